Source: an optimization exercise on an open RTL-to-GDS flow (aim: small area). Production flows keep margins and buffers that such runs may drop.
In this exercise RTL edits were held to simulation tests only and were not proved equivalent to the original.
Runs are listed by start time; runs that overlapped did not see each other's results, and the first one shown may already differ from the original design.
The series may have gaps, and a smaller design here may also do less where the tests do not look.
Power is estimated from default activity; no workload was simulated.

==> design/flow/design.v <==
module register_file_2r_1w
#(
    parameter ADDR_WIDTH    = 5,  
    parameter DATA_WIDTH    = 32
)
(
    input  logic         clk,
    input  logic         rst_n,
    input  logic [ADDR_WIDTH-1:0]  raddr_a_i,
    output logic [DATA_WIDTH-1:0]  rdata_a_o,
    input  logic [ADDR_WIDTH-1:0]  raddr_b_i,
    output logic [DATA_WIDTH-1:0]  rdata_b_o,
    input logic [ADDR_WIDTH-1:0]   waddr_c_i,
    input logic [DATA_WIDTH-1:0]   wdata_c_i,
    input logic                    we_c_i
);
  localparam    NUM_WORDS = 2**ADDR_WIDTH;
  logic [NUM_WORDS-1:0][DATA_WIDTH-1:0] rf_reg;
  logic [NUM_WORDS-1:0]                 we_c_dec;
  always_comb begin : we_c_decoder
    for (int i=0; i<NUM_WORDS; i++) begin
      if (waddr_c_i == i)
        we_c_dec[i] = we_c_i;
      else
        we_c_dec[i] = 1'b0;
    end
  end
  genvar i;
  generate 
   for (i=0; i<NUM_WORDS; i++) begin : rf_gen
      always_ff @(posedge clk or negedge rst_n) begin : register_write_behavioral
         if (rst_n==1'b0) begin
            rf_reg[i] <= 'b0;
         end else begin
            if(we_c_dec[i])
              rf_reg[i] <= wdata_c_i;
            else
              rf_reg[i] <= rf_reg[i];
         end
      end
    end 
  endgenerate
  always_comb begin : register_read_a_behavioral
    rdata_a_o = rf_reg[raddr_a_i];
  end
  always_comb begin : register_read_b_behavioral
    rdata_b_o = rf_reg[raddr_b_i];
  end
endmodule
module alu
#(
    parameter DATA_WIDTH    = 32
)
(
    input logic                   clk,
    input logic                   rst_n,
    input logic [1:0]             op_i,
    input logic [DATA_WIDTH-1:0]  data_a_i,
    input logic [DATA_WIDTH-1:0]  data_b_i,
    output logic [DATA_WIDTH-1:0] data_c_o,
    output logic                  c_o
);
  logic                           carry;
  always_comb begin
     carry = 1'b0;
     case(op_i)
        2'b00: {carry,data_c_o} = $signed(data_a_i) + $signed(data_b_i);
        2'b01: {carry,data_c_o} = $signed(data_a_i) - $signed(data_b_i);
        2'b10: data_c_o         = data_a_i ^ data_b_i;
        2'b11: data_c_o         = data_a_i & data_b_i;
     endcase  
  end
  assign c_o = carry;
endmodule
module top
#(
    parameter ADDR_WIDTH    = 5,  
    parameter DATA_WIDTH    = 32
)
(
    input logic                   clk,
    input logic                   rst_n,
    input logic [1:0]             op_i,
    input logic [ADDR_WIDTH-1:0]  raddr_a_i,
    output logic [DATA_WIDTH-1:0] rdata_a_o,
    input logic [ADDR_WIDTH-1:0]  raddr_b_i,
    output logic [DATA_WIDTH-1:0] rdata_b_o,
    input logic [ADDR_WIDTH-1:0]  waddr_c_i,
    input logic [DATA_WIDTH-1:0]  wdata_c_i,
    input logic                   we_c_i,
    output logic [DATA_WIDTH-1:0] data_c_o,
    output logic                  c_o 
);
   logic [DATA_WIDTH-1:0]         data_a;
   logic [DATA_WIDTH-1:0]         data_b;
   register_file_2r_1w i_rf(
             .clk       ( clk       ),
             .rst_n     ( rst_n     ),
             .raddr_a_i ( raddr_a_i ),
             .rdata_a_o ( data_a    ),
             .raddr_b_i ( raddr_b_i ),
             .rdata_b_o ( data_b    ),
             .waddr_c_i ( waddr_c_i ),
             .wdata_c_i ( wdata_c_i ),
             .we_c_i    ( we_c_i    )
             );
   assign rdata_a_o = data_a;
   assign rdata_b_o = data_b;
   alu i_alu(
      .clk       ( clk      ),
      .rst_n     ( rst_n    ),
      .op_i      ( op_i     ),
      .data_a_i  ( data_a   ),
      .data_b_i  ( data_b   ),
      .data_c_o  ( data_c_o ),
      .c_o       ( c_o      )
  );
endmodule
==> design/flow/run.sh <==
#!/bin/bash
# synth_recipe.tcl (not shown) runs the flow's synth.tcl, then flattens the netlist and writes it again
# the make line also repeats each setting of config.mk as NAME=value (left out here)
make -C /OpenROAD-flow-scripts/flow DESIGN_CONFIG=/design/flow/config.mk WORK_HOME=/design/flow/orfs CLKGATE_MAP_FILE= SYNTH_SCRIPT=/design/flow/synth_recipe.tcl finish
==> design/flow/config.mk <==
export PLATFORM = sky130hd
export DESIGN_NAME = top
export DESIGN_NICKNAME = top
export VERILOG_FILES = /design/flow/design.v
export SDC_FILE = /design/flow/constraint.sdc
export NUM_CORES = 4
export LEC_CHECK = 0
export CAP_MARGIN = 20
export CORE_MARGIN = 2
export CORE_UTILIZATION = 40
export SLEW_MARGIN = 20
==> design/flow/constraint.sdc <==
create_clock -name core_clock -period 9.0 [get_ports {clk}]
set_input_delay 1.8000 -clock core_clock [delete_from_list [all_inputs] [get_ports {clk}]]
set_output_delay 1.8000 -clock core_clock [all_outputs]
set_load 0.01 [all_outputs]
==> results_dict.tcl, run 1 <==
set metrics [dict create \
    die_y_um 386 \
    hpwlAfterDp_um 112000 \
    io_buffers 148 \
    grt-busiest-layer "met2" \
    required_ns 7.20 \
    rsz0062_at_grt "no" \
    finalCritPeriodShare_pct 97.1 \
    holdWs_ns 0.504 \
    fp.dieW_um 386 \
    finalPower_w 0.0159 \
    cpLargestDelayFamily "compound AO/OA/AOI/OAI gates" \
    drv_slew 0 \
    cp_slowest_cell "clkdlybuf4s50_1" \
    grt_pass1_vias 38300 \
    synth-compound-area-share_pct 3.63 \
    routedWlPerCell_um 31.0 \
    clk_pin_slew_ns 0.06 \
    ys.flop_type "dfrtp_1" \
    cts.htree.levels 3 \
    post_cts_resized 0 \
    drv_cap 0 \
    fp-row-count 140 \
    syn_area_um2 58500 \
    synth_xor_area_share_pct 0.0749 \
    setup-violations-final 0 \
    worst_pin_slew_ns 1.14 \
    cp_cell_sequence "buf_8 -> buf_12 -> buf_4 -> mux4_2 -> mux4_2 -> mux2_2 -> ha_1 -> o211ai_1 -> a21oi_1 -> o211ai_1 -> a2111oi_2 -> o211ai_1 -> o21ai_2 -> a21oi_1 -> xor2_1 -> o221ai_1 -> clkdlybuf4s50_1" \
    ys_ff_latch 1024 \
    fin_ws_ns 0.263 \
    cpMostUsedCell "o211ai_1" \
    arrival_ns 6.94 \
    grtUsageTotal_pct 25.2 \
    worstSetupStartpointType "input port" \
    crit_type "in2out" \
    start_util_pct 40.2 \
    hold_class "reg2reg" \
    synth_edf_count 0 \
    ant_nets 0 \
    vias 37600 \
    place_ws_ns 0.268 \
    syn_nets 3991 \
    antenna_found_initial 13 \
    yosys.area_share.simple_pct 2.20 \
    setup_tns_ns 0 \
    fin_skew_ns 0 \
    initialDrtViolationCount 3570 \
    synth_top_family_by_area "multiplexers" \
    drive_gt1_share_pct 53.4 \
    synthMuxAreaShare_pct 45.7 \
    ir_drop_mv 0.149 \
    yosysWarnings 2 \
    status "no timing/DRC/antenna violations" \
    coreArea_um2 145000 \
    cts_root_buf "clkbuf_16" \
    synth_area_per_cell_um2 15.1 \
    gp_congestion 0.957 \
    dr.pass1.iters 5 \
    timing.fmax_ghz 0.114 \
    cts.sinks 1024 \
    maxSlewHeadroom_pct 23.9 \
    holdBufCountCts 0 \
    synthDistinctLibCells 79 \
    end_kind "output port" \
    vias_per_cell 6.28 \
    final_cell_area_um2 66800 \
    grt_util_met2_pct 37.8 \
    ios 149 \
    crit_fanout 11 \
    synth-seq-area-share_pct 43.8 \
    path_buf_inv 4 \
    fin_crit_ns 8.74 \
    async_reset_ff_share_pct 100 \
    clk_path_buf_depth 3 \
    hold_violations 0 \
    drc_errors 0 \
    globalRouteMet3Util_pct 5.20 \
    wirelength_um 185000 \
    nets 4085 \
    power_density_nw_per_um2 238 \
    cts_tree "done" \
    syn_inst 3873 \
    cts_buffers 112 \
    postPlaceCellArea_um2 63200 \
    p_leak_nw 28.4 \
    n_fill_cell 12800 \
    slowest_delay_ns 0.60 \
    cts_setup_buffers 0 \
    clock_latency_ns 0.72 \
    synth-adder-area-share_pct 1.44 \
    area_growth_syn_to_layout_pct 14.2 \
    grt-ovfl-total 0 \
    grt_max_degree 182 \
    grt_pass1_wl_um 274000 \
    die-area_um2 149000 \
    largest_register_ffs 1024 \
    use_met1_pct 37.3 \
]
-- layer usage --
layer  vias up  wire length (um)
met5         -                27
met4         4              5270
met3       298             14000
met2      1440             82800
met1     20500             83400
li1      15300                 -
-- synth_stat cells (8+ instances only) --
cell type	instances	share of area (%)
a211oi_1	18	0.23
a21o_1	18	0.23
a21oi_1	86	0.74
a31oi_1	11	0.12
buf_1	64	0.41
buf_2	57	0.49
clkbuf_1	269	1.7
dfrtp_1	1024	44
ha_1	64	1.4
inv_1	65	0.42
mux2_1	19	0.37
mux2_2	1039	20
mux2i_1	38	0.65
mux4_2	640	25
nand2_1	61	0.39
nand2b_1	17	0.18
nand3_1	16	0.14
nor2_1	91	0.58
nor2b_1	13	0.14
nor3_1	40	0.34
nor4_1	8	0.086
o211ai_1	15	0.19
o21ai_0	46	0.39
o21bai_1	10	0.13
o31ai_1	11	0.14
-- worst paths after layout --
kind | from | to | slack, ns | depth (start not counted)
setup / recovery | raddr_a_i[0] | data_c_o[27] | 0.26 | 17
max in group asynchronous | rst_n | i_rf.rf_reg[787] | 5.88 | 3
setup reg to reg | i_rf.rf_reg[16] | i_rf.rf_reg[16] | 8.19 | 1
hold / removal | i_rf.rf_reg[375] | i_rf.rf_reg[375] | 0.50 | 1
min in group asynchronous | rst_n | i_rf.rf_reg[614] | 1.06 | 1
hold reg to reg | i_rf.rf_reg[375] | i_rf.rf_reg[375] | 0.50 | 1
-- layout by cell type, fill, tap and decap left out, types with 21 or more instances in the layout --
master	instances
mux2_2	1039
dfrtp_1	1024
mux4_2	640
buf_4	187
clkdlybuf4s50_1	119
clkbuf_16	112
a21oi_1	86
nor2_1	80
inv_1	65
ha_1	63
nand2_1	51
o21ai_0	46
buf_12	43
mux2i_1	37
nor3_1	37
clkbuf_1	36
clkbuf_8	23
clkinv_2	21
-- power by group --
group / switching (W) / internal (W) / leakage (nW) / total (W)
combinational: 0.00239 / 0.00281 / 13.6 / 0.00521
sequential: 0.000625 / 0.00551 / 13.1 / 0.00613
clock: 0.00195 / 0.00260 / 1.77 / 0.00455
total: 0.00497 / 0.0109 / 28.4 / 0.0159
-- area by class of cell --
cell class              instances  area, um2  share of cell area (%)
inverters                      68        255                   0.382
diodes                          6       15.0                  0.0225
clock buffers                 171       3250                    4.87
repair buffers                376       3670                    5.50
well taps                    1917       2400                    3.59
multi-input cells            2385      31200                    46.8
flip-flops and latches       1024      25600                    38.4
clock inverters                34        335                   0.502
-- stage by stage --
step	util [%]	instances
floorplan	-	3873
global placement	43.5	5768
detailed placement	43.5	5768
CTS	46.0	5973
global route	45.9	5979
finish	45.9	5981
-- kinds of logic after synthesis --
kind of cell    count (synthesis)
fa+ha+maj                      66
mux                          1736
buf+inv                       464
simple gates                  275
compound gates                303
flops                        1024
xor+xnor                        5
==> run 2, diff against run 1 <==
==> design/flow/design.v (replaced) <==
module rf_aoi222 (
    input  logic s0, d0, s1, d1, s2, d2,
    output logic y_n
);
  assign y_n = ~((s0 & d0) | (s1 & d1) | (s2 & d2));
endmodule
module rf_aoi22 (
    input  logic s0, d0, s1, d1,
    output logic y_n
);
  assign y_n = ~((s0 & d0) | (s1 & d1));
endmodule
module rf_nand4 (
    input  logic a, b, c, d,
    output logic y
);
  assign y = ~(a & b & c & d);
endmodule
module rf_nand3 (
    input  logic a, b, c,
    output logic y
);
  assign y = ~(a & b & c);
endmodule
module rf_or3 (
    input  logic a, b, c,
    output logic y
);
  assign y = a | b | c;
endmodule
module rf_rmux32 (
    input  logic [31:0] sel,
    input  logic [31:0] d,
    output logic        y
);
  logic [10:0] t_n;
  logic [2:0]  p;
  genvar g;
  generate
    for (g = 0; g < 10; g++) begin : aoi
      rf_aoi222 u (.s0(sel[3*g]), .d0(d[3*g]), .s1(sel[3*g+1]), .d1(d[3*g+1]),
                   .s2(sel[3*g+2]), .d2(d[3*g+2]), .y_n(t_n[g]));
    end
  endgenerate
  rf_aoi22 u_last (.s0(sel[30]), .d0(d[30]), .s1(sel[31]), .d1(d[31]), .y_n(t_n[10]));
  rf_nand4 u_p0 (.a(t_n[0]), .b(t_n[1]), .c(t_n[2]),  .d(t_n[3]), .y(p[0]));
  rf_nand4 u_p1 (.a(t_n[4]), .b(t_n[5]), .c(t_n[6]),  .d(t_n[7]), .y(p[1]));
  rf_nand3 u_p2 (.a(t_n[8]), .b(t_n[9]), .c(t_n[10]), .y(p[2]));
  rf_or3   u_y  (.a(p[0]), .b(p[1]), .c(p[2]), .y(y));
endmodule
module rf_wcell (
    input  logic we, we_n, d, q,
    output logic y
);
  assign y = (we & d) | (we_n & q);
endmodule
module alu_xor2 (input logic a, b, output logic y);
  assign y = a ^ b;
endmodule
module alu_xnor2 (input logic a, b, output logic y);
  assign y = ~(a ^ b);
endmodule
module alu_nand3 (input logic a, b, c, output logic y);
  assign y = ~(a & b & c);
endmodule
module alu_nand2 (input logic a, b, output logic y);
  assign y = ~(a & b);
endmodule
module alu_nor2 (input logic a, b, output logic y);
  assign y = ~(a | b);
endmodule
module alu_inv (input logic a, output logic y);
  assign y = ~a;
endmodule
module alu_aoi21 (input logic a1, a2, b1, output logic y);
  assign y = ~((a1 & a2) | b1);
endmodule
module alu_oai21 (input logic a1, a2, b1, output logic y);
  assign y = ~((a1 | a2) & b1);
endmodule
module alu_g0 (input logic a, tn, arith, cin, output logic y);
  assign y = ~((a & tn & arith) | (~tn & cin));
endmodule
module alu_cout (input logic arith, tn, c, output logic y);
  assign y = arith & ~(tn ^ c);
endmodule
module alu
#(
    parameter DATA_WIDTH    = 32
)
(
    input  logic                  clk,
    input  logic                  rst_n,
    input  logic [1:0]            op_i,
    input  logic [DATA_WIDTH-1:0] data_a_i,
    input  logic [DATA_WIDTH-1:0] data_b_i,
    output logic [DATA_WIDTH-1:0] data_c_o,
    output logic                  c_o
);
  logic sub, arith, op_and;
  assign sub    = ~op_i[1] & op_i[0];
  assign arith  = ~op_i[1];
  assign op_and = op_i[1] & op_i[0];
  logic tn0;
  logic gn0;
  logic tn1;
  logic gn1;
  logic tn2;
  logic gn2;
  logic tn3;
  logic gn3;
  logic tn4;
  logic gn4;
  logic tn5;
  logic gn5;
  logic tn6;
  logic gn6;
  logic tn7;
  logic gn7;
  logic tn8;
  logic gn8;
  logic tn9;
  logic gn9;
  logic tn10;
  logic gn10;
  logic tn11;
  logic gn11;
  logic tn12;
  logic gn12;
  logic tn13;
  logic gn13;
  logic tn14;
  logic gn14;
  logic tn15;
  logic gn15;
  logic tn16;
  logic gn16;
  logic tn17;
  logic gn17;
  logic tn18;
  logic gn18;
  logic tn19;
  logic gn19;
  logic tn20;
  logic gn20;
  logic tn21;
  logic gn21;
  logic tn22;
  logic gn22;
  logic tn23;
  logic gn23;
  logic tn24;
  logic gn24;
  logic tn25;
  logic gn25;
  logic tn26;
  logic gn26;
  logic tn27;
  logic gn27;
  logic tn28;
  logic gn28;
  logic tn29;
  logic gn29;
  logic tn30;
  logic gn30;
  logic tn31;
  logic gn31;
  logic g10_0;
  alu_oai21 u1 (.a1(tn1), .a2(gn0), .b1(gn1), .y(g10_0));
  logic p10_0;
  alu_nor2 u2 (.a(tn1), .b(tn0), .y(p10_0));
  logic g32_0;
  alu_oai21 u3 (.a1(tn3), .a2(gn2), .b1(gn3), .y(g32_0));
  logic p32_0;
  alu_nor2 u4 (.a(tn3), .b(tn2), .y(p32_0));
  logic gn2_i;
  alu_inv u5 (.a(gn2), .y(gn2_i));
  logic tn2_i;
  alu_inv u6 (.a(tn2), .y(tn2_i));
  logic g210_0;
  alu_aoi21 u7 (.a1(tn2_i), .a2(g10_0), .b1(gn2_i), .y(g210_0));
  logic p210_0;
  alu_nand2 u8 (.a(tn2_i), .b(p10_0), .y(p210_0));
  logic gb0;
  alu_aoi21 u9 (.a1(p32_0), .a2(g10_0), .b1(g32_0), .y(gb0));
  logic pb0;
  alu_nand2 u10 (.a(p32_0), .b(p10_0), .y(pb0));
  logic g10_1;
  alu_oai21 u11 (.a1(tn5), .a2(gn4), .b1(gn5), .y(g10_1));
  logic p10_1;
  alu_nor2 u12 (.a(tn5), .b(tn4), .y(p10_1));
  logic g32_1;
  alu_oai21 u13 (.a1(tn7), .a2(gn6), .b1(gn7), .y(g32_1));
  logic p32_1;
  alu_nor2 u14 (.a(tn7), .b(tn6), .y(p32_1));
  logic gn6_i;
  alu_inv u15 (.a(gn6), .y(gn6_i));
  logic tn6_i;
  alu_inv u16 (.a(tn6), .y(tn6_i));
  logic g210_1;
  alu_aoi21 u17 (.a1(tn6_i), .a2(g10_1), .b1(gn6_i), .y(g210_1));
  logic p210_1;
  alu_nand2 u18 (.a(tn6_i), .b(p10_1), .y(p210_1));
  logic gb1;
  alu_aoi21 u19 (.a1(p32_1), .a2(g10_1), .b1(g32_1), .y(gb1));
  logic pb1;
  alu_nand2 u20 (.a(p32_1), .b(p10_1), .y(pb1));
  logic g10_2;
  alu_oai21 u21 (.a1(tn9), .a2(gn8), .b1(gn9), .y(g10_2));
  logic p10_2;
  alu_nor2 u22 (.a(tn9), .b(tn8), .y(p10_2));
  logic g32_2;
  alu_oai21 u23 (.a1(tn11), .a2(gn10), .b1(gn11), .y(g32_2));
  logic p32_2;
  alu_nor2 u24 (.a(tn11), .b(tn10), .y(p32_2));
  logic gn10_i;
  alu_inv u25 (.a(gn10), .y(gn10_i));
  logic tn10_i;
  alu_inv u26 (.a(tn10), .y(tn10_i));
  logic g210_2;
  alu_aoi21 u27 (.a1(tn10_i), .a2(g10_2), .b1(gn10_i), .y(g210_2));
  logic p210_2;
  alu_nand2 u28 (.a(tn10_i), .b(p10_2), .y(p210_2));
  logic gb2;
  alu_aoi21 u29 (.a1(p32_2), .a2(g10_2), .b1(g32_2), .y(gb2));
  logic pb2;
  alu_nand2 u30 (.a(p32_2), .b(p10_2), .y(pb2));
  logic g10_3;
  alu_oai21 u31 (.a1(tn13), .a2(gn12), .b1(gn13), .y(g10_3));
  logic p10_3;
  alu_nor2 u32 (.a(tn13), .b(tn12), .y(p10_3));
  logic g32_3;
  alu_oai21 u33 (.a1(tn15), .a2(gn14), .b1(gn15), .y(g32_3));
  logic p32_3;
  alu_nor2 u34 (.a(tn15), .b(tn14), .y(p32_3));
  logic gn14_i;
  alu_inv u35 (.a(gn14), .y(gn14_i));
  logic tn14_i;
  alu_inv u36 (.a(tn14), .y(tn14_i));
  logic g210_3;
  alu_aoi21 u37 (.a1(tn14_i), .a2(g10_3), .b1(gn14_i), .y(g210_3));
  logic p210_3;
  alu_nand2 u38 (.a(tn14_i), .b(p10_3), .y(p210_3));
  logic gb3;
  alu_aoi21 u39 (.a1(p32_3), .a2(g10_3), .b1(g32_3), .y(gb3));
  logic pb3;
  alu_nand2 u40 (.a(p32_3), .b(p10_3), .y(pb3));
  logic g10_4;
  alu_oai21 u41 (.a1(tn17), .a2(gn16), .b1(gn17), .y(g10_4));
  logic p10_4;
  alu_nor2 u42 (.a(tn17), .b(tn16), .y(p10_4));
  logic g32_4;
  alu_oai21 u43 (.a1(tn19), .a2(gn18), .b1(gn19), .y(g32_4));
  logic p32_4;
  alu_nor2 u44 (.a(tn19), .b(tn18), .y(p32_4));
  logic gn18_i;
  alu_inv u45 (.a(gn18), .y(gn18_i));
  logic tn18_i;
  alu_inv u46 (.a(tn18), .y(tn18_i));
  logic g210_4;
  alu_aoi21 u47 (.a1(tn18_i), .a2(g10_4), .b1(gn18_i), .y(g210_4));
  logic p210_4;
  alu_nand2 u48 (.a(tn18_i), .b(p10_4), .y(p210_4));
  logic gb4;
  alu_aoi21 u49 (.a1(p32_4), .a2(g10_4), .b1(g32_4), .y(gb4));
  logic pb4;
  alu_nand2 u50 (.a(p32_4), .b(p10_4), .y(pb4));
  logic g10_5;
  alu_oai21 u51 (.a1(tn21), .a2(gn20), .b1(gn21), .y(g10_5));
  logic p10_5;
  alu_nor2 u52 (.a(tn21), .b(tn20), .y(p10_5));
  logic g32_5;
  alu_oai21 u53 (.a1(tn23), .a2(gn22), .b1(gn23), .y(g32_5));
  logic p32_5;
  alu_nor2 u54 (.a(tn23), .b(tn22), .y(p32_5));
  logic gn22_i;
  alu_inv u55 (.a(gn22), .y(gn22_i));
  logic tn22_i;
  alu_inv u56 (.a(tn22), .y(tn22_i));
  logic g210_5;
  alu_aoi21 u57 (.a1(tn22_i), .a2(g10_5), .b1(gn22_i), .y(g210_5));
  logic p210_5;
  alu_nand2 u58 (.a(tn22_i), .b(p10_5), .y(p210_5));
  logic gb5;
  alu_aoi21 u59 (.a1(p32_5), .a2(g10_5), .b1(g32_5), .y(gb5));
  logic pb5;
  alu_nand2 u60 (.a(p32_5), .b(p10_5), .y(pb5));
  logic g10_6;
  alu_oai21 u61 (.a1(tn25), .a2(gn24), .b1(gn25), .y(g10_6));
  logic p10_6;
  alu_nor2 u62 (.a(tn25), .b(tn24), .y(p10_6));
  logic g32_6;
  alu_oai21 u63 (.a1(tn27), .a2(gn26), .b1(gn27), .y(g32_6));
  logic p32_6;
  alu_nor2 u64 (.a(tn27), .b(tn26), .y(p32_6));
  logic gn26_i;
  alu_inv u65 (.a(gn26), .y(gn26_i));
  logic tn26_i;
  alu_inv u66 (.a(tn26), .y(tn26_i));
  logic g210_6;
  alu_aoi21 u67 (.a1(tn26_i), .a2(g10_6), .b1(gn26_i), .y(g210_6));
  logic p210_6;
  alu_nand2 u68 (.a(tn26_i), .b(p10_6), .y(p210_6));
  logic gb6;
  alu_aoi21 u69 (.a1(p32_6), .a2(g10_6), .b1(g32_6), .y(gb6));
  logic pb6;
  alu_nand2 u70 (.a(p32_6), .b(p10_6), .y(pb6));
  logic g10_7;
  alu_oai21 u71 (.a1(tn29), .a2(gn28), .b1(gn29), .y(g10_7));
  logic p10_7;
  alu_nor2 u72 (.a(tn29), .b(tn28), .y(p10_7));
  logic g32_7;
  alu_oai21 u73 (.a1(tn31), .a2(gn30), .b1(gn31), .y(g32_7));
  logic p32_7;
  alu_nor2 u74 (.a(tn31), .b(tn30), .y(p32_7));
  logic gn30_i;
  alu_inv u75 (.a(gn30), .y(gn30_i));
  logic tn30_i;
  alu_inv u76 (.a(tn30), .y(tn30_i));
  logic g210_7;
  alu_aoi21 u77 (.a1(tn30_i), .a2(g10_7), .b1(gn30_i), .y(g210_7));
  logic p210_7;
  alu_nand2 u78 (.a(tn30_i), .b(p10_7), .y(p210_7));
  logic gb7;
  alu_aoi21 u79 (.a1(p32_7), .a2(g10_7), .b1(g32_7), .y(gb7));
  logic pb7;
  alu_nand2 u80 (.a(p32_7), .b(p10_7), .y(pb7));
  logic pg_1_0;
  alu_oai21 u81 (.a1(pb1), .a2(gb0), .b1(gb1), .y(pg_1_0));
  logic pg_3_2;
  alu_oai21 u82 (.a1(pb3), .a2(gb2), .b1(gb3), .y(pg_3_2));
  logic pp_3_2;
  alu_nor2 u83 (.a(pb3), .b(pb2), .y(pp_3_2));
  logic pg_5_4;
  alu_oai21 u84 (.a1(pb5), .a2(gb4), .b1(gb5), .y(pg_5_4));
  logic pp_5_4;
  alu_nor2 u85 (.a(pb5), .b(pb4), .y(pp_5_4));
  logic pg_7_6;
  alu_oai21 u86 (.a1(pb7), .a2(gb6), .b1(gb7), .y(pg_7_6));
  logic pp_7_6;
  alu_nor2 u87 (.a(pb7), .b(pb6), .y(pp_7_6));
  logic gb2_i;
  alu_inv u88 (.a(gb2), .y(gb2_i));
  logic pb2_i;
  alu_inv u89 (.a(pb2), .y(pb2_i));
  logic pg_2_0;
  alu_aoi21 u90 (.a1(pb2_i), .a2(pg_1_0), .b1(gb2_i), .y(pg_2_0));
  logic pg_3_0;
  alu_aoi21 u91 (.a1(pp_3_2), .a2(pg_1_0), .b1(pg_3_2), .y(pg_3_0));
  logic gb6_i;
  alu_inv u92 (.a(gb6), .y(gb6_i));
  logic pb6_i;
  alu_inv u93 (.a(pb6), .y(pb6_i));
  logic pg_6_4;
  alu_aoi21 u94 (.a1(pb6_i), .a2(pg_5_4), .b1(gb6_i), .y(pg_6_4));
  logic pp_6_4;
  alu_nand2 u95 (.a(pb6_i), .b(pp_5_4), .y(pp_6_4));
  logic pg_7_4;
  alu_aoi21 u96 (.a1(pp_7_6), .a2(pg_5_4), .b1(pg_7_6), .y(pg_7_4));
  logic pp_7_4;
  alu_nand2 u97 (.a(pp_7_6), .b(pp_5_4), .y(pp_7_4));
  logic pg_4_0;
  alu_oai21 u98 (.a1(pb4), .a2(pg_3_0), .b1(gb4), .y(pg_4_0));
  logic pg_5_4_i;
  alu_inv u99 (.a(pg_5_4), .y(pg_5_4_i));
  logic pp_5_4_i;
  alu_inv u100 (.a(pp_5_4), .y(pp_5_4_i));
  logic pg_5_0;
  alu_oai21 u101 (.a1(pp_5_4_i), .a2(pg_3_0), .b1(pg_5_4_i), .y(pg_5_0));
  logic pg_6_0;
  alu_oai21 u102 (.a1(pp_6_4), .a2(pg_3_0), .b1(pg_6_4), .y(pg_6_0));
  logic pg_7_0;
  alu_oai21 u103 (.a1(pp_7_4), .a2(pg_3_0), .b1(pg_7_4), .y(pg_7_0));
  logic c5;
  alu_oai21 u104 (.a1(tn4), .a2(gb0), .b1(gn4), .y(c5));
  logic g10_1_i;
  alu_inv u105 (.a(g10_1), .y(g10_1_i));
  logic p10_1_i;
  alu_inv u106 (.a(p10_1), .y(p10_1_i));
  logic c6;
  alu_oai21 u107 (.a1(p10_1_i), .a2(gb0), .b1(g10_1_i), .y(c6));
  logic c7;
  alu_oai21 u108 (.a1(p210_1), .a2(gb0), .b1(g210_1), .y(c7));
  logic gn8_i;
  alu_inv u109 (.a(gn8), .y(gn8_i));
  logic tn8_i;
  alu_inv u110 (.a(tn8), .y(tn8_i));
  logic c9;
  alu_aoi21 u111 (.a1(tn8_i), .a2(pg_1_0), .b1(gn8_i), .y(c9));
  logic c10;
  alu_aoi21 u112 (.a1(p10_2), .a2(pg_1_0), .b1(g10_2), .y(c10));
  logic g210_2_i;
  alu_inv u113 (.a(g210_2), .y(g210_2_i));
  logic p210_2_i;
  alu_inv u114 (.a(p210_2), .y(p210_2_i));
  logic c11;
  alu_aoi21 u115 (.a1(p210_2_i), .a2(pg_1_0), .b1(g210_2_i), .y(c11));
  logic c13;
  alu_oai21 u116 (.a1(tn12), .a2(pg_2_0), .b1(gn12), .y(c13));
  logic g10_3_i;
  alu_inv u117 (.a(g10_3), .y(g10_3_i));
  logic p10_3_i;
  alu_inv u118 (.a(p10_3), .y(p10_3_i));
  logic c14;
  alu_oai21 u119 (.a1(p10_3_i), .a2(pg_2_0), .b1(g10_3_i), .y(c14));
  logic c15;
  alu_oai21 u120 (.a1(p210_3), .a2(pg_2_0), .b1(g210_3), .y(c15));
  logic c17;
  alu_oai21 u121 (.a1(tn16), .a2(pg_3_0), .b1(gn16), .y(c17));
  logic g10_4_i;
  alu_inv u122 (.a(g10_4), .y(g10_4_i));
  logic p10_4_i;
  alu_inv u123 (.a(p10_4), .y(p10_4_i));
  logic c18;
  alu_oai21 u124 (.a1(p10_4_i), .a2(pg_3_0), .b1(g10_4_i), .y(c18));
  logic c19;
  alu_oai21 u125 (.a1(p210_4), .a2(pg_3_0), .b1(g210_4), .y(c19));
  logic gn20_i;
  alu_inv u126 (.a(gn20), .y(gn20_i));
  logic tn20_i;
  alu_inv u127 (.a(tn20), .y(tn20_i));
  logic c21;
  alu_aoi21 u128 (.a1(tn20_i), .a2(pg_4_0), .b1(gn20_i), .y(c21));
  logic c22;
  alu_aoi21 u129 (.a1(p10_5), .a2(pg_4_0), .b1(g10_5), .y(c22));
  logic g210_5_i;
  alu_inv u130 (.a(g210_5), .y(g210_5_i));
  logic p210_5_i;
  alu_inv u131 (.a(p210_5), .y(p210_5_i));
  logic c23;
  alu_aoi21 u132 (.a1(p210_5_i), .a2(pg_4_0), .b1(g210_5_i), .y(c23));
  logic gn24_i;
  alu_inv u133 (.a(gn24), .y(gn24_i));
  logic tn24_i;
  alu_inv u134 (.a(tn24), .y(tn24_i));
  logic c25;
  alu_aoi21 u135 (.a1(tn24_i), .a2(pg_5_0), .b1(gn24_i), .y(c25));
  logic c26;
  alu_aoi21 u136 (.a1(p10_6), .a2(pg_5_0), .b1(g10_6), .y(c26));
  logic g210_6_i;
  alu_inv u137 (.a(g210_6), .y(g210_6_i));
  logic p210_6_i;
  alu_inv u138 (.a(p210_6), .y(p210_6_i));
  logic c27;
  alu_aoi21 u139 (.a1(p210_6_i), .a2(pg_5_0), .b1(g210_6_i), .y(c27));
  logic gn28_i;
  alu_inv u140 (.a(gn28), .y(gn28_i));
  logic tn28_i;
  alu_inv u141 (.a(tn28), .y(tn28_i));
  logic c29;
  alu_aoi21 u142 (.a1(tn28_i), .a2(pg_6_0), .b1(gn28_i), .y(c29));
  logic c30;
  alu_aoi21 u143 (.a1(p10_7), .a2(pg_6_0), .b1(g10_7), .y(c30));
  logic g210_7_i;
  alu_inv u144 (.a(g210_7), .y(g210_7_i));
  logic p210_7_i;
  alu_inv u145 (.a(p210_7), .y(p210_7_i));
  logic c31;
  alu_aoi21 u146 (.a1(p210_7_i), .a2(pg_6_0), .b1(g210_7_i), .y(c31));
  logic x0, hn0, sn0;
  alu_xor2  ux0 (.a(data_a_i[0]), .b(data_b_i[0]), .y(x0));
  alu_xnor2 ut0 (.a(x0), .b(sub), .y(tn0));
  alu_g0    ug0 (.a(data_a_i[0]), .tn(tn0), .arith(arith), .cin(sub), .y(gn0));
  alu_nand3 uh0 (.a(data_a_i[0]), .b(tn0), .c(op_and), .y(hn0));
  logic x1, hn1, sn1;
  alu_xor2  ux1 (.a(data_a_i[1]), .b(data_b_i[1]), .y(x1));
  alu_xnor2 ut1 (.a(x1), .b(sub), .y(tn1));
  alu_nand3 ug1 (.a(data_a_i[1]), .b(tn1), .c(arith), .y(gn1));
  alu_nand3 uh1 (.a(data_a_i[1]), .b(tn1), .c(op_and), .y(hn1));
  logic x2, hn2, sn2;
  alu_xor2  ux2 (.a(data_a_i[2]), .b(data_b_i[2]), .y(x2));
  alu_xnor2 ut2 (.a(x2), .b(sub), .y(tn2));
  alu_nand3 ug2 (.a(data_a_i[2]), .b(tn2), .c(arith), .y(gn2));
  alu_nand3 uh2 (.a(data_a_i[2]), .b(tn2), .c(op_and), .y(hn2));
  logic x3, hn3, sn3;
  alu_xor2  ux3 (.a(data_a_i[3]), .b(data_b_i[3]), .y(x3));
  alu_xnor2 ut3 (.a(x3), .b(sub), .y(tn3));
  alu_nand3 ug3 (.a(data_a_i[3]), .b(tn3), .c(arith), .y(gn3));
  alu_nand3 uh3 (.a(data_a_i[3]), .b(tn3), .c(op_and), .y(hn3));
  logic x4, hn4, sn4;
  alu_xor2  ux4 (.a(data_a_i[4]), .b(data_b_i[4]), .y(x4));
  alu_xnor2 ut4 (.a(x4), .b(sub), .y(tn4));
  alu_nand3 ug4 (.a(data_a_i[4]), .b(tn4), .c(arith), .y(gn4));
  alu_nand3 uh4 (.a(data_a_i[4]), .b(tn4), .c(op_and), .y(hn4));
  logic x5, hn5, sn5;
  alu_xor2  ux5 (.a(data_a_i[5]), .b(data_b_i[5]), .y(x5));
  alu_xnor2 ut5 (.a(x5), .b(sub), .y(tn5));
  alu_nand3 ug5 (.a(data_a_i[5]), .b(tn5), .c(arith), .y(gn5));
  alu_nand3 uh5 (.a(data_a_i[5]), .b(tn5), .c(op_and), .y(hn5));
  logic x6, hn6, sn6;
  alu_xor2  ux6 (.a(data_a_i[6]), .b(data_b_i[6]), .y(x6));
  alu_xnor2 ut6 (.a(x6), .b(sub), .y(tn6));
  alu_nand3 ug6 (.a(data_a_i[6]), .b(tn6), .c(arith), .y(gn6));
  alu_nand3 uh6 (.a(data_a_i[6]), .b(tn6), .c(op_and), .y(hn6));
  logic x7, hn7, sn7;
  alu_xor2  ux7 (.a(data_a_i[7]), .b(data_b_i[7]), .y(x7));
  alu_xnor2 ut7 (.a(x7), .b(sub), .y(tn7));
  alu_nand3 ug7 (.a(data_a_i[7]), .b(tn7), .c(arith), .y(gn7));
  alu_nand3 uh7 (.a(data_a_i[7]), .b(tn7), .c(op_and), .y(hn7));
  logic x8, hn8, sn8;
  alu_xor2  ux8 (.a(data_a_i[8]), .b(data_b_i[8]), .y(x8));
  alu_xnor2 ut8 (.a(x8), .b(sub), .y(tn8));
  alu_nand3 ug8 (.a(data_a_i[8]), .b(tn8), .c(arith), .y(gn8));
  alu_nand3 uh8 (.a(data_a_i[8]), .b(tn8), .c(op_and), .y(hn8));
  logic x9, hn9, sn9;
  alu_xor2  ux9 (.a(data_a_i[9]), .b(data_b_i[9]), .y(x9));
  alu_xnor2 ut9 (.a(x9), .b(sub), .y(tn9));
  alu_nand3 ug9 (.a(data_a_i[9]), .b(tn9), .c(arith), .y(gn9));
  alu_nand3 uh9 (.a(data_a_i[9]), .b(tn9), .c(op_and), .y(hn9));
  logic x10, hn10, sn10;
  alu_xor2  ux10 (.a(data_a_i[10]), .b(data_b_i[10]), .y(x10));
  alu_xnor2 ut10 (.a(x10), .b(sub), .y(tn10));
  alu_nand3 ug10 (.a(data_a_i[10]), .b(tn10), .c(arith), .y(gn10));
  alu_nand3 uh10 (.a(data_a_i[10]), .b(tn10), .c(op_and), .y(hn10));
  logic x11, hn11, sn11;
  alu_xor2  ux11 (.a(data_a_i[11]), .b(data_b_i[11]), .y(x11));
  alu_xnor2 ut11 (.a(x11), .b(sub), .y(tn11));
  alu_nand3 ug11 (.a(data_a_i[11]), .b(tn11), .c(arith), .y(gn11));
  alu_nand3 uh11 (.a(data_a_i[11]), .b(tn11), .c(op_and), .y(hn11));
  logic x12, hn12, sn12;
  alu_xor2  ux12 (.a(data_a_i[12]), .b(data_b_i[12]), .y(x12));
  alu_xnor2 ut12 (.a(x12), .b(sub), .y(tn12));
  alu_nand3 ug12 (.a(data_a_i[12]), .b(tn12), .c(arith), .y(gn12));
  alu_nand3 uh12 (.a(data_a_i[12]), .b(tn12), .c(op_and), .y(hn12));
  logic x13, hn13, sn13;
  alu_xor2  ux13 (.a(data_a_i[13]), .b(data_b_i[13]), .y(x13));
  alu_xnor2 ut13 (.a(x13), .b(sub), .y(tn13));
  alu_nand3 ug13 (.a(data_a_i[13]), .b(tn13), .c(arith), .y(gn13));
  alu_nand3 uh13 (.a(data_a_i[13]), .b(tn13), .c(op_and), .y(hn13));
  logic x14, hn14, sn14;
  alu_xor2  ux14 (.a(data_a_i[14]), .b(data_b_i[14]), .y(x14));
  alu_xnor2 ut14 (.a(x14), .b(sub), .y(tn14));
  alu_nand3 ug14 (.a(data_a_i[14]), .b(tn14), .c(arith), .y(gn14));
  alu_nand3 uh14 (.a(data_a_i[14]), .b(tn14), .c(op_and), .y(hn14));
  logic x15, hn15, sn15;
  alu_xor2  ux15 (.a(data_a_i[15]), .b(data_b_i[15]), .y(x15));
  alu_xnor2 ut15 (.a(x15), .b(sub), .y(tn15));
  alu_nand3 ug15 (.a(data_a_i[15]), .b(tn15), .c(arith), .y(gn15));
  alu_nand3 uh15 (.a(data_a_i[15]), .b(tn15), .c(op_and), .y(hn15));
  logic x16, hn16, sn16;
  alu_xor2  ux16 (.a(data_a_i[16]), .b(data_b_i[16]), .y(x16));
  alu_xnor2 ut16 (.a(x16), .b(sub), .y(tn16));
  alu_nand3 ug16 (.a(data_a_i[16]), .b(tn16), .c(arith), .y(gn16));
  alu_nand3 uh16 (.a(data_a_i[16]), .b(tn16), .c(op_and), .y(hn16));
  logic x17, hn17, sn17;
  alu_xor2  ux17 (.a(data_a_i[17]), .b(data_b_i[17]), .y(x17));
  alu_xnor2 ut17 (.a(x17), .b(sub), .y(tn17));
  alu_nand3 ug17 (.a(data_a_i[17]), .b(tn17), .c(arith), .y(gn17));
  alu_nand3 uh17 (.a(data_a_i[17]), .b(tn17), .c(op_and), .y(hn17));
  logic x18, hn18, sn18;
  alu_xor2  ux18 (.a(data_a_i[18]), .b(data_b_i[18]), .y(x18));
  alu_xnor2 ut18 (.a(x18), .b(sub), .y(tn18));
  alu_nand3 ug18 (.a(data_a_i[18]), .b(tn18), .c(arith), .y(gn18));
  alu_nand3 uh18 (.a(data_a_i[18]), .b(tn18), .c(op_and), .y(hn18));
  logic x19, hn19, sn19;
  alu_xor2  ux19 (.a(data_a_i[19]), .b(data_b_i[19]), .y(x19));
  alu_xnor2 ut19 (.a(x19), .b(sub), .y(tn19));
  alu_nand3 ug19 (.a(data_a_i[19]), .b(tn19), .c(arith), .y(gn19));
  alu_nand3 uh19 (.a(data_a_i[19]), .b(tn19), .c(op_and), .y(hn19));
  logic x20, hn20, sn20;
  alu_xor2  ux20 (.a(data_a_i[20]), .b(data_b_i[20]), .y(x20));
  alu_xnor2 ut20 (.a(x20), .b(sub), .y(tn20));
  alu_nand3 ug20 (.a(data_a_i[20]), .b(tn20), .c(arith), .y(gn20));
  alu_nand3 uh20 (.a(data_a_i[20]), .b(tn20), .c(op_and), .y(hn20));
  logic x21, hn21, sn21;
  alu_xor2  ux21 (.a(data_a_i[21]), .b(data_b_i[21]), .y(x21));
  alu_xnor2 ut21 (.a(x21), .b(sub), .y(tn21));
  alu_nand3 ug21 (.a(data_a_i[21]), .b(tn21), .c(arith), .y(gn21));
  alu_nand3 uh21 (.a(data_a_i[21]), .b(tn21), .c(op_and), .y(hn21));
  logic x22, hn22, sn22;
  alu_xor2  ux22 (.a(data_a_i[22]), .b(data_b_i[22]), .y(x22));
  alu_xnor2 ut22 (.a(x22), .b(sub), .y(tn22));
  alu_nand3 ug22 (.a(data_a_i[22]), .b(tn22), .c(arith), .y(gn22));
  alu_nand3 uh22 (.a(data_a_i[22]), .b(tn22), .c(op_and), .y(hn22));
  logic x23, hn23, sn23;
  alu_xor2  ux23 (.a(data_a_i[23]), .b(data_b_i[23]), .y(x23));
  alu_xnor2 ut23 (.a(x23), .b(sub), .y(tn23));
  alu_nand3 ug23 (.a(data_a_i[23]), .b(tn23), .c(arith), .y(gn23));
  alu_nand3 uh23 (.a(data_a_i[23]), .b(tn23), .c(op_and), .y(hn23));
  logic x24, hn24, sn24;
  alu_xor2  ux24 (.a(data_a_i[24]), .b(data_b_i[24]), .y(x24));
  alu_xnor2 ut24 (.a(x24), .b(sub), .y(tn24));
  alu_nand3 ug24 (.a(data_a_i[24]), .b(tn24), .c(arith), .y(gn24));
  alu_nand3 uh24 (.a(data_a_i[24]), .b(tn24), .c(op_and), .y(hn24));
  logic x25, hn25, sn25;
  alu_xor2  ux25 (.a(data_a_i[25]), .b(data_b_i[25]), .y(x25));
  alu_xnor2 ut25 (.a(x25), .b(sub), .y(tn25));
  alu_nand3 ug25 (.a(data_a_i[25]), .b(tn25), .c(arith), .y(gn25));
  alu_nand3 uh25 (.a(data_a_i[25]), .b(tn25), .c(op_and), .y(hn25));
  logic x26, hn26, sn26;
  alu_xor2  ux26 (.a(data_a_i[26]), .b(data_b_i[26]), .y(x26));
  alu_xnor2 ut26 (.a(x26), .b(sub), .y(tn26));
  alu_nand3 ug26 (.a(data_a_i[26]), .b(tn26), .c(arith), .y(gn26));
  alu_nand3 uh26 (.a(data_a_i[26]), .b(tn26), .c(op_and), .y(hn26));
  logic x27, hn27, sn27;
  alu_xor2  ux27 (.a(data_a_i[27]), .b(data_b_i[27]), .y(x27));
  alu_xnor2 ut27 (.a(x27), .b(sub), .y(tn27));
  alu_nand3 ug27 (.a(data_a_i[27]), .b(tn27), .c(arith), .y(gn27));
  alu_nand3 uh27 (.a(data_a_i[27]), .b(tn27), .c(op_and), .y(hn27));
  logic x28, hn28, sn28;
  alu_xor2  ux28 (.a(data_a_i[28]), .b(data_b_i[28]), .y(x28));
  alu_xnor2 ut28 (.a(x28), .b(sub), .y(tn28));
  alu_nand3 ug28 (.a(data_a_i[28]), .b(tn28), .c(arith), .y(gn28));
  alu_nand3 uh28 (.a(data_a_i[28]), .b(tn28), .c(op_and), .y(hn28));
  logic x29, hn29, sn29;
  alu_xor2  ux29 (.a(data_a_i[29]), .b(data_b_i[29]), .y(x29));
  alu_xnor2 ut29 (.a(x29), .b(sub), .y(tn29));
  alu_nand3 ug29 (.a(data_a_i[29]), .b(tn29), .c(arith), .y(gn29));
  alu_nand3 uh29 (.a(data_a_i[29]), .b(tn29), .c(op_and), .y(hn29));
  logic x30, hn30, sn30;
  alu_xor2  ux30 (.a(data_a_i[30]), .b(data_b_i[30]), .y(x30));
  alu_xnor2 ut30 (.a(x30), .b(sub), .y(tn30));
  alu_nand3 ug30 (.a(data_a_i[30]), .b(tn30), .c(arith), .y(gn30));
  alu_nand3 uh30 (.a(data_a_i[30]), .b(tn30), .c(op_and), .y(hn30));
  logic x31, hn31, sn31;
  alu_xor2  ux31 (.a(data_a_i[31]), .b(data_b_i[31]), .y(x31));
  alu_xnor2 ut31 (.a(x31), .b(sub), .y(tn31));
  alu_nand3 ug31 (.a(data_a_i[31]), .b(tn31), .c(arith), .y(gn31));
  alu_nand3 uh31 (.a(data_a_i[31]), .b(tn31), .c(op_and), .y(hn31));
  alu_xor2  us0 (.a(tn0), .b(sub), .y(sn0));
  alu_oai21 uo0 (.a1(op_and), .a2(sn0), .b1(hn0), .y(data_c_o[0]));
  alu_xnor2 us1 (.a(tn1), .b(gn0), .y(sn1));
  alu_oai21 uo1 (.a1(op_and), .a2(sn1), .b1(hn1), .y(data_c_o[1]));
  alu_xor2  us2 (.a(tn2), .b(g10_0), .y(sn2));
  alu_oai21 uo2 (.a1(op_and), .a2(sn2), .b1(hn2), .y(data_c_o[2]));
  alu_xnor2 us3 (.a(tn3), .b(g210_0), .y(sn3));
  alu_oai21 uo3 (.a1(op_and), .a2(sn3), .b1(hn3), .y(data_c_o[3]));
  alu_xnor2 us4 (.a(tn4), .b(gb0), .y(sn4));
  alu_oai21 uo4 (.a1(op_and), .a2(sn4), .b1(hn4), .y(data_c_o[4]));
  alu_xor2  us5 (.a(tn5), .b(c5), .y(sn5));
  alu_oai21 uo5 (.a1(op_and), .a2(sn5), .b1(hn5), .y(data_c_o[5]));
  alu_xor2  us6 (.a(tn6), .b(c6), .y(sn6));
  alu_oai21 uo6 (.a1(op_and), .a2(sn6), .b1(hn6), .y(data_c_o[6]));
  alu_xor2  us7 (.a(tn7), .b(c7), .y(sn7));
  alu_oai21 uo7 (.a1(op_and), .a2(sn7), .b1(hn7), .y(data_c_o[7]));
  alu_xor2  us8 (.a(tn8), .b(pg_1_0), .y(sn8));
  alu_oai21 uo8 (.a1(op_and), .a2(sn8), .b1(hn8), .y(data_c_o[8]));
  alu_xnor2 us9 (.a(tn9), .b(c9), .y(sn9));
  alu_oai21 uo9 (.a1(op_and), .a2(sn9), .b1(hn9), .y(data_c_o[9]));
  alu_xnor2 us10 (.a(tn10), .b(c10), .y(sn10));
  alu_oai21 uo10 (.a1(op_and), .a2(sn10), .b1(hn10), .y(data_c_o[10]));
  alu_xnor2 us11 (.a(tn11), .b(c11), .y(sn11));
  alu_oai21 uo11 (.a1(op_and), .a2(sn11), .b1(hn11), .y(data_c_o[11]));
  alu_xnor2 us12 (.a(tn12), .b(pg_2_0), .y(sn12));
  alu_oai21 uo12 (.a1(op_and), .a2(sn12), .b1(hn12), .y(data_c_o[12]));
  alu_xor2  us13 (.a(tn13), .b(c13), .y(sn13));
  alu_oai21 uo13 (.a1(op_and), .a2(sn13), .b1(hn13), .y(data_c_o[13]));
  alu_xor2  us14 (.a(tn14), .b(c14), .y(sn14));
  alu_oai21 uo14 (.a1(op_and), .a2(sn14), .b1(hn14), .y(data_c_o[14]));
  alu_xor2  us15 (.a(tn15), .b(c15), .y(sn15));
  alu_oai21 uo15 (.a1(op_and), .a2(sn15), .b1(hn15), .y(data_c_o[15]));
  alu_xnor2 us16 (.a(tn16), .b(pg_3_0), .y(sn16));
  alu_oai21 uo16 (.a1(op_and), .a2(sn16), .b1(hn16), .y(data_c_o[16]));
  alu_xor2  us17 (.a(tn17), .b(c17), .y(sn17));
  alu_oai21 uo17 (.a1(op_and), .a2(sn17), .b1(hn17), .y(data_c_o[17]));
  alu_xor2  us18 (.a(tn18), .b(c18), .y(sn18));
  alu_oai21 uo18 (.a1(op_and), .a2(sn18), .b1(hn18), .y(data_c_o[18]));
  alu_xor2  us19 (.a(tn19), .b(c19), .y(sn19));
  alu_oai21 uo19 (.a1(op_and), .a2(sn19), .b1(hn19), .y(data_c_o[19]));
  alu_xor2  us20 (.a(tn20), .b(pg_4_0), .y(sn20));
  alu_oai21 uo20 (.a1(op_and), .a2(sn20), .b1(hn20), .y(data_c_o[20]));
  alu_xnor2 us21 (.a(tn21), .b(c21), .y(sn21));
  alu_oai21 uo21 (.a1(op_and), .a2(sn21), .b1(hn21), .y(data_c_o[21]));
  alu_xnor2 us22 (.a(tn22), .b(c22), .y(sn22));
  alu_oai21 uo22 (.a1(op_and), .a2(sn22), .b1(hn22), .y(data_c_o[22]));
  alu_xnor2 us23 (.a(tn23), .b(c23), .y(sn23));
  alu_oai21 uo23 (.a1(op_and), .a2(sn23), .b1(hn23), .y(data_c_o[23]));
  alu_xor2  us24 (.a(tn24), .b(pg_5_0), .y(sn24));
  alu_oai21 uo24 (.a1(op_and), .a2(sn24), .b1(hn24), .y(data_c_o[24]));
  alu_xnor2 us25 (.a(tn25), .b(c25), .y(sn25));
  alu_oai21 uo25 (.a1(op_and), .a2(sn25), .b1(hn25), .y(data_c_o[25]));
  alu_xnor2 us26 (.a(tn26), .b(c26), .y(sn26));
  alu_oai21 uo26 (.a1(op_and), .a2(sn26), .b1(hn26), .y(data_c_o[26]));
  alu_xnor2 us27 (.a(tn27), .b(c27), .y(sn27));
  alu_oai21 uo27 (.a1(op_and), .a2(sn27), .b1(hn27), .y(data_c_o[27]));
  alu_xor2  us28 (.a(tn28), .b(pg_6_0), .y(sn28));
  alu_oai21 uo28 (.a1(op_and), .a2(sn28), .b1(hn28), .y(data_c_o[28]));
  alu_xnor2 us29 (.a(tn29), .b(c29), .y(sn29));
  alu_oai21 uo29 (.a1(op_and), .a2(sn29), .b1(hn29), .y(data_c_o[29]));
  alu_xnor2 us30 (.a(tn30), .b(c30), .y(sn30));
  alu_oai21 uo30 (.a1(op_and), .a2(sn30), .b1(hn30), .y(data_c_o[30]));
  alu_xnor2 us31 (.a(tn31), .b(c31), .y(sn31));
  alu_oai21 uo31 (.a1(op_and), .a2(sn31), .b1(hn31), .y(data_c_o[31]));
  alu_cout  ucout (.arith(arith), .tn(tn31), .c(pg_7_0), .y(c_o));
endmodule
module top
#(
    parameter ADDR_WIDTH    = 5,
    parameter DATA_WIDTH    = 32
)
(
    input  logic                  clk,
    input  logic                  rst_n,
    input  logic [1:0]            op_i,
    input  logic [ADDR_WIDTH-1:0] raddr_a_i,
    output logic [DATA_WIDTH-1:0] rdata_a_o,
    input  logic [ADDR_WIDTH-1:0] raddr_b_i,
    output logic [DATA_WIDTH-1:0] rdata_b_o,
    input  logic [ADDR_WIDTH-1:0] waddr_c_i,
    input  logic [DATA_WIDTH-1:0] wdata_c_i,
    input  logic                  we_c_i,
    output logic [DATA_WIDTH-1:0] data_c_o,
    output logic                  c_o
);
  localparam NUM_WORDS = 2**ADDR_WIDTH;
  logic [NUM_WORDS-1:0][DATA_WIDTH-1:0] mem, mem_d;
  logic [NUM_WORDS-1:0]                 valid;
  logic [NUM_WORDS-1:0]                 we_dec, we_dec_n;
  logic [NUM_WORDS-1:0]                 sel_a, sel_b;
  always_comb begin
    for (int i = 0; i < NUM_WORDS; i++) begin
      we_dec[i]   = we_c_i && (waddr_c_i == i);
      we_dec_n[i] = ~we_dec[i];
      sel_a[i]    = valid[i] && (raddr_a_i == i);
      sel_b[i]    = valid[i] && (raddr_b_i == i);
    end
  end
  always_ff @(posedge clk or negedge rst_n) begin
    if (!rst_n) valid <= '0;
    else        valid <= valid | we_dec;
  end
  always_ff @(posedge clk) begin
    mem <= mem_d;
  end
  genvar g, b;
  generate
    for (g = 0; g < NUM_WORDS; g++) begin : wr_gen
      for (b = 0; b < DATA_WIDTH; b++) begin : bit_gen
        rf_wcell u_w (.we(we_dec[g]), .we_n(we_dec_n[g]), .d(wdata_c_i[b]),
                      .q(mem[g][b]), .y(mem_d[g][b]));
      end
    end
    for (b = 0; b < DATA_WIDTH; b++) begin : rd_gen
      logic [NUM_WORDS-1:0] col;
      for (g = 0; g < NUM_WORDS; g++) begin : col_gen
        assign col[g] = mem[g][b];
      end
      rf_rmux32 u_ra (.sel(sel_a), .d(col), .y(rdata_a_o[b]));
      rf_rmux32 u_rb (.sel(sel_b), .d(col), .y(rdata_b_o[b]));
    end
  endgenerate
  alu i_alu (
      .clk      ( clk       ),
      .rst_n    ( rst_n     ),
      .op_i     ( op_i      ),
      .data_a_i ( rdata_a_o ),
      .data_b_i ( rdata_b_o ),
      .data_c_o ( data_c_o  ),
      .c_o      ( c_o       )
  );
endmodule
==> design/flow/flow/run.sh (new file) <==
#!/bin/bash
# The standard layout (standard.sh, with its synthesis unchanged), with:
#  - plain buf_1 cells as the input/output port buffers,
#  - a clock tree of clkbuf_8 cells in sink clusters of up to 20, without dummy loads.
# make's full output goes to flow_make.log in this folder.
set -euo pipefail
bash standard.sh \
  "BUFFER_PORTS_ARGS=-buffer_cell sky130_fd_sc_hd__buf_1" \
  "CTS_ARGS=-sink_clustering_enable -repair_clock_nets -buf_list sky130_fd_sc_hd__clkbuf_8 -sink_clustering_size 20 -sink_clustering_max_diameter 55 -dont_use_dummy_load" \
  finish > flow_make.log 2>&1
==> design/flow/standard.sh (new file) <==
#!/bin/bash
# synth_recipe.tcl (not shown) runs the flow's synth.tcl, then flattens the netlist and writes it again
# the make line also repeats each setting of config.mk as NAME=value (left out here)
make -C /OpenROAD-flow-scripts/flow DESIGN_CONFIG=/design/flow/config.mk WORK_HOME=/design/flow/orfs CLKGATE_MAP_FILE= SYNTH_SCRIPT=/design/flow/synth_recipe.tcl "${@:-finish}"
--- a/design/flow/config.mk
+++ b/design/flow/config.mk
@@ -9,3 +9,6 @@
 export CORE_MARGIN = 2
 export CORE_UTILIZATION = 40
+export GPL_TIMING_DRIVEN = 0
+export SETUP_SLACK_MARGIN = 0.15
 export SLEW_MARGIN = 20
+export SYNTH_HIERARCHICAL = 1
removed: design/flow/run.sh
==> run 2 against run 1 <==
Highest routed layer unchanged. Clock skew unchanged. Via count increased by 13%. Area after synthesis decreased by 27%. Fmax decreased by 1.7%. Power decreased by 30%.
==> results_dict.tcl, run 2 <==
set metrics [dict create \
    rsz0062_at_grt "yes" \
    syn_nets 3662 \
    grt-ovfl-total 0 \
    synthMuxAreaShare_pct 0 \
    ant_nets 0 \
    fin_skew_ns 0 \
    grt-busiest-layer "met2" \
    vias 42300 \
    cts.sinks 1056 \
    synth_xor_area_share_pct 2.00 \
    ys.flop_type "dfxtp_1" \
    area_growth_syn_to_layout_pct 19.0 \
    slowest_delay_ns 0.81 \
    cp_slowest_cell "nor2b_1" \
    synth-seq-area-share_pct 50.1 \
    cts_tree "done" \
    ys_top_cells_by_count "a22o_1 (1,024), dfxtp_1 (1,024), a222oi_1 (640)" \
    cp_cell_sequence "buf_1 -> nor2b_1 -> and3_2 -> buf_12 -> a222oi_1 -> nand4_1 -> or3_1 -> xor2_1 -> xnor2_1 -> nor2_1 -> nand2_1 -> o21ai_4 -> a21oi_4 -> buf_12 -> o21ai_2 -> a21oi_2 -> xnor2_1 -> o21ai_1 -> buf_1" \
    timing.fmax_ghz 0.113 \
    worstSetupStartpointType "input port" \
    fp-row-count 119 \
    clock_latency_ns 0.83 \
    syn_area_um2 42500 \
    synth_area_leaders "dfxtp_1 (48%), a22o_1 (21%), a222oi_1 (15%)" \
    finalNonFillerCells 5418 \
    setup_tns_ns 0 \
    ios 149 \
    power_density_nw_per_um2 220 \
    vias_per_cell 7.81 \
    antenna_found_initial 37 \
    yosysWarnings 7 \
    synth_edf_count 0 \
    n_fill_cell 9377 \
    fin_crit_ns 8.88 \
    start_util_pct 40.4 \
    cts.htree.levels 3 \
    grtUsageTotal_pct 36.6 \
    async_reset_ff_share_pct 3.03 \
    holdWs_ns 0.467 \
    synthDistinctLibCells 39 \
    grt_pass1_vias 39800 \
    routedWlPerCell_um 38.4 \
    drv_slew 0 \
    grt_util_met2_pct 51.0 \
    cts_root_buf "clkbuf_8" \
    hold_violations 0 \
    nets 4073 \
    maxSlewHeadroom_pct 28.3 \
    clk_path_buf_depth 3 \
    required_ns 7.20 \
    synth_area_per_cell_um2 11.8 \
    synth_top_family_by_area "compound AO/OA/AOI/OAI gates" \
    crit_fanout 20 \
    use_met1_pct 46.1 \
    hpwlAfterDp_um 135000 \
    ys_ff_latch 1056 \
    syn_inst 3610 \
    synth_top_area_cell "dfxtp_1" \
    clk_pin_slew_ns 0.07 \
    arrival_ns 7.08 \
    crit_type "in2out" \
    worst_pin_slew_ns 1.08 \
    coreArea_um2 105000 \
    io_buffers 148 \
    initialDrtViolationCount 8860 \
    status "no timing/DRC/antenna violations" \
    fin_ws_ns 0.116 \
    fp.dieW_um 330 \
    drive_gt1_share_pct 14.4 \
    place_ws_ns -0.960 \
    synth-adder-area-share_pct 0 \
    setup-violations-final 0 \
    synth-compound-area-share_pct 40.1 \
    dr.pass1.iters 14 \
    seqCellArea_um2 21300 \
    hold_class "reg2reg" \
    most-common-layout-cells "a22o_1 (1,024), dfxtp_1 (1,024), a222oi_1 (640)" \
    finalCritPeriodShare_pct 98.7 \
    grt_max_degree 65 \
    die_y_um 330 \
    ir_drop_mv 0.138 \
    end_kind "output port" \
    p_leak_nw 20.1 \
    drc_errors 0 \
    globalRouteMet3Util_pct 14.9 \
    yosys.area_share.simple_pct 7.13 \
    multi_input_area_um2 21600 \
    drv_cap 0 \
    grt_pass1_wl_um 290000 \
    wirelength_um 208000 \
    gp_congestion 0.937 \
    die-area_um2 109000 \
    largest_register_ffs 1024 \
    placed_cells 5304 \
    cts_buffers 100 \
    synth_top_area_share_pct 48.3 \
]
-- run 2: cell count changes in the layout (fill, tap and decap cells not counted), sizes merged, moves of 60 or more --
| cell | delta |
|---|---|
| a222oi | +640 |
| a22o | +1023 |
| a22oi | +63 |
| and3 | +66 |
| buf | +60 |
| clkdlybuf4s50 | -119 |
| dfrtp | -992 |
| dfxtp | +1024 |
| ha | -64 |
| mux2 | -1058 |
| mux4 | -640 |
| nand3 | +111 |
| nand4 | +123 |
-- run 2: path summary, 6_finish.rpt --
check	slack [ns]	end	startpoint	cells past startpoint
max	0.12	data_c_o[21]	raddr_b_i[0]	19
min	0.47	valid[20]	valid[20]	1
max reg2reg	8.17	valid[30]	valid[30]	1
min reg2reg	0.47	valid[20]	valid[20]	1
max in group asynchronous	7.62	valid[12]	rst_n	2
min in group asynchronous	0.94	valid[19]	rst_n	1
-- run 2: Yosys stat by module, one instance, submodules excluded, a selection --
module | cells | cell area (um2) | flip-flops and latches
alu_inv | 1 | 3.75 | 0
alu_nand3 | 1 | 5.00 | 0
rf_or3 | 1 | 6.26 | 0
alu_oai21 | 1 | 5.00 | 0
rf_nand3 | 1 | 5.00 | 0
rf_aoi22 | 1 | 12.5 | 0
alu | 3 | 16.3 | 0
-- run 2: cell families after synthesis --
family,Yosys count
AOI/OAI and AO/OA,1858
xor gates and xnor gates,97
buffers and inverters,66
DFF,1056
and+or+nand+nor,533
-- run 2: critical path, delay by kind of cell --
family          cells  cell delay [ns]
xor+xnor            3             0.89
compound gates      6             1.08
buf+inv             4             0.78
simple gates        6             2.47
-- run 2: cell type report --
cell class / count / share of cell area, %
multi-input cells: 2489 / 42.7
flip-flops and latches: 1056 / 42.1
repair buffers: 308 / 8.46
well taps: 1391 / 3.44
clock buffers: 100 / 2.72
inverters: 45 / 0.334
plain buffers: 21 / 0.208
diodes: 8 / 0.0396
-- run 2: power by group --
part	internal, W	switching (W)	leakage, nW
clock network	0.000984	0.00163	0.719
logic	0.00101	0.00115	10.5
registers	0.00561	0.000742	8.89
total	0.00761	0.00351	20.1
-- run 2: timing repair --
action	in CTS	in global routing
gates resized for setup	18	35
pin swaps	6	20
buffers inserted	2	3
endpoints found under the setup margin	21	17
hold buffers	0	0
gates cloned	0	1
-- run 2: routing by layer --
metal	share of wire, %	vias to the layer above
met5	0.11	-
met4	7.6	36
met3	16	828
met2	40	3675
met1	37	20700
li1	-	17100
-- run 2: per-stage QoR --
stage               cell area (um2)  power (W)  util [%]
floorplan                     42500    0.00759         -
global route                  50500     0.0115      48.0
CTS                           50300     0.0110      47.8
global placement              44800    0.00829      42.5
finish                        50600     0.0111      48.0
detailed placement            48900    0.00845      46.4
==> run 3, diff against run 2 <==
==> design/flow/run.sh (new file) <==
#!/bin/bash
# synth_recipe.tcl (not shown) runs the flow's synth.tcl, then flattens the netlist and writes it again
# the make line also repeats each setting of config.mk as NAME=value (left out here)
make -C /OpenROAD-flow-scripts/flow DESIGN_CONFIG=/design/flow/config.mk WORK_HOME=/design/flow/orfs CLKGATE_MAP_FILE= SYNTH_SCRIPT=/design/flow/synth_recipe.tcl finish
--- a/design/flow/config.mk
+++ b/design/flow/config.mk
@@ -9,4 +9,7 @@
 export CORE_MARGIN = 2
 export CORE_UTILIZATION = 40
+export CTS_BUF_LIST = sky130_fd_sc_hd__clkbuf_8
+export CTS_CLUSTER_DIAMETER = 50
+export CTS_CLUSTER_SIZE = 16
 export GPL_TIMING_DRIVEN = 0
 export SETUP_SLACK_MARGIN = 0.15
removed: design/flow/flow/run.sh
removed: design/flow/standard.sh
==> run 3 against run 2 <==
Sequential share of layout area down 1.7 points. Register-to-register slack better by 0.12 ns. Setup slack gained 0.010 ns. Count of clock-buffer cells in the layout grew 15. Highest routed layer unchanged. Largest power group unchanged.
==> results_dict.tcl, run 3 <==
set metrics [dict create \
    vias 43600 \
    drc_errors 0 \
    fin_crit_ns 8.87 \
    startpoint "raddr_b_i[3]" \
    routedWlPerCell_um 38.5 \
    io_buffers 148 \
    n_fill_cell 9104 \
    clk_pin_slew_ns 0.11 \
    crit_fanout 20 \
    dr.pass1.iters 13 \
    cts_buffers 110 \
    nets 4094 \
    hold_class "reg2reg" \
    synth-seq-area-share_pct 50.1 \
    syn_inst 3610 \
    worst_pin_slew_ns 1.08 \
    timing.rr.start "valid[10]" \
    drv_slew 0 \
    die_y_um 330 \
    gp_congestion 0.900 \
    synth_area_per_cell_um2 11.8 \
    ys.flop_type "dfxtp_1" \
    setup_tns_ns 0 \
    fp.dieW_um 330 \
    ys_ff_latch 1056 \
    antenna_found_initial 16 \
    use_met1_pct 47.0 \
    final_cell_area_um2 52700 \
    rsz0062_at_grt "yes" \
    cts_tree "done" \
    postPlaceCellArea_um2 49300 \
    grtUsageTotal_pct 37.4 \
    hold_violations 0 \
    timing.fmax_ghz 0.113 \
    yosysWarnings 7 \
    synth_top_area_cell "dfxtp_1" \
    clk_path_buf_depth 3 \
    holdBufCountCts 0 \
    arrival_ns 7.07 \
    vias_per_cell 7.87 \
    async_reset_ff_share_pct 3.03 \
    syn_area_um2 42500 \
    maxSlewHeadroom_pct 28.3 \
    globalRouteMet3Util_pct 14.7 \
    finalCritPeriodShare_pct 98.6 \
    initialDrtViolationCount 9022 \
    grt-busiest-layer "met2" \
    area_growth_syn_to_layout_pct 24.0 \
    cts.sinks 1056 \
    ant_nets 0 \
    hpwlAfterDp_um 135000 \
    synth_edf_count 0 \
    drv_cap 0 \
    coreArea_um2 105000 \
    synth_top_area_share_pct 48.3 \
    grt_pass1_wl_um 297000 \
    ys_top_cells_by_count "a22o_1 (1,024), dfxtp_1 (1,024), a222oi_1 (640)" \
    start_util_pct 40.4 \
    setup-violations-final 0 \
    syn_nets 3662 \
    ir_drop_mv 0.170 \
    die-area_um2 109000 \
    worstSetupStartpointType "input port" \
    grt_pass1_vias 40700 \
    wirelength_um 213000 \
    crit_type "in2out" \
    status "no timing/DRC/antenna violations" \
    place_ws_ns -1.60 \
    required_ns 7.20 \
    clock_latency_ns 0.83 \
    most-common-layout-cells "a22o_1 (1,024), dfxtp_1 (1,024), a222oi_1 (640)" \
    drive_gt1_share_pct 17.8 \
    fin_ws_ns 0.126 \
    largest_register_ffs 1024 \
    cts.htree.levels 3 \
    grt-ovfl-total 0 \
    synth_area_leaders "dfxtp_1 (48%), a22o_1 (21%), a222oi_1 (15%)" \
    fp-row-count 119 \
    cts_root_buf "clkbuf_8" \
    end_kind "output port" \
    fin_skew_ns 0 \
    power_density_nw_per_um2 236 \
    ios 149 \
    synthDistinctLibCells 39 \
    grt_max_degree 65 \
    p_leak_nw 21.1 \
    grt_util_met2_pct 52.3 \
    min_from "valid[13]" \
]
[run 3: cell types whose count changed in the layout (fill, tap and decap cells not counted), moves of 22 or more]
cell,previous run,this run
clkdlybuf4s50_1,0,94
inv_6,0,22
buf_1,108,0
buf_12,87,118
buf_16,69,35
[run 3: path summary, 6_finish.rpt]
path,endpoint,slack (ns),depth (start not counted)
setup / recovery,data_c_o[27],0.13,20
max in group asynchronous,valid[7],7.79,2
hold / removal,valid[13],0.48,1
setup reg to reg,valid[10],8.29,1
hold reg to reg,valid[13],0.48,1
min in group asynchronous,valid[22],0.81,1
[run 3: logic make-up after synthesis]
group                  Yosys count  synth area share (%)
AO/OA/AOI/OAI                 1858                  40.1
buffers and inverters           66                 0.645
XOR/XNOR                        97                  2.00
flip-flops                    1056                  50.1
AND/OR/NAND/NOR                533                  7.13
[run 3: per-layer routing]
layer | vias up | wire, um
li1 | 17300 | -
met1 | 21300 | 77400
met2 | 4044 | 85200
met3 | 954 | 33300
met4 | 13 | 17400
met5 | - | 112
[run 3: per-module statistics from Yosys, one instance, submodules excluded, excerpt]
| module | flops+latches | cell area [um2] | cells inside |
|---|---|---|---|
| alu_nand2 | 0 | 3.75 | 1 |
| alu_cout | 0 | 15.0 | 2 |
| rf_wcell | 0 | 8.76 | 1 |
| rf_nand3 | 0 | 5.00 | 1 |
| rf_or3 | 0 | 6.26 | 1 |
| alu_g0 | 0 | 12.5 | 2 |
| alu_nor2 | 0 | 3.75 | 1 |
[run 3: critical path, cell delays in order]
cell	delay, ns
clkdlybuf4s15_1	0.43
nor3_1	0.21
and3_4	0.33
buf_12	0.22
a222oi_1	0.45
nand4_1	0.59
or3_4	0.60
xor2_2	0.20
xnor2_2	0.24
nand3_1	0.13
o21ai_2	0.13
a21oi_4	0.11
o21ai_4	0.23
a21oi_4	0.09
buf_12	0.15
o21ai_4	0.22
a21oi_2	0.09
xnor2_1	0.13
o21ai_1	0.14
clkdlybuf4s50_1	0.55
[run 3: area by class of cell]
| cell class | instances | area, um2 | area share, % |
|---|---|---|---|
| multi-input cells | 2488 | 21900 | 41.6 |
| flip-flops and latches | 1056 | 21300 | 40.4 |
| repair buffers | 320 | 4790 | 9.10 |
| well taps | 1391 | 1740 | 3.30 |
| clock buffers | 115 | 1580 | 3.01 |
| clock inverters | 94 | 1040 | 1.98 |
| inverters | 45 | 169 | 0.321 |
| plain buffers | 21 | 105 | 0.200 |
| diodes | 7 | 17.5 | 0.0333 |
[run 3: power breakdown]
group / internal [W] / total [W] / switching, W
Sequential: 0.00561 / 0.00636 / 0.000748
Combinational: 0.00121 / 0.00236 / 0.00116
Clock: 0.00164 / 0.00369 / 0.00204
Total: 0.00846 / 0.0124 / 0.00395
[run 3: stage by stage]
| stage | utilization, % | std cells | total power (W) | hold slack (ns) |
|---|---|---|---|---|
| 2_1_floorplan | - | 3610 | 0.00759 | 0.433 |
| 3_3_place_gp | 43.4 | 5149 | 0.00845 | 0.445 |
| 3_5_place_dp | 46.8 | 5301 | 0.00860 | 0.451 |
| 4_1_cts | 49.7 | 5520 | 0.0123 | 0.474 |
| 5_1_grt | 50.0 | 5531 | 0.0128 | 0.492 |
| 6_report | 50.0 | 5537 | 0.0124 | 0.477 |
[run 3: what timing repair did]
item,4_1_cts,5_1_grt
endpoints found under the setup margin,28,28
buffers inserted,10,10
resized for setup,92,56
pin swaps,37,28
==> run 4, diff against run 3 <==
==> design/flow/flow/run.sh (new file) <==
#!/bin/bash
# The standard layout (standard.sh, with its synthesis unchanged), with:
#  - plain buf_1 cells as the input/output port buffers,
#  - a clock tree of clkbuf_8 cells in sink clusters of up to 18, without dummy loads.
# make's full output goes to flow_make.log in this folder.
set -euo pipefail
bash standard.sh \
  "BUFFER_PORTS_ARGS=-buffer_cell sky130_fd_sc_hd__buf_1" \
  "CTS_ARGS=-sink_clustering_enable -repair_clock_nets -buf_list sky130_fd_sc_hd__clkbuf_8 -sink_clustering_size 18 -sink_clustering_max_diameter 55 -dont_use_dummy_load" \
  finish > flow_make.log 2>&1
==> design/flow/standard.sh (new file) <==
#!/bin/bash
# synth_recipe.tcl (not shown) runs the flow's synth.tcl, then flattens the netlist and writes it again
# the make line also repeats each setting of config.mk as NAME=value (left out here)
make -C /OpenROAD-flow-scripts/flow DESIGN_CONFIG=/design/flow/config.mk WORK_HOME=/design/flow/orfs CLKGATE_MAP_FILE= SYNTH_SCRIPT=/design/flow/synth_recipe.tcl "${@:-finish}"
==> design/flow/config.mk (replaced) <==
export PLATFORM = sky130hd
export DESIGN_NAME = top
export DESIGN_NICKNAME = top
export VERILOG_FILES = /design/flow/design.v
export SDC_FILE = /design/flow/constraint.sdc
export NUM_CORES = 4
export LEC_CHECK = 0
export CAP_MARGIN = 0
export CORE_MARGIN = 2
export CORE_UTILIZATION = 40
export GPL_TIMING_DRIVEN = 0
export SETUP_SLACK_MARGIN = 0.15
export SLEW_MARGIN = 0
export SYNTH_HIERARCHICAL = 1
removed: design/flow/run.sh
==> run 4 against run 3 <==
Via count decreased by 3.1%. Routed wire length decreased by 2.3%. Count of clock-buffer cells in the layout decreased by 18. Sequential power about the same. Fmax increased by 1.3%. Critical path depth decreased by 1. Largest cell class unchanged. Largest power group unchanged.
==> results_dict.tcl, run 4 <==
set metrics [dict create \
    grt-ovfl-total 0 \
    io_buffers 148 \
    clk_pin_slew_ns 0.06 \
    postPlaceCellArea_um2 47300 \
    synth_top_area_cell "dfxtp_1" \
    status "no timing/DRC/antenna violations" \
    drive_gt1_share_pct 13.1 \
    cpMostUsedCell "o21ai_2" \
    cts_root_buf "clkbuf_8" \
    grtUsageTotal_pct 36.3 \
    setup_tns_ns 0 \
    required_ns 7.20 \
    synth_top_area_share_pct 48.3 \
    ios 149 \
    initialDrtViolationCount 9162 \
    async_reset_ff_share_pct 3.03 \
    place_ws_ns -0.992 \
    ys_ff_latch 1056 \
    worst_pin_slew_ns 1.36 \
    syn_area_um2 42500 \
    cp_cell_sequence "buf_2 -> nor3b_2 -> and3_2 -> buf_12 -> a222oi_1 -> nand4_1 -> or3_4 -> xor2_2 -> xnor2_2 -> nor2b_1 -> a31oi_2 -> o21ai_2 -> a21oi_4 -> o21ai_4 -> a21oi_2 -> o21ai_1 -> xor2_1 -> o21ai_2 -> clkbuf_2" \
    cpLargestDelayFamily "compound AO/OA/AOI/OAI gates" \
    crit_fanout 32 \
    fin_crit_ns 8.76 \
    fin_skew_ns 0 \
    syn_nets 3662 \
    synthDistinctLibCells 39 \
    vias_per_cell 7.87 \
    routedWlPerCell_um 38.8 \
    crit_type "in2out" \
    die-area_um2 109000 \
    coreArea_um2 105000 \
    timing.fmax_ghz 0.114 \
    cts.htree.levels 3 \
    cp_slowest_cell "nand4_1" \
    hpwlAfterDp_um 123000 \
    yosysWarnings 7 \
    die_y_um 330 \
    nets 4013 \
    cts_buffers 97 \
    clk_path_buf_depth 3 \
    synth_edf_count 0 \
    drv_cap 0 \
    drv_slew 0 \
    area_growth_syn_to_layout_pct 15.6 \
    p_leak_nw 19.4 \
    most-common-layout-cells "a22o_1 (1,024), dfxtp_1 (1,024), a222oi_1 (640)" \
    ys_top_cells_by_count "a22o_1 (1,024), dfxtp_1 (1,024), a222oi_1 (640)" \
    power_density_nw_per_um2 225 \
    cts_tree "done" \
    hold_violations 0 \
    synth_area_per_cell_um2 11.8 \
    largest_register_ffs 1024 \
    start_util_pct 40.4 \
    hold_class "reg2reg" \
    rsz0062_at_grt "no" \
    cts.sinks 1056 \
    synth-seq-area-share_pct 50.1 \
    maxSlewHeadroom_pct 9.53 \
    arrival_ns 6.96 \
    path_buf_inv 3 \
    grt_max_degree 34 \
    finalCritPeriodShare_pct 97.4 \
    end_kind "output port" \
    final_cell_area_um2 49100 \
    slowest_delay_ns 0.68 \
    grt_pass1_wl_um 287000 \
    gp_congestion 0.937 \
    grt_pass1_vias 39000 \
    synth_area_leaders "dfxtp_1 (48%), a22o_1 (21%), a222oi_1 (15%)" \
    antenna_found_initial 36 \
    syn_inst 3610 \
    worstSetupStartpointType "input port" \
    wirelength_um 208000 \
    ys.flop_type "dfxtp_1" \
    ant_nets 0 \
    clock_latency_ns 0.82 \
    drc_errors 0 \
    fp-row-count 119 \
    fin_ws_ns 0.236 \
    ir_drop_mv 0.158 \
    vias 42200 \
    setup-violations-final 0 \
    dr.pass1.iters 14 \
    fp.dieW_um 330 \
    final_util_pct 46.6 \
]
## run 4: cell counts after synthesis
Identical to the previous run, type by type.
## run 4: final timing paths
check                              from  cells after the start  slack [ns]            to
max reg2reg                    valid[3]                      1        8.11      valid[3]
max                        raddr_b_i[2]                     19        0.24  data_c_o[15]
min reg2reg                    valid[5]                      1        0.46      valid[5]
min                            valid[5]                      1        0.46      valid[5]
max in group asynchronous         rst_n                      1        7.28      valid[1]
min in group asynchronous         rst_n                      1        1.09      valid[0]
## run 4: cell families after synthesis
kind of cell / Yosys count / synth area share (%)
XOR/XNOR: 97 / 2.00
AO/OA/AOI/OAI: 1858 / 40.1
flip-flops: 1056 / 50.1
buffers and inverters: 66 / 0.645
AND/OR/NAND/NOR: 533 / 7.13
## run 4: timing repair
item | in CTS | in global routing
hold buffers | 0 | 0
cloned | 2 | 2
pin swaps | 5 | 13
gates resized for setup | 49 | 47
endpoints found under the setup margin | 24 | 20
buffers inserted | 2 | 3
## run 4: where the power goes
part / internal (W) / switching [W]
registers: 0.00561 / 0.000748
logic: 0.000972 / 0.00114
clock network: 0.000957 / 0.00160
## run 4: per-stage QoR
step                instances  hold slack (ns)  power [W]
floorplan                3610            0.433    0.00759
global placement         5149            0.443    0.00829
CTS                      5345            0.461     0.0109
finish                   5369            0.461     0.0110
global route             5362            0.482     0.0114
detailed placement       5244            0.449    0.00840
## run 4: layout make-up
type                       count  area (um2)
antenna                       19        47.5
tap                         1391        1740
timing repair buffer         248        2700
inverter                      45         169
multi-input combinational   2492       21700
clock buffer                  97        1340
sequential                  1056       21300
buffer                        21         105
fill                        9541       56200
## run 4: per-module statistics from Yosys, one instance, submodules excluded, a selection
module / copies in the design / area, um2 / flops+latches
rf_or3: 64 / 6.26 / 0
alu_oai21: 65 / 5.00 / 0
alu_aoi21: 32 / 8.76 / 0
rf_aoi222: 640 / 10.0 / 0
alu_cout: 1 / 15.0 / 0
rf_nand4: 128 / 6.26 / 0
alu_nand2: 16 / 3.75 / 0
alu_nor2: 18 / 3.75 / 0
alu_xor2: 47 / 8.76 / 0
alu_inv: 44 / 3.75 / 0
alu_xnor2: 49 / 8.76 / 0
alu: 1 / 16.3 / 0
## run 4: metal layers
metal	track usage [%]	vias to the layer above	part of all wire [%]
li1	-	17000	-
met1	46.5	20700	37
met2	51.3	3683	41
met3	13.8	764	15
met4	22.6	32	6.8
met5	0	-	0.10
==> run 5, diff against run 4 <==
==> design/flow/flow/run.sh (replaced) <==
#!/bin/bash
# The standard layout (standard.sh, with its synthesis unchanged), with:
#  - plain buf_1 cells as the input/output port buffers,
#  - a clock tree of clkbuf_8 cells in sink clusters of up to 18, without dummy loads,
#  - after global routing, flow/dz.tcl swaps large repair buffers for smaller ones
#    where timing, slew and capacitance allow (its output is in the global route log).
# make's full output goes to flow_make.log in this folder.
set -euo pipefail
bash standard.sh \
  "BUFFER_PORTS_ARGS=-buffer_cell sky130_fd_sc_hd__buf_1" \
  "CTS_ARGS=-sink_clustering_enable -repair_clock_nets -buf_list sky130_fd_sc_hd__clkbuf_8 -sink_clustering_size 18 -sink_clustering_max_diameter 55 -dont_use_dummy_load" \
  "POST_GLOBAL_ROUTE_TCL=$PWD/flow/dz.tcl" \
  finish > flow_make.log 2>&1
==> design/flow/flow/dz.tcl (new file) <==
# Sourced at the end of ORFS's global route step (POST_GLOBAL_ROUTE_TCL), on the
# repaired design with global-route parasitics. Repair leaves large buffers
# (buf_12 / buf_16) on many non-critical high-fanout nets; swap each for the
# smallest of buf_2 .. buf_8 that keeps: the worst setup slack and the total
# negative slack no worse, no max-slew or max-capacitance violation, the worst
# slew slack at least 0.3 ns (or no worse than before), and setup slack at the
# buffer's output of at least 0.3 ns.
proc dz_state {} {
  estimate_parasitics -global_routing
  return [list [sta::worst_slack_cmd max] [sta::total_negative_slack_cmd max] \
            [sta::max_slew_violation_count] [sta::max_capacitance_violation_count] \
            [sta::max_slew_check_slack]]
}

global_route -start_incremental
set base [dz_state]
puts "dz start: $base"
set ws0 [lindex $base 0]
set tns0 [lindex $base 1]
set slew_floor [expr {min(0.3e-9, [lindex $base 4])}]
set changed 0
set tried 0
foreach inst [get_cells *] {
  set m [get_property $inst ref_name]
  if {$m ne "sky130_fd_sc_hd__buf_16" && $m ne "sky130_fd_sc_hd__buf_12"} { continue }
  incr tried
  set name [get_property $inst full_name]
  foreach cand {sky130_fd_sc_hd__buf_2 sky130_fd_sc_hd__buf_4 sky130_fd_sc_hd__buf_6 sky130_fd_sc_hd__buf_8} {
    replace_cell $inst $cand
    set s [dz_state]
    set ps [get_property [get_pins $name/X] slack_max]
    if {[lindex $s 0] >= $ws0 - 1e-13 && [lindex $s 1] >= $tns0 - 1e-13
        && [lindex $s 2] == 0 && [lindex $s 3] == 0 && [lindex $s 4] >= $slew_floor
        && $ps >= 0.3} {
      incr changed
      puts "dz: $name $m -> $cand"
      break
    }
    replace_cell $inst $m
  }
}
set s [dz_state]
puts "dz end: $s; changed $changed of $tried"
detailed_placement
global_route -end_incremental
estimate_parasitics -global_routing
--- a/design/flow/config.mk
+++ b/design/flow/config.mk
@@ -6,9 +6,9 @@
 export NUM_CORES = 4
 export LEC_CHECK = 0
-export CAP_MARGIN = 0
+export CAP_MARGIN = 20
 export CORE_MARGIN = 2
 export CORE_UTILIZATION = 40
 export GPL_TIMING_DRIVEN = 0
 export SETUP_SLACK_MARGIN = 0.15
-export SLEW_MARGIN = 0
+export SLEW_MARGIN = 20
 export SYNTH_HIERARCHICAL = 1
==> run 5 against run 4 <==
Power is 0.45% higher. Final cell count is 1.0% higher. Setup slack worse by 0.021 ns. Still clean. Highest routed layer unchanged. Area after synthesis stayed put. First-iteration DRC count is 1.1% lower. Count of clock-buffer cells in the layout is 3 higher. Largest power group unchanged. Global-route usage is 0.23 points higher. Fmax is 0.24% lower. Critical path depth stayed put.
==> results_dict.tcl, run 5 <==
set metrics [dict create \
    p_comb_share_pct 19.0 \
    worst_pin_slew_ns 1.10 \
    grt-ovfl-total 0 \
    crit_type "in2out" \
    grtUsageTotal_pct 36.6 \
    cts_root_buf "clkbuf_8" \
    coreArea_um2 105000 \
    synth-seq-area-share_pct 50.1 \
    cts.htree.levels 3 \
    crit_fanout 20 \
    cts_buffers 100 \
    ant_nets 0 \
    cpLargestDelayFamily "simple AND/OR/NAND/NOR gates" \
    vias_per_cell 7.79 \
    post_cts_resized 18 \
    arrival_ns 6.99 \
    place_ws_ns -0.960 \
    async_reset_ff_share_pct 3.03 \
    synth_edf_count 0 \
    antenna_found_initial 33 \
    gp_congestion 0.937 \
    p_seq_share_pct 57.4 \
    clk_path_buf_depth 3 \
    final_cell_area_um2 48400 \
    p_leak_nw 19.3 \
    grt_max_degree 65 \
    holdWs_ns 0.468 \
    cp_cell_sequence "buf_1 -> nor2b_1 -> and3_2 -> buf_12 -> a222oi_1 -> nand4_1 -> or3_1 -> xor2_1 -> xnor2_1 -> nor2_1 -> nand2_1 -> o21ai_4 -> a21oi_4 -> buf_12 -> o21ai_4 -> a21oi_2 -> xnor2_1 -> o21ai_1 -> buf_1" \
    ys.flop_type "dfxtp_1" \
    die-area_um2 109000 \
    drive_gt1_share_pct 14.3 \
    cts.sinks 1056 \
    final_util_pct 46.0 \
    drv_slew 0 \
    syn_inst 3610 \
    die_y_um 330 \
    internal_power_w 0.00757 \
    hold_class "reg2reg" \
    synth_area_per_cell_um2 11.8 \
    worstSetupStartpointType "input port" \
    start_util_pct 40.4 \
    largest_register_ffs 1024 \
    cts_setup_buffers 2 \
    switching_share_pct 31.7 \
    fp.dieW_um 330 \
    synth_area_leaders "dfxtp_1 (48%), a22o_1 (21%), a222oi_1 (15%)" \
    finalCritPeriodShare_pct 97.6 \
    end_kind "output port" \
    fp-row-count 119 \
    fin_crit_ns 8.79 \
    io_buffers 148 \
    status "no timing/DRC/antenna violations" \
    nets 4073 \
    drc_errors 0 \
    holdBufCountCts 0 \
    syn_area_um2 42500 \
    hpwlAfterDp_um 135000 \
    ios 149 \
    most-common-layout-cells "a22o_1 (1,024), dfxtp_1 (1,024), a222oi_1 (640)" \
    yosysWarnings 7 \
    ys_ff_latch 1056 \
    timing.fmax_ghz 0.114 \
    slowest_delay_ns 0.82 \
    area_growth_syn_to_layout_pct 14.0 \
    maxSlewHeadroom_pct 27.0 \
    clk_pin_slew_ns 0.07 \
    syn_nets 3662 \
    hold_violations 0 \
    synth_top_area_cell "dfxtp_1" \
    required_ns 7.20 \
    routedWlPerCell_um 38.4 \
    synthDistinctLibCells 39 \
    drv_cap 0 \
    power_frac_clock_pct 23.6 \
    fin_skew_ns 0 \
    fin_ws_ns 0.215 \
    dr.pass1.iters 13 \
    postPlaceCellArea_um2 48900 \
    power_switching_w 0.00351 \
    cts_tree "done" \
    grt_pass1_vias 39800 \
    path_buf_inv 4 \
    ir_drop_mv 0.142 \
    ys_top_cells_by_count "a22o_1 (1,024), dfxtp_1 (1,024), a222oi_1 (640)" \
    vias 42300 \
    wirelength_um 208000 \
    grt_pass1_wl_um 290000 \
    power_density_nw_per_um2 229 \
    synth_top_area_share_pct 48.3 \
    initialDrtViolationCount 9058 \
    setup-violations-final 0 \
    cp_slowest_cell "nor2b_1" \
    clock_latency_ns 0.85 \
]
run 5: area by class of cell:
cell class                 count  area [um2]
fill                        9648       56800
multi-input combinational   2489       21600
sequential                  1056       21300
timing repair buffer         308        2140
tap                         1391        1740
clock buffer                 100        1380
inverter                      45         169
buffer                        21         105
antenna                       15        37.5
run 5: per-module statistics from Yosys (local to each module, per instance), excerpt:
module | flops+latches | area [um2]
alu_g0 | 0 | 12.5
rf_aoi22 | 0 | 12.5
top | 1056 | 22700
alu_inv | 0 | 3.75
rf_aoi222 | 0 | 10.0
rf_nand4 | 0 | 6.26
alu | 0 | 16.3
alu_nand2 | 0 | 3.75
rf_or3 | 0 | 6.26
alu_aoi21 | 0 | 8.76
run 5: per-layer routing:
layer | wire length (um) | GRT usage, % | vias up
met5 | 190 | 0 | -
met4 | 15000 | 24.4 | 30
met3 | 32400 | 14.7 | 770
met2 | 83900 | 51.0 | 3627
met1 | 77000 | 46.2 | 20700
li1 | - | - | 17100
run 5: logic make-up (layout without fill, tap and decap cells):
logic type	Yosys count	count (layout)	share of synthesized area (%)
AO/OA/AOI/OAI	1858	1858	40.1
flip-flops	1056	1056	50.1
AND/OR/NAND/NOR	533	534	7.13
XOR/XNOR	97	97	2.00
buffers and inverters	66	474	0.645
other	0	15	0
run 5: power by group through the flow:
stage                     combinational, W  clock (W)  sequential, W
after floorplan                    0.00136          0        0.00623
after CTS                          0.00207    0.00262        0.00631
final                              0.00211    0.00262        0.00636
after global placement             0.00192          0        0.00637
after detailed placement           0.00206          0        0.00640
run 5: worst paths after layout:
check                                  start      endpoint  slack [ns]  cells past startpoint
worst max-delay path            raddr_b_i[0]  data_c_o[21]        0.21                     19
worst min-delay path               valid[20]     valid[20]        0.47                      1
worst max register to register     valid[30]     valid[30]        8.18                      1
worst min register to register     valid[20]     valid[20]        0.47                      1
max in group asynchronous              rst_n     valid[28]        7.22                      2
min in group asynchronous              rst_n     valid[22]        0.89                      1
run 5: metrics by stage:
step / power, W / instances / setup TNS [ns]
floorplan: 0.00759 / 3610 / 0
global placement: 0.00829 / 5149 / -39.46
detailed placement: 0.00845 / 5304 / -11.30
CTS: 0.0110 / 5406 / 0
finish: 0.0111 / 5425 / 0
==> run 6, diff against run 5 <==
--- a/design/flow/flow/run.sh
+++ b/design/flow/flow/run.sh
@@ -3,5 +3,5 @@
 #  - plain buf_1 cells as the input/output port buffers,
 #  - a clock tree of clkbuf_8 cells in sink clusters of up to 18, without dummy loads,
-#  - after global routing, flow/dz.tcl swaps large repair buffers for smaller ones
+#  - after global routing, flow/dz.tcl swaps gates repair or synthesis upsized for smaller sizes
 #    where timing, slew and capacitance allow (its output is in the global route log).
 # make's full output goes to flow_make.log in this folder.
==> design/flow/flow/dz.tcl (replaced) <==
# Sourced at the end of ORFS's global route step (POST_GLOBAL_ROUTE_TCL), on the
# repaired design with global-route parasitics. Synthesis and repair leave many
# gates and buffers larger than their paths need. Try each such instance (not
# flip-flops, not the clock tree, not port buffers) at the smaller sizes of its
# cell, smallest first, and keep the first that leaves: the worst setup slack and
# the total negative slack no worse, no max-slew or max-capacitance violation, the
# worst slew slack at least 0.3 ns (or no worse than before), and setup slack at
# the instance's output of at least 0.3 ns.
proc dz_state {} {
  estimate_parasitics -global_routing
  return [list [sta::worst_slack_cmd max] [sta::total_negative_slack_cmd max] \
            [sta::max_slew_violation_count] [sta::max_capacitance_violation_count] \
            [sta::max_slew_check_slack]]
}

global_route -start_incremental
set base [dz_state]
puts "dz start: $base"
set ws0 [lindex $base 0]
set tns0 [lindex $base 1]
set slew_floor [expr {min(0.3, [lindex $base 4])}]
set changed 0
set tried 0
set area_saved 0.0
foreach inst [get_cells *] {
  set m [get_property $inst ref_name]
  if {![regexp {^(sky130_fd_sc_hd__([a-z0-9]+))_([0-9]+)$} $m -> fam short size]} { continue }
  if {[regexp {^(df|edf|sdf|dl|clk|conb|tap|fill|decap|diode)} $short]} { continue }
  set name [get_property $inst full_name]
  if {[regexp {^(input|output)[0-9]+$} $name]} { continue }
  set opins [get_pins -of_objects $inst -filter "direction == output"]
  if {[llength $opins] != 1} { continue }
  set cur_area [get_property [get_lib_cells $m] area]
  set cands {}
  foreach lc [get_lib_cells ${fam}_*] {
    set ln [get_property $lc name]
    if {![regexp "^${fam}_(\[0-9\]+)\$" $ln]} { continue }
    set a [get_property $lc area]
    if {$a < $cur_area - 1e-6} { lappend cands [list $a $ln] }
  }
  if {[llength $cands] == 0} { continue }
  incr tried
  foreach c [lsort -real -index 0 $cands] {
    set cand [lindex $c 1]
    if {[catch {replace_cell $inst $cand}]} { continue }
    set s [dz_state]
    set ps [get_property $opins slack_max]
    if {[lindex $s 0] >= $ws0 - 1e-13 && [lindex $s 1] >= $tns0 - 1e-13
        && [lindex $s 2] == 0 && [lindex $s 3] == 0 && [lindex $s 4] >= $slew_floor
        && $ps >= 0.3} {
      incr changed
      set area_saved [expr {$area_saved + $cur_area - [lindex $c 0]}]
      puts "dz: $name $m -> $cand"
      break
    }
    replace_cell $inst $m
  }
}
set s [dz_state]
puts "dz end: $s; changed $changed of $tried, area saved $area_saved"
detailed_placement
global_route -end_incremental
estimate_parasitics -global_routing
==> run 6 against run 5 <==
Still clean. Count of clock-buffer cells in the layout unchanged. Final cell count about the same. Setup slack got worse by 0.029 ns. Critical endpoint unchanged.
==> results_dict.tcl, run 6 <==
set metrics [dict create \
    drv_cap 0 \
    regToRegSetupSlack_ns 8.17 \
    largest_register_ffs 1024 \
    area_growth_syn_to_layout_pct 12.5 \
    fin_skew_ns 0 \
    finalCritPeriodShare_pct 97.9 \
    start_util_pct 40.4 \
    synth_area_leaders "dfxtp_1 (48%), a22o_1 (21%), a222oi_1 (15%)" \
    min_from "valid[20]" \
    status "no timing/DRC/antenna violations" \
    yosysWarnings 7 \
    die-area_um2 109000 \
    clk_path_buf_depth 3 \
    ys_top_cells_by_count "a22o_1 (1,024), dfxtp_1 (1,024), a222oi_1 (640)" \
    wl_met2_um 83300 \
    cts_setup_buffers 2 \
    worstSetupStartpointType "input port" \
    synth_edf_count 0 \
    syn_area_um2 42500 \
    synthDistinctLibCells 39 \
    vias_per_cell 7.81 \
    syn_nets 3662 \
    maxSlewHeadroom_pct 16.6 \
    holdPathStages 1 \
    hold_violations 0 \
    drc_errors 0 \
    drive_gt1_share_pct 10.7 \
    hold_class "reg2reg" \
    p_leak_nw 19.1 \
    cts_tree "done" \
    grtUsageTotal_pct 36.6 \
    hold_end "valid[20]" \
    cts_buffers 100 \
    most-common-layout-cells "a22o_1 (1,024), dfxtp_1 (1,024), a222oi_1 (640)" \
    crit_fanout 20 \
    setup_tns_ns 0 \
    setup-violations-final 0 \
    grt_pass1_wl_um 290000 \
    drv_slew 0 \
    crit_type "in2out" \
    grt_max_degree 65 \
    post_cts_resized 18 \
    worst_pin_slew_ns 1.25 \
    required_ns 7.20 \
    wl_met3_um 31900 \
    initialDrtViolationCount 8950 \
    holdWs_ns 0.469 \
    antenna_found_initial 33 \
    synth_top_area_cell "dfxtp_1" \
    end_kind "output port" \
    dr.max_layer_used "met5" \
    fp-row-count 119 \
    nets 4073 \
    vias 42300 \
    finalPower_w 0.0110 \
    power_density_nw_per_um2 231 \
    wirelength_um 208000 \
    syn_inst 3610 \
    timing.rr.start "valid[30]" \
    ir_drop_mv 0.144 \
    place_ws_ns -0.960 \
    async_reset_ff_share_pct 3.03 \
    synth-seq-area-share_pct 50.1 \
    grt_pass1_vias 39800 \
    timing.fmax_ghz 0.113 \
    synth_area_per_cell_um2 11.8 \
    coreArea_um2 105000 \
    r2r_end "valid[30]" \
    dr.pass1.iters 13 \
    n_fill_cell 9793 \
    fin_crit_ns 8.81 \
    cts.sinks 1056 \
    holdBufCountCts 0 \
    met1_length_um 77800 \
    fp.dieW_um 330 \
    hpwlAfterDp_um 135000 \
    clk_pin_slew_ns 0.08 \
    ys_ff_latch 1056 \
    ios 149 \
    io_buffers 148 \
    ys.flop_type "dfxtp_1" \
    ant_nets 0 \
    arrival_ns 7.01 \
    fin_ws_ns 0.186 \
    cts.htree.levels 3 \
    r2r_cells 1 \
    gp_congestion 0.937 \
    cts_root_buf "clkbuf_8" \
    die_y_um 330 \
    grt-ovfl-total 0 \
    synth_top_area_share_pct 48.3 \
    clock_latency_ns 0.84 \
    routedWlPerCell_um 38.4 \
]
## run 6: cell types whose count changed in the layout (fill, tap and decap cells not counted), sizes merged
| cell | before | now |
|---|---|---|
| diode | 15 | 10 |
## run 6: worst max-delay path by stage
| stage | from | end | slack, ns | cells after the start |
|---|---|---|---|---|
| detailed placement | raddr_a_i[1] | data_c_o[21] | -0.96 | 18 |
| finish | raddr_b_i[0] | data_c_o[21] | 0.19 | 19 |
| floorplan | op_i[1] | data_c_o[31] | 0.71 | 12 |
| CTS | raddr_a_i[1] | data_c_o[21] | 0.17 | 20 |
| global placement | raddr_a_i[1] | data_c_o[21] | -2.07 | 17 |
## run 6: kinds of logic (layout without fill, tap and decap cells)
kind of cell | count (synthesis) | after routing | share of synthesized area, %
AOI/OAI and AO/OA | 1858 | 1858 | 40.1
buffers and inverters | 66 | 474 | 0.645
xor gates and xnor gates | 97 | 97 | 2.00
DFF | 1056 | 1056 | 50.1
other | 0 | 10 | 0
and+or+nand+nor | 533 | 534 | 7.13
## run 6: critical path, cell delays in order
cell and delay (ns):
buf_1 0.13, nor2b_1 0.80, and3_2 0.64, buf_12 0.26
a222oi_1 0.14, nand4_1 0.32, or3_1 0.36, xor2_1 0.48
xnor2_1 0.25, nor2_1 0.24, nand2_1 0.13, o21ai_4 0.25
a21oi_4 0.09, buf_12 0.15, o21ai_4 0.25, a21oi_2 0.09
xnor2_1 0.14, o21ai_1 0.20, buf_1 0.25
## run 6: modules after synthesis (local to each module, per instance), a selection
module,cells,times used,cell area (um2)
alu_nand2,1,16,3.75
top,1285,1,22700
alu_xnor2,1,49,8.76
rf_wcell,1,1024,8.76
alu_cout,2,1,15.0
alu_nor2,1,18,3.75
alu_xor2,1,47,8.76
rf_aoi22,1,64,12.5
alu_oai21,1,65,5.00
rf_nand3,1,64,5.00
alu,3,1,16.3
alu_g0,2,1,12.5
alu_aoi21,1,32,8.76
alu_inv,1,44,3.75
rf_nand4,1,128,6.26
rf_aoi222,1,640,10.0
## run 6: where the power goes
group	internal, W	switching [W]
registers	0.00561	0.000727
logic	0.000953	0.00112
clock network	0.000985	0.00163
## run 6: metal layers
metal,up-vias,GRT usage [%]
met3,796,14.7
met2,3588,51.0
met1,20800,46.2
met4,28,24.4
met5,-,0
li1,17100,-
## run 6: cell type report
cell class	instances	area, um2	area share [%]
antenna	10	25.0	0.0524
buffer	21	80.1	0.168
clock buffer	100	1380	2.88
inverter	45	169	0.354
multi-input combinational	2489	21000	43.9
sequential	1056	21300	44.6
tap	1391	1740	3.64
timing repair buffer	308	2100	4.39
## run 6: through the flow
step	instances	utilization, %	cell area, um2
after CTS	5406	47.8	50300
after floorplan	3610	-	42500
final	5420	45.4	47800
after detailed placement	5304	46.4	48900
after global placement	5149	42.5	44800
==> run 7, diff against run 6 <==
--- a/design/flow/config.mk
+++ b/design/flow/config.mk
@@ -6,9 +6,9 @@
 export NUM_CORES = 4
 export LEC_CHECK = 0
-export CAP_MARGIN = 20
+export CAP_MARGIN = 0
 export CORE_MARGIN = 2
 export CORE_UTILIZATION = 40
 export GPL_TIMING_DRIVEN = 0
 export SETUP_SLACK_MARGIN = 0.15
-export SLEW_MARGIN = 20
+export SLEW_MARGIN = 0
 export SYNTH_HIERARCHICAL = 1
==> run 7 against run 6 <==
Fmax rose by 0.78%. Via count is 0.82% lower. Clock power shrank 2%. Setup slack better by 0.068 ns. Count of clock-buffer cells in the layout down 3. The layout now fails its checks (capacitance limit, slew limit). Critical path depth stayed put. Combinational power about the same. Global-route usage shrank 0.23 points. Critical endpoint is now data_c_o[15]. Sequential power about the same. Non-clock buffer count decreased by 60.
==> results_dict.tcl, run 7 <==
set metrics [dict create \
    status "complete, but fails checks" \
    so_faults "capacitance limit, slew limit" \
    r2r_cells 1 \
    drv_slew 16 \
    most-common-layout-cells "a22o_1 (1,024), dfxtp_1 (1,024), a222oi_1 (640)" \
    placed_cells 5244 \
    hpwlAfterDp_um 123000 \
    clk_pin_slew_ns 0.06 \
    post_cts_resized 49 \
    syn_nets 3662 \
    die_y_um 330 \
    finalCritPeriodShare_pct 97.2 \
    cts_buffers 97 \
    yosysWarnings 7 \
    fp.dieW_um 330 \
    grt_max_degree 34 \
    nets 4013 \
    coreArea_um2 105000 \
    cts_setup_buffers 2 \
    hold_violations 0 \
    drv_cap 1 \
    synth_edf_count 0 \
    crit_fanout 32 \
    synth_top_area_share_pct 48.3 \
    largest_register_ffs 1024 \
    area_growth_syn_to_layout_pct 10.8 \
    fp-row-count 119 \
    cts.htree.levels 3 \
    power_density_nw_per_um2 233 \
    fin_crit_ns 8.75 \
    p_leak_nw 18.8 \
    hold_class "reg2reg" \
    ys_top_cells_by_count "a22o_1 (1,024), dfxtp_1 (1,024), a222oi_1 (640)" \
    drc_errors 0 \
    synthDistinctLibCells 39 \
    dr.pass1.iters 13 \
    fin_skew_ns 0 \
    grt_pass1_vias 39000 \
    ys.flop_type "dfxtp_1" \
    die-area_um2 109000 \
    end_kind "output port" \
    setup-violations-final 0 \
    timing.rr.start "valid[3]" \
    io_buffers 148 \
    clock_latency_ns 0.83 \
    r2r_end "valid[3]" \
    cts.sinks 1056 \
    grtUsageTotal_pct 36.3 \
    ant_nets 0 \
    regToRegSetupSlack_ns 8.10 \
    cts_tree "done" \
    grt-ovfl-total 0 \
    async_reset_ff_share_pct 3.03 \
    routedWlPerCell_um 38.7 \
    startpoint "raddr_b_i[2]" \
    finalPower_w 0.0110 \
    finalNonFillerCells 5370 \
    maxSlewHeadroom_pct -0.310 \
    holdBufCountCts 0 \
    crit_type "in2out" \
    syn_area_um2 42500 \
    syn_inst 3610 \
    start_util_pct 40.4 \
    gp_congestion 0.937 \
    initialDrtViolationCount 9532 \
    cts_root_buf "clkbuf_8" \
    arrival_ns 6.95 \
    antenna_found_initial 36 \
    timing.fmax_ghz 0.114 \
    vias 42000 \
    grt_pass1_wl_um 287000 \
    ys_ff_latch 1056 \
    ios 149 \
    vias_per_cell 7.82 \
    synth_area_leaders "dfxtp_1 (48%), a22o_1 (21%), a222oi_1 (15%)" \
    synth_top_area_cell "dfxtp_1" \
    required_ns 7.20 \
    synth-seq-area-share_pct 50.1 \
    endpoint "data_c_o[15]" \
    synth_area_per_cell_um2 11.8 \
    worstSetupStartpointType "input port" \
    wirelength_um 208000 \
    clk_path_buf_depth 3 \
    ir_drop_mv 0.159 \
    worst_pin_slew_ns 1.50 \
    drive_gt1_share_pct 8.99 \
]
==> run 7: cell count changes in the layout (fill, tap and decap cells not counted), moves of 8 or more <==
cell     delta
buf_2      -33
and3_2     -18
and3_4     +13
nor2_1     +13
nor2_4     -12
buf_16     -11
diode_2    +10
and3_1      +8
buf_6       -8
==> run 7: logic make-up after synthesis <==
group	share of synthesized area, %
xor gates and xnor gates	2.00
buffers and inverters	0.645
DFF	50.1
and+or+nand+nor	7.13
AOI/OAI and AO/OA	40.1
==> run 7: where the power goes <==
group,internal [W],switching [W],leakage (nW)
combinational,0.000942,0.00113,9.22
sequential,0.00561,0.000730,8.89
clock,0.000957,0.00159,0.698
total,0.00751,0.00345,18.8
==> run 7: critical path: stages <==
cell,delay [ns]
buf_2,0.18
nor3b_2,0.21
and3_2,0.25
buf_12,0.19
a222oi_1,0.56
nand4_1,0.68
or3_4,0.63
xor2_2,0.20
xnor2_2,0.23
nor2b_1,0.09
a31oi_2,0.22
o21ai_2,0.13
a21oi_4,0.25
o21ai_4,0.13
a21oi_2,0.26
o21ai_1,0.17
xor2_1,0.20
o21ai_2,0.30
clkbuf_2,0.22
==> run 7: stage by stage <==
step                      setup slack (ns)  hold WS [ns]  area [um2]  utilization [%]  setup TNS, ns
after global placement               -2.07         0.443       44800             42.5         -39.46
after detailed placement            -0.992         0.449       47300             44.9         -12.46
after floorplan                      0.710         0.433       42500                -              0
final                                0.254         0.467       47100             44.7              0
after CTS                            0.158         0.461       48800             46.4              0
==> run 7: area by class of cell <==
| type | count | area (um2) |
|---|---|---|
| Antenna cell | 20 | 50.0 |
| Buffer | 21 | 80.1 |
| Clock buffer | 97 | 1340 |
| Fill cell | 9861 | 58200 |
| Inverter | 45 | 169 |
| Multi-Input combinational cell | 2492 | 21000 |
| Sequential cell | 1056 | 21300 |
| Tap cell | 1391 | 1740 |
| Timing Repair Buffer | 248 | 1380 |
==> run 7: worst min path at each step <==
stage,startpoint,end,depth (start not counted),slack [ns]
after floorplan,valid[0],valid[0],1,0.43
after global placement,valid[27],valid[27],1,0.44
after detailed placement,valid[5],valid[5],1,0.45
after CTS,valid[5],valid[5],1,0.46
final,valid[5],valid[5],1,0.47
==> run 7: layer usage <==
metal | global-route usage [%] | wire [um] | up-vias
met5 | 0 | 202 | -
met4 | 22.6 | 13700 | 30
met3 | 13.8 | 31400 | 739
met2 | 51.3 | 84700 | 3554
met1 | 46.5 | 77900 | 20600
li1 | - | - | 17000
==> run 7: Yosys stat by module, one instance, submodules excluded, excerpt <==
| module | flops+latches | times used |
|---|---|---|
| alu_nand3 | 0 | 63 |
| rf_nand4 | 0 | 128 |
| rf_aoi22 | 0 | 64 |
| alu_nor2 | 0 | 18 |
| top | 1056 | 1 |
| alu_xor2 | 0 | 47 |
==> run 8, diff against run 7 <==
--- a/design/flow/flow/dz.tcl
+++ b/design/flow/flow/dz.tcl
@@ -5,6 +5,6 @@
 # cell, smallest first, and keep the first that leaves: the worst setup slack and
 # the total negative slack no worse, no max-slew or max-capacitance violation, the
-# worst slew slack at least 0.3 ns (or no worse than before), and setup slack at
-# the instance's output of at least 0.3 ns.
+# no more pins over 80% of the slew limit (1.2 ns) than before, setup slack at
+# the instance's output of at least 0.2 ns.
 proc dz_state {} {
   estimate_parasitics -global_routing
@@ -15,9 +15,11 @@
 
 global_route -start_incremental
+set_max_transition 1.2 [current_design]
 set base [dz_state]
 puts "dz start: $base"
 set ws0 [lindex $base 0]
 set tns0 [lindex $base 1]
-set slew_floor [expr {min(0.3, [lindex $base 4])}]
+set slew_floor -1e9
+set slew0 [lindex $base 2]
 set changed 0
 set tried 0
@@ -47,6 +49,6 @@
     set ps [get_property $opins slack_max]
     if {[lindex $s 0] >= $ws0 - 1e-13 && [lindex $s 1] >= $tns0 - 1e-13
-        && [lindex $s 2] == 0 && [lindex $s 3] == 0 && [lindex $s 4] >= $slew_floor
-        && $ps >= 0.3} {
+        && [lindex $s 2] <= $slew0 && [lindex $s 3] == 0 && [lindex $s 4] >= $slew_floor
+        && $ps >= 0.2} {
       incr changed
       set area_saved [expr {$area_saved + $cur_area - [lindex $c 0]}]
@@ -59,4 +61,5 @@
 set s [dz_state]
 puts "dz end: $s; changed $changed of $tried, area saved $area_saved"
+set_max_transition 1.5 [current_design]
 detailed_placement
 global_route -end_incremental
--- a/design/flow/config.mk
+++ b/design/flow/config.mk
@@ -6,9 +6,9 @@
 export NUM_CORES = 4
 export LEC_CHECK = 0
-export CAP_MARGIN = 0
+export CAP_MARGIN = 20
 export CORE_MARGIN = 2
 export CORE_UTILIZATION = 40
 export GPL_TIMING_DRIVEN = 0
-export SETUP_SLACK_MARGIN = 0.15
-export SLEW_MARGIN = 0
+export SETUP_SLACK_MARGIN = 0.08
+export SLEW_MARGIN = 20
 export SYNTH_HIERARCHICAL = 1
==> run 8 against run 7 <==
The run now finishes clean. Clock power grew 2%. Utilization grew 0.42 points. Sequential cell count is the same. Die area is the same. Critical path depth is the same. Fmax shrank 0.76%. Routed wire length shrank 0.11%. Sequential power is essentially flat. Clock skew is the same. Setup slack lost 0.067 ns. Final cell count grew 1.1%. Critical path type unchanged. Largest power group unchanged.
==> results_dict.tcl, run 8 <==
set metrics [dict create \
    maxSlewHeadroom_pct 13.0 \
    holdBufCountCts 0 \
    required_ns 7.20 \
    crit_type "in2out" \
    syn_nets 3662 \
    antenna_found_initial 33 \
    post_cts_resized 15 \
    path_buf_inv 4 \
    synthDistinctLibCells 39 \
    p_leak_nw 19.1 \
    power_frac_clock_pct 23.7 \
    wirelength_um 208000 \
    finalNonFillerCells 5427 \
    cp_slowest_cell "nor2b_1" \
    die_y_um 330 \
    largest_register_ffs 1024 \
    drv_cap 0 \
    drv_slew 0 \
    n_fill_cell 9851 \
    async_reset_ff_share_pct 3.03 \
    area_growth_syn_to_layout_pct 11.9 \
    synth-seq-area-share_pct 50.1 \
    fin_skew_ns 0 \
    most-common-layout-cells "a22o_1 (1,024), dfxtp_1 (1,024), a222oi_1 (640)" \
    vias_per_cell 7.81 \
    ys.flop_type "dfxtp_1" \
    hpwlAfterDp_um 135000 \
    syn_area_um2 42500 \
    vias 42400 \
    worst_pin_slew_ns 1.31 \
    slowest_delay_ns 0.77 \
    crit_fanout 20 \
    die-area_um2 109000 \
    ant_nets 0 \
    start_util_pct 40.4 \
    fin_crit_ns 8.81 \
    ys_ff_latch 1056 \
    synth_top_area_share_pct 48.3 \
    setup-violations-final 0 \
    synth_edf_count 0 \
    drive_gt1_share_pct 10.4 \
    fp-row-count 119 \
    fp.dieW_um 330 \
    cts.htree.levels 3 \
    coreArea_um2 105000 \
    switching_share_pct 31.5 \
    synth_area_leaders "dfxtp_1 (48%), a22o_1 (21%), a222oi_1 (15%)" \
    io_buffers 148 \
    timing.fmax_ghz 0.113 \
    ir_drop_mv 0.142 \
    clk_pin_slew_ns 0.07 \
    setup_tns_ns 0 \
    hold_class "reg2reg" \
    grt-ovfl-total 0 \
    internal_power_w 0.00754 \
    routedWlPerCell_um 38.2 \
    grt_pass1_wl_um 290000 \
    cts_buffers 100 \
    grtUsageTotal_pct 36.6 \
    ys_top_cells_by_count "a22o_1 (1,024), dfxtp_1 (1,024), a222oi_1 (640)" \
    arrival_ns 7.01 \
    p_comb_share_pct 18.8 \
    grt_max_degree 65 \
    end_kind "output port" \
    initialDrtViolationCount 9083 \
    clk_path_buf_depth 3 \
    syn_inst 3610 \
    ios 149 \
    synth_top_area_cell "dfxtp_1" \
    cts_setup_buffers 1 \
    synth_area_per_cell_um2 11.8 \
    placed_cells 5304 \
    cpLargestDelayFamily "simple AND/OR/NAND/NOR gates" \
    worstSetupStartpointType "input port" \
    yosysWarnings 7 \
    clock_latency_ns 0.85 \
    cts_tree "done" \
    hold_violations 0 \
    nets 4075 \
    power_density_nw_per_um2 232 \
    finalPower_w 0.0110 \
    grt_pass1_vias 39700 \
    drc_errors 0 \
    cts_root_buf "clkbuf_8" \
    dr.pass1.iters 12 \
    gp_congestion 0.937 \
    cp_cell_sequence "buf_1 -> nor2b_1 -> and3_2 -> buf_12 -> a222oi_1 -> nand4_1 -> or3_1 -> xor2_1 -> xnor2_1 -> nor2_1 -> nand2_1 -> o21ai_4 -> a21oi_4 -> buf_12 -> o21ai_4 -> a21oi_2 -> xnor2_1 -> o21ai_1 -> buf_1" \
    status "no timing/DRC/antenna violations" \
    p_seq_share_pct 57.6 \
    finalCritPeriodShare_pct 97.9 \
    cts.sinks 1056 \
    power_switching_w 0.00346 \
]
==> run 8: cell count changes in the layout (fill, tap and decap cells not counted), moves of 11 or more <==
cell	previous run	this run
buf_6	8	28
and3_2	28	39
and3_4	28	15
nor2_4	1	13
buf_2	88	121
nor2_1	34	21
==> run 8: metal layers <==
| layer | GRT usage [%] | up-vias | part of all wire [%] |
|---|---|---|---|
| met4 | 24.3 | 30 | 7.3 |
| met1 | 46.2 | 20800 | 37 |
| met3 | 14.5 | 798 | 15 |
| met2 | 51.2 | 3661 | 40 |
| li1 | - | 17100 | - |
| met5 | 0 | - | 0.093 |
==> run 8: power by group through the flow <==
| stage | clock network, W | registers, W | logic, W |
|---|---|---|---|
| CTS | 0.00262 | 0.00631 | 0.00207 |
| global placement | 0 | 0.00637 | 0.00192 |
| detailed placement | 0 | 0.00640 | 0.00206 |
| finish | 0.00260 | 0.00634 | 0.00206 |
| floorplan | 0 | 0.00623 | 0.00136 |
==> run 8: layout make-up <==
cell class / count / area, um2 / share of cell area [%]
sequential: 1056 / 21300 / 44.8
multi-input combinational: 2488 / 20900 / 44.0
timing repair buffer: 311 / 1880 / 3.97
tap: 1391 / 1740 / 3.66
clock buffer: 100 / 1380 / 2.90
inverter: 45 / 169 / 0.355
buffer: 21 / 80.1 / 0.169
antenna: 15 / 37.5 / 0.0790
==> run 8: worst paths after layout <==
kind | start | endpoint | slack, ns | cells after the start
setup / recovery | raddr_b_i[0] | data_c_o[21] | 0.19 | 19
hold / removal | valid[20] | valid[20] | 0.47 | 1
setup reg to reg | valid[10] | valid[10] | 8.29 | 1
hold reg to reg | valid[20] | valid[20] | 0.47 | 1
max in group asynchronous | rst_n | valid[28] | 7.17 | 2
min in group asynchronous | rst_n | valid[22] | 0.90 | 1
==> run 8: cells by family after synthesis <==
| group | share of synthesized area, % |
|---|---|
| AO/OA/AOI/OAI | 40.1 |
| XOR/XNOR | 2.00 |
| buffers and inverters | 0.645 |
| flip-flops | 50.1 |
| AND/OR/NAND/NOR | 7.13 |
==> run 8: stage by stage <==
stage / utilization [%] / area (um2) / setup WS, ns / hold slack, ns
2_1_floorplan: - / 42500 / 0.710 / 0.433
3_3_place_gp: 42.5 / 44800 / -2.07 / 0.443
3_5_place_dp: 46.4 / 48900 / -0.960 / 0.449
4_1_cts: 47.8 / 50300 / 0.0489 / 0.468
6_report: 45.1 / 47500 / 0.187 / 0.467
==> run 8: Yosys stat by module, one instance, submodules excluded, a selection <==
module,times used,flip-flops and latches,cells
rf_or3,64,0,1
alu_nand3,63,0,1
alu_nor2,18,0,1
alu,1,0,3
alu_oai21,65,0,1
rf_aoi222,640,0,1
alu_cout,1,0,2
==> run 9, diff against run 8 <==
--- a/design/flow/config.mk
+++ b/design/flow/config.mk
@@ -6,9 +6,9 @@
 export NUM_CORES = 4
 export LEC_CHECK = 0
-export CAP_MARGIN = 20
+export CAP_MARGIN = 10
 export CORE_MARGIN = 2
 export CORE_UTILIZATION = 40
 export GPL_TIMING_DRIVEN = 0
 export SETUP_SLACK_MARGIN = 0.08
-export SLEW_MARGIN = 20
+export SLEW_MARGIN = 10
 export SYNTH_HIERARCHICAL = 1
==> run 9 against run 8 <==
Register-to-register slack hardly changed. Hold slack better by 0.0019 ns. Global-route usage hardly changed. Setup slack lost 0.036 ns. Final cell count is 0.24% lower. Sequential power about the same. First-iteration DRC count down 0.56%. Synthesized cell count stayed put. Power about the same. Critical path depth is 1 higher. Utilization increased by 0.12 points. Critical endpoint unchanged. Largest power group unchanged.
==> results_dict.tcl, run 9 <==
set metrics [dict create \
    status "no timing/DRC/antenna violations" \
    cts_root_buf "clkbuf_8" \
    drive_gt1_share_pct 10.4 \
    drv_cap 0 \
    crit_type "in2out" \
    cts.sinks 1056 \
    internal_power_w 0.00755 \
    drv_slew 0 \
    finalPower_w 0.0110 \
    fin_skew_ns 0 \
    synth-seq-area-share_pct 50.1 \
    synth-adder-area-share_pct 0 \
    ys_top_cells_by_count "a22o_1 (1,024), dfxtp_1 (1,024), a222oi_1 (640)" \
    hpwlAfterDp_um 135000 \
    final_util_pct 45.3 \
    hold_violations 0 \
    ant_nets 0 \
    synth_area_leaders "dfxtp_1 (48%), a22o_1 (21%), a222oi_1 (15%)" \
    yosysWarnings 7 \
    worstSetupStartpointType "input port" \
    switching_share_pct 31.5 \
    grt_pass1_vias 39100 \
    ys.flop_type "dfxtp_1" \
    routedWlPerCell_um 38.6 \
    crit_fanout 20 \
    worst_pin_slew_ns 1.23 \
    io_buffers 148 \
    p_seq_share_pct 57.5 \
    synthDistinctLibCells 39 \
    fp.dieW_um 330 \
    placed_cells 5295 \
    n_fill_cell 9870 \
    area_growth_syn_to_layout_pct 12.2 \
    cts.htree.levels 3 \
    yosys.area_share.simple_pct 7.13 \
    end_kind "output port" \
    dr.pass1.iters 13 \
    p_comb_share_pct 18.8 \
    coreArea_um2 105000 \
    clk_path_buf_depth 3 \
    arrival_ns 7.05 \
    final_cell_area_um2 47600 \
    syn_nets 3662 \
    fin_crit_ns 8.85 \
    finalNonFillerCells 5414 \
    ys_ff_latch 1056 \
    power_frac_clock_pct 23.6 \
    synthMuxAreaShare_pct 0 \
    vias_per_cell 7.84 \
    syn_inst 3610 \
    multi_input_area_um2 20900 \
    nets 4063 \
    syn_area_um2 42500 \
    drc_errors 0 \
    synth_top_family_by_area "compound AO/OA/AOI/OAI gates" \
    wirelength_um 209000 \
    hold_class "reg2reg" \
    grt-ovfl-total 0 \
    fp-row-count 119 \
    postPlaceCellArea_um2 48500 \
    synth-compound-area-share_pct 40.1 \
    gp_congestion 0.937 \
    start_util_pct 40.4 \
    grt_max_degree 34 \
    holdBufCountCts 0 \
    setup_tns_ns 0 \
    async_reset_ff_share_pct 3.03 \
    timing.fmax_ghz 0.113 \
    finalCritPeriodShare_pct 98.3 \
    cts_buffers 100 \
    cts_tree "done" \
    synth_area_per_cell_um2 11.8 \
    clk_pin_slew_ns 0.07 \
    antenna_found_initial 33 \
    cts_setup_buffers 3 \
    die_y_um 330 \
    p_leak_nw 19.2 \
    ios 149 \
    grt_pass1_wl_um 290000 \
    synth_xor_area_share_pct 2.00 \
    largest_register_ffs 1024 \
    vias 42500 \
    power_switching_w 0.00347 \
    power_density_nw_per_um2 231 \
    most-common-layout-cells "a22o_1 (1,024), dfxtp_1 (1,024), a222oi_1 (640)" \
    grtUsageTotal_pct 36.6 \
    seqCellArea_um2 21300 \
    synth_top_area_share_pct 48.3 \
    synth_top_area_cell "dfxtp_1" \
    clock_latency_ns 0.81 \
    die-area_um2 109000 \
    maxSlewHeadroom_pct 17.9 \
    synth_edf_count 0 \
    ir_drop_mv 0.184 \
    setup-violations-final 0 \
    initialDrtViolationCount 9032 \
    required_ns 7.20 \
    post_cts_resized 13 \
]
## run 9: cell counts after synthesis
Identical to the previous run, type by type.
## run 9: worst paths after layout
path | from | end | slack (ns) | cells past startpoint
worst max-delay path | raddr_b_i[1] | data_c_o[21] | 0.15 | 20
worst min-delay path | valid[16] | valid[16] | 0.47 | 1
worst max register to register | valid[9] | valid[9] | 8.29 | 1
worst min register to register | valid[16] | valid[16] | 0.47 | 1
max in group asynchronous | rst_n | valid[31] | 7.18 | 2
min in group asynchronous | rst_n | valid[30] | 1.18 | 2
## run 9: Yosys stat by module, one instance, submodules excluded, a selection
module | copies in the design | area (um2) | cells | flip-flops and latches
rf_nand3 | 64 | 5.00 | 1 | 0
alu_g0 | 1 | 12.5 | 2 | 0
alu_xor2 | 47 | 8.76 | 1 | 0
alu_nand3 | 63 | 5.00 | 1 | 0
alu_nor2 | 18 | 3.75 | 1 | 0
alu_cout | 1 | 15.0 | 2 | 0
rf_nand4 | 128 | 6.26 | 1 | 0
alu | 1 | 16.3 | 3 | 0
alu_xnor2 | 49 | 8.76 | 1 | 0
alu_aoi21 | 32 | 8.76 | 1 | 0
## run 9: per-stage QoR
step,hold WS [ns],worst slack (ns)
6_report,0.469,0.151
3_5_place_dp,0.454,-0.936
2_1_floorplan,0.433,0.710
3_3_place_gp,0.443,-2.07
4_1_cts,0.465,0.0854
## run 9: cells by family after synthesis
| kind of cell | Yosys count |
|---|---|
| AND/OR/NAND/NOR | 533 |
| AO/OA/AOI/OAI | 1858 |
| XOR/XNOR | 97 |
| buffers and inverters | 66 |
| flip-flops | 1056 |
## run 9: final cells by class
type | count | share of cell area [%]
Timing Repair Buffer | 299 | 4.34
Multi-Input combinational cell | 2488 | 43.8
Tap cell | 1391 | 3.65
Antenna cell | 14 | 0.0735
Sequential cell | 1056 | 44.7
Inverter | 45 | 0.355
Buffer | 21 | 0.168
Clock buffer | 100 | 2.89
## run 9: power groups by stage
stage               Combinational, W  Clock, W  Sequential [W]
floorplan                    0.00136         0         0.00623
global placement             0.00192         0         0.00637
detailed placement           0.00204         0         0.00640
CTS                          0.00206   0.00260         0.00631
finish                       0.00207   0.00260         0.00634
## run 9: metal layers
layer	track usage (%)	routed length, um	part of all wire [%]
met1	46.6	77700	37
met2	51.2	84100	40
met3	14.4	31800	15
met4	23.4	15100	7.2
met5	0	194	0.093
## run 9: worst max-delay path: stages
cell,delay [ns]
buf_1,0.13
and2_1,0.33
and3_2,0.44
buf_12,0.24
a222oi_1,0.38
nand4_1,0.68
or3_4,0.64
xor2_1,0.20
xnor2_2,0.27
nand3_1,0.16
o21ai_2,0.26
a21oi_2,0.09
o21ai_1,0.22
a21oi_4,0.05
buf_12,0.15
o21ai_2,0.30
a21oi_2,0.10
xnor2_1,0.14
o21ai_1,0.20
buf_1,0.24

[static timing again, ports no longer ideal]
Ports are ideal in the flow. The routed layouts listed here were re-timed in OpenROAD. Step 1, drivers: a clkbuf_16 drives clk and a buf_2 each remaining input, both assumed. Step 2 moves the port delays by t, midway between the first and last clock arrival at a register: inputs arrive t later, outputs are due t later. That takes back most of the time a late clock gives input paths. Slacks: ideal ports / drivers / drivers and shift; pairs: ideal ports / drivers.
| run | t, ns | setup slack, ns | latest minus earliest clock arrival (ns) | pins driven straight from the clock port |
|---|---|---|---|---|
| run 1 | 0.799 | 0.263 / 0.211 / 0.211 | 0.029 / 0.028 | 1 |
| run 2 | 0.854 | 0.116 / 0.008 / 0.008 | 0.141 / 0.142 | 1 |
| run 3 | 0.886 | 0.126 / 0.101 / 0.101 | 0.066 / 0.066 | 1 |
| run 4 | 0.825 | 0.236 / 0.135 / 0.135 | 0.161 / 0.161 | 1 |
| run 5 | 0.857 | 0.215 / 0.107 / 0.107 | 0.139 / 0.139 | 1 |
| run 6 | 0.851 | 0.186 / 0.082 / 0.082 | 0.137 / 0.137 | 1 |
| run 7 | 0.833 | 0.254 / 0.147 / 0.147 | 0.162 / 0.162 | 1 |
| run 8 | 0.850 | 0.187 / 0.079 / 0.079 | 0.148 / 0.149 | 1 |
| run 9 | 0.837 | 0.151 / 0.071 / 0.071 | 0.137 / 0.137 | 1 |
